What follows belongs to an exercise in optimizing a design on an open flow for small area; a production flow would make more cautious choices. At most, simulation tests tie the RTL to the original design; equivalence was not proved. Runs are listed by start time; runs that overlapped did not see each other's results, and the first one shown may already differ from the original design. Some runs may be left out. An edit can pass the tests and still lose a function that they never use. The RTL of runs 2 and 3 was laid out without a check of its function. The flow treats the clock pin as an ideal source, which a real chip does not have. No activity file was given, so power comes from the tool's default toggle rates.

**flow/config.mk**
```make
export PLATFORM = sky130hd
export DESIGN_NAME = gpio
export DESIGN_NICKNAME = gpio
export VERILOG_FILES = /design/flow/design.v
export SDC_FILE = /design/flow/constraint.sdc
export NUM_CORES = 4
export LEC_CHECK = 0
export CAP_MARGIN = 20
export CORE_MARGIN = 2
export CORE_UTILIZATION = 40
export SLEW_MARGIN = 20
```
**flow/constraint.sdc**
```tcl
create_clock -name core_clock -period 10.0 [get_ports {clk_i}]
set_input_delay 2.0000 -clock core_clock [delete_from_list [all_inputs] [get_ports {clk_i}]]
set_output_delay 2.0000 -clock core_clock [all_outputs]
set_load 0.01 [all_outputs]
```
**flow/design.v**
```verilog
package gpio_reg_pkg;
  parameter int GPIOCount = 32;
  parameter int BlockAw = 11;
  parameter logic [BlockAw-1:0] GPIO_INFO_OFFSET = 11'h 0;
  parameter logic [BlockAw-1:0] GPIO_CFG_OFFSET = 11'h 4;
  parameter logic [BlockAw-1:0] GPIO_GPIO_MODE_0_OFFSET = 11'h 8;
  parameter logic [BlockAw-1:0] GPIO_GPIO_MODE_1_OFFSET = 11'h c;
  parameter logic [BlockAw-1:0] GPIO_GPIO_EN_OFFSET = 11'h 80;
  parameter logic [BlockAw-1:0] GPIO_GPIO_IN_OFFSET = 11'h 100;
  parameter logic [BlockAw-1:0] GPIO_GPIO_OUT_OFFSET = 11'h 180;
  parameter logic [BlockAw-1:0] GPIO_GPIO_SET_OFFSET = 11'h 200;
  parameter logic [BlockAw-1:0] GPIO_GPIO_CLEAR_OFFSET = 11'h 280;
  parameter logic [BlockAw-1:0] GPIO_GPIO_TOGGLE_OFFSET = 11'h 300;
  parameter logic [BlockAw-1:0] GPIO_INTRPT_RISE_EN_OFFSET = 11'h 380;
  parameter logic [BlockAw-1:0] GPIO_INTRPT_FALL_EN_OFFSET = 11'h 400;
  parameter logic [BlockAw-1:0] GPIO_INTRPT_LVL_HIGH_EN_OFFSET = 11'h 480;
  parameter logic [BlockAw-1:0] GPIO_INTRPT_LVL_LOW_EN_OFFSET = 11'h 500;
  parameter logic [BlockAw-1:0] GPIO_INTRPT_STATUS_OFFSET = 11'h 580;
  parameter logic [BlockAw-1:0] GPIO_INTRPT_RISE_STATUS_OFFSET = 11'h 600;
  parameter logic [BlockAw-1:0] GPIO_INTRPT_FALL_STATUS_OFFSET = 11'h 680;
  parameter logic [BlockAw-1:0] GPIO_INTRPT_LVL_HIGH_STATUS_OFFSET = 11'h 700;
  parameter logic [BlockAw-1:0] GPIO_INTRPT_LVL_LOW_STATUS_OFFSET = 11'h 780;
  parameter logic [19:0] GPIO_INFO_RESVAL = 20'h 800;
  parameter logic [9:0] GPIO_INFO_VERSION_RESVAL = 10'h 2;
  parameter logic [31:0] GPIO_GPIO_IN_RESVAL = 32'h 0;
  parameter logic [31:0] GPIO_GPIO_SET_RESVAL = 32'h 0;
  parameter logic [31:0] GPIO_GPIO_CLEAR_RESVAL = 32'h 0;
  parameter logic [31:0] GPIO_GPIO_TOGGLE_RESVAL = 32'h 0;
  parameter logic [31:0] GPIO_INTRPT_STATUS_RESVAL = 32'h 0;
  typedef enum int {
    GPIO_INFO,
    GPIO_CFG,
    GPIO_GPIO_MODE_0,
    GPIO_GPIO_MODE_1,
    GPIO_GPIO_EN,
    GPIO_GPIO_IN,
    GPIO_GPIO_OUT,
    GPIO_GPIO_SET,
    GPIO_GPIO_CLEAR,
    GPIO_GPIO_TOGGLE,
    GPIO_INTRPT_RISE_EN,
    GPIO_INTRPT_FALL_EN,
    GPIO_INTRPT_LVL_HIGH_EN,
    GPIO_INTRPT_LVL_LOW_EN,
    GPIO_INTRPT_STATUS,
    GPIO_INTRPT_RISE_STATUS,
    GPIO_INTRPT_FALL_STATUS,
    GPIO_INTRPT_LVL_HIGH_STATUS,
    GPIO_INTRPT_LVL_LOW_STATUS
  } gpio_id_e;
  parameter logic [75:0] GPIO_PERMIT = {
    4'b 1111,
    4'b 1111,
    4'b 1111,
    4'b 1111,
    4'b 1111,
    4'b 1111,
    4'b 1111,
    4'b 1111,
    4'b 1111,
    4'b 1111,
    4'b 1111,
    4'b 1111,
    4'b 1111,
    4'b 1111,
    4'b 1111,
    4'b 1111,
    4'b 1111,
    4'b 0001,
    4'b 0111
  };
endpackage
module gpio (
  input  logic        clk_i,
  input  logic        rst_ni,
  input  logic [31:0] gpio_in,
  output logic [31:0] gpio_out,
  output logic [31:0] gpio_tx_en_o,
  output logic [31:0] gpio_in_sync_o,
  output logic        global_interrupt_o,
  output logic [31:0] pin_level_interrupts_o,
  input  logic        reg_valid_i,
  input  logic        reg_write_i,
  input  logic [10:0] reg_addr_i,
  input  logic [31:0] reg_wdata_i,
  input  logic [3:0]  reg_wstrb_i,
  output logic [31:0] reg_rdata_o,
  output logic        reg_error_o,
  output logic        reg_ready_o
);
  logic [10:0] a;
  assign a = reg_addr_i;
  logic lo_grp;
  assign lo_grp = (a[10:4] == 7'd0) && (a[1:0] == 2'd0);
  logic hi_grp;
  assign hi_grp = (a[6:0] == 7'd0) && (a[10:7] != 4'd0);
  logic h_info, h_cfg, h_mode0, h_mode1;
  assign h_info  = lo_grp && (a[3:2] == 2'd0);
  assign h_cfg   = lo_grp && (a[3:2] == 2'd1);
  assign h_mode0 = lo_grp && (a[3:2] == 2'd2);
  assign h_mode1 = lo_grp && (a[3:2] == 2'd3);
  logic [15:0] h;   
  always_comb begin
    for (int k = 0; k < 16; k++) h[k] = hi_grp && (a[10:7] == k[3:0]);
  end
  logic hit;
  assign hit = lo_grp | hi_grp;
  logic strb_all, strb_bad;
  assign strb_all = &reg_wstrb_i;
  assign strb_bad = h_info ? ~&reg_wstrb_i[2:0] :
                    h_cfg  ? ~reg_wstrb_i[0] : ~strb_all;
  assign reg_error_o = ~hit | (reg_write_i & strb_bad);
  assign reg_ready_o = 1'b1;
  logic wr, wr_full;
  assign wr      = reg_valid_i & reg_write_i;
  assign wr_full = wr & strb_all;
  logic rst;
  assign rst = ~rst_ni;
  logic we_cfg, we_mode0, we_mode1, we_en, we_re, we_fe, we_he, we_le;
  assign we_cfg   = (wr & reg_wstrb_i[0] & h_cfg) | rst;
  assign we_mode0 = (wr_full & h_mode0) | rst;
  assign we_mode1 = (wr_full & h_mode1) | rst;
  assign we_en    = (wr_full & h[1]) | rst;
  assign we_re    = (wr_full & h[7]) | rst;
  assign we_fe    = (wr_full & h[8]) | rst;
  assign we_he    = (wr_full & h[9]) | rst;
  assign we_le    = (wr_full & h[10]) | rst;
  logic [31:0] wd;   
  assign wd = reg_wdata_i & {32{rst_ni}};
  logic [1:0]  cfg_q;
  logic [31:0] mode0_q, mode1_q, en_q, re_q, fe_q, he_q, le_q;
  always_ff @(posedge clk_i) begin
    if (we_cfg)   cfg_q   <= wd[1:0];
    if (we_mode0) mode0_q <= wd;
    if (we_mode1) mode1_q <= wd;
    if (we_en)    en_q    <= wd;
    if (we_re)    re_q    <= wd;
    if (we_fe)    fe_q    <= wd;
    if (we_he)    he_q    <= wd;
    if (we_le)    le_q    <= wd;
  end
  logic [63:0] mode;
  assign mode = {mode1_q, mode0_q};
  logic [31:0] out_q, out_d;
  logic w_out, w_set, w_clr, w_tog;
  assign w_out = wr_full & h[3];
  assign w_set = wr_full & h[4];
  assign w_clr = wr_full & h[5];
  assign w_tog = wr_full & h[6];
  always_comb begin
    for (int i = 0; i < 32; i++) begin
      if (rst)
        out_d[i] = 1'b0;
      else if (w_out)
        out_d[i] = reg_wdata_i[i];
      else if (reg_wdata_i[i] & w_set)
        out_d[i] = 1'b1;
      else if (reg_wdata_i[i] & w_clr)
        out_d[i] = 1'b0;
      else if (reg_wdata_i[i] & w_tog)
        out_d[i] = ~out_q[i];
      else
        out_d[i] = out_q[i];
    end
  end
  always_ff @(posedge clk_i) out_q <= out_d;
  assign gpio_out = out_q;
  logic [31:0] s1_q, s2_q, in_q;
  always_ff @(posedge clk_i, negedge rst_ni) begin
    if (!rst_ni) s1_q <= '0;
    else         s1_q <= gpio_in;
  end
  always_ff @(posedge clk_i) s2_q <= s1_q;
  logic [31:0] in_en;
  always_comb begin
    for (int i = 0; i < 32; i++)
      in_en[i] = rst | (en_q[i] & (mode[2*i +: 2] == 2'b00));
  end
  always_ff @(posedge clk_i) begin
    for (int i = 0; i < 32; i++)
      if (in_en[i]) in_q[i] <= s2_q[i];
  end
  assign gpio_in_sync_o = in_q;
  always_comb begin
    for (int i = 0; i < 32; i++)
      gpio_tx_en_o[i] = mode[2*i] ^ (mode[2*i+1] & out_q[i]);
  end
  logic [31:0] ev_r, ev_f, ev_h, ev_l, edges, pending;
  assign ev_r  =  s2_q & ~in_q & re_q;
  assign ev_f  = ~s2_q &  in_q & fe_q;
  assign ev_h  =  in_q & he_q;
  assign ev_l  = ~in_q & le_q;
  assign edges = ev_r | ev_f | ev_h | ev_l;
  logic [31:0] rs_q, fs_q, hs_q, ls_q;
  assign pending = rs_q | fs_q | hs_q | ls_q;
  logic w_st, c_rs, c_fs, c_hs, c_ls;
  assign w_st = wr_full & h[11];
  assign c_rs = (wr_full & h[12]) | w_st | rst;
  assign c_fs = (wr_full & h[13]) | w_st | rst;
  assign c_hs = (wr_full & h[14]) | w_st | rst;
  assign c_ls = (wr_full & h[15]) | w_st | rst;
  logic [31:0] wc;   
  assign wc = reg_wdata_i | {32{rst}};
  always_ff @(posedge clk_i) begin
    rs_q <= (rs_q | ev_r) & ~(wc & {32{c_rs}});
    fs_q <= (fs_q | ev_f) & ~(wc & {32{c_fs}});
    hs_q <= (hs_q | ev_h) & ~(wc & {32{c_hs}});
    ls_q <= (ls_q | ev_l) & ~(wc & {32{c_ls}});
  end
  assign pin_level_interrupts_o = cfg_q[1] ? pending : edges;
  assign global_interrupt_o     = cfg_q[0] ? |pending : |edges;
  logic [31:0] info_v, cfg_v, lo_v;
  assign info_v = 32'h0000_0820;
  assign cfg_v  = {30'd0, cfg_q};
  always_comb begin
    reg_rdata_o = {32{~hit}}
                | ({32{h_info}}  & info_v)
                | ({32{h_cfg}}   & cfg_v)
                | ({32{h_mode0}} & mode0_q)
                | ({32{h_mode1}} & mode1_q)
                | ({32{h[1]}}    & en_q)
                | ({32{h[2]}}    & in_q)
                | ({32{h[3]}}    & out_q)
                | ({32{h[7]}}    & re_q)
                | ({32{h[8]}}    & fe_q)
                | ({32{h[9]}}    & he_q)
                | ({32{h[10]}}   & le_q)
                | ({32{h[11]}}   & pending)
                | ({32{h[12]}}   & rs_q)
                | ({32{h[13]}}   & fs_q)
                | ({32{h[14]}}   & hs_q)
                | ({32{h[15]}}   & ls_q);
  end
endmodule
```
**flow/run.sh**
```bash
#!/bin/bash
# synth_recipe.tcl (not shown) runs the flow's synth.tcl, then flattens the netlist and writes it again
# the make line also repeats each setting of config.mk as NAME=value (left out here)
make -C /OpenROAD-flow-scripts/flow DESIGN_CONFIG=/design/flow/config.mk WORK_HOME=/design/flow/orfs CLKGATE_MAP_FILE= SYNTH_SCRIPT=/design/flow/synth_recipe.tcl finish
```
==> results.yml, run 1 <==
placement:
  gp_congestion: 0.990
  dp_hpwl_microns: 63600
  pre_cts_ws_ns: 1.93
  place.port_buffers: 244
  post_dp_cell_area_sq_mm: 0.0249
yosys:
  synth-simple-area-share: 0.134
  synth-main-ff-cell: "edfxtp_1"
  synth_fa_ha_area_frac: 0
  muxShareOfSynthArea: 0.0301
  syn_inst: 2078
  synth.distinct_cells: 71
  yosys_warnings: 1
  synth_top_area_share: 0.359
  synth_compound_area_frac: 0.216
  synth_xor_area_frac: 0.0130
  synth_seq_cells: 482
  synth_area_leaders: "edfxtp_1 36%, dfxtp_1 18%, a21oi_1 7.3%, nand2_1 3.8%, dfrtp_1 3.7%"
  synth_area_sq_mm: 0.0216
  synth.avg_cell_area_sq_um: 10.4
  synth_top_family_by_area: "compound AO/OA/AOI/OAI gates"
  seq_area_frac_synth: 0.574
  synth-async-reset-ratio: 0.0664
  synth_top_area_cell: "edfxtp_1"
  synth_nets: 2161
  synth_edf_count: 258
clock_network:
  tritoncts: "built"
  cts_made_buffers: 52
  cts-resized-gates: 0
  clockRootBuffer: "clkbuf_16"
  insertion_delay_ns: 0.61
  cts_hold_buffers: 0
  cts_setup_buffers: 0
  cts_max_level: 2
  clk_pin_slew_worst_paths_ns: 0.06
  cts_sinks: 482
  clock_path_buffers: 3
global_route:
  met1_usage: 0.435
  grt_pass1_vias: 18591
  grt_overflow: 0
  grt-busiest-layer: "met2"
  use_met2: 0.485
  antenna_found_initial: 1
  grt_start_max_net_pins: 63
  grtUsageTotal: 0.325
  grt_pass1_wl_microns: 131000
  grtUsageMet3: 0.0823
timing:
  tightest_slew_ns: 1.23
  setup_tns_ns: 0
  hold_viol_final: 0
  finalSetupViolations: 0
  min_period_ns: 8.33
  clock_skew_ns: 0.0152
  slew_viol_final: 0
  worst_slack_ns: 1.67
  period_share: 0.833
  timing.fmax_ghz: 0.120
  slew_headroom: 0.174
  rsz0062_at_grt: "no"
floorplan:
  die_h_microns: 236
  io_pins: 246
  placementRows: 85
  start_util: 0.403
  die_width_microns: 236
  dieArea_sq_mm: 0.0559
  core_sq_mm: 0.0536
pwr:
  p_per_area_mw_per_mm2: 187
  power_leakage_nw: 9.60
  power_mw: 4.98
  irDropWorstVdd_v: 0.000137
cells_and_area:
  final_util: 0.496
  antenna_cells: 0
  drive_gt1_frac: 0.0752
  syn_to_final_growth_pct: 23.1
  fin_nets: 2394
  final_area_sq_mm: 0.0266
  final_cell_mix: "315 x a21oi_1, 258 x edfxtp_1, 238 x clkdlybuf4s50_1"
  final_common_cell: "a21oi_1"
route:
  dr.pass1.iters: 8
  routedWlPerCell_microns: 30.7
  wl_microns: 93500
  ant_nets: 0
  drc: 0
  vias_per_cell: 6.50
  vias: 19833
  drtIter0Drc: 3209
worst_setup_path:
  r2r_end: "in_q[20]"
  reg2reg_slack_ns: 8.44
  cp-start-kind: "input pin"
  cp.arrival_ns: 6.33
  r2r_start: "mode1_q[8]"
  r2r_cells: 3
  crit_required_ns: 8.00
  cp_max_fo: 17
  path_class: "input pin to output pin"
  cp-end-kind: "output pin"
worst_hold_path:
  min_from: "s1_q[4]"
  min_to: "s2_q[4]"
  hold_depth: 0
  hp-class: "flop to flop"
status:
  status: "complete, no violations"
job:
  cap_violations: 0
## synthesized netlist by cell type (5+ instances only)
cell type	n
nor3_1	28
a2111oi_0	5
buf_2	42
nand2_1	218
mux2i_1	57
or4_1	6
nand3_1	23
a211oi_1	46
o31ai_1	33
buf_6	5
o22ai_1	27
o21ai_0	94
dfrtp_1	32
and2_1	35
nor2_1	116
a22oi_1	49
a222oi_1	6
dfxtp_1	192
nand4_1	22
nand2b_1	48
a32oi_1	7
buf_1	8
inv_1	40
a21oi_1	315
nor4_1	36
a211o_1	10
o211ai_1	9
a22o_1	20
mux2_2	5
clkbuf_1	59
a31oi_1	33
nor2b_1	35
a221oi_1	25
a221o_1	8
xnor2_1	32
a21o_1	35
edfxtp_1	258
## where the power goes
part           internal (mW)  total (mW)  switching, mW
combinational          0.243       0.621          0.378
sequential              2.26        2.42          0.162
clock                   1.12        1.94          0.824
## routing by layer
layer  share of wire  up-vias  wire, microns
li1                -     8309              -
met3            0.12      342          11600
met1            0.38     9574          35900
met4           0.062        2           5770
met5         0.00014        -             13
met2            0.43     1606          40200
## flip-flops by register name (all words and copies together), names as in the netlist
name / cells
fe_q: 32
hs_q: 32
mode0_q: 32
s2_q: 32
out_q: 32
rs_q: 32
s1_q: 32
le_q: 32
re_q: 32
en_q: 32
in_q: 32
fs_q: 32
cfg_q: 2
ls_q: 32
mode1_q: 32
he_q: 32
## cells by family after synthesis
group	count (synthesis)
AND/OR/NAND/NOR	592
flip-flops	482
AO/OA/AOI/OAI	747
multiplexers	63
other	1
XOR/XNOR	32
buffers and inverters	161
## worst max-delay path, stage by stage
cell             delay, ns
clkdlybuf4s50_1       0.94
inv_2                 0.59
nand4_1               0.57
nor3_4                0.64
buf_4                 0.49
a22o_1                0.21
nor3_1                0.05
o211ai_1              0.20
clkdlybuf4s50_1       0.61
## stage by stage
step	hold slack [ns]	instances
detailed placement	0.327	2951
floorplan	0.324	2078
CTS	0.339	3047
global placement	0.325	2948
global route	0.346	3049
finish	0.336	3049
## area by class of cell
type / instances / area (sq um)
multi-input combinational: 1435 / 8650
inverter: 43 / 161
clock inverter: 24 / 216
tap: 696 / 871
sequential: 482 / 12400
fill: 4887 / 27000
clock buffer: 72 / 1460
timing repair buffer: 297 / 2850
## worst max-delay path by stage
stage	from	endpoint	slack [ns]	cells past startpoint
3_5_place_dp	reg_addr_i[3]	reg_rdata_o[14]	1.93	9
5_1_grt	reg_addr_i[3]	reg_rdata_o[14]	1.72	9
4_1_cts	reg_addr_i[10]	reg_rdata_o[1]	1.92	9
2_1_floorplan	reg_addr_i[1]	mode1_q[0]	4.04	6
3_3_place_gp	reg_addr_i[10]	reg_rdata_o[0]	1.92	9
6_report	reg_addr_i[3]	reg_rdata_o[14]	1.67	9
==> run 2: changes to the inputs <==
--- a/flow/design.v
+++ b/flow/design.v
@@ -226,9 +226,8 @@
                 | ({32{h[9]}}    & he_q)
                 | ({32{h[10]}}   & le_q)
-                | ({32{h[11]}}   & pending)
-                | ({32{h[12]}}   & rs_q)
-                | ({32{h[13]}}   & fs_q)
-                | ({32{h[14]}}   & hs_q)
-                | ({32{h[15]}}   & ls_q);
+                | ({32{h[11] | h[12]}} & rs_q)
+                | ({32{h[11] | h[13]}} & fs_q)
+                | ({32{h[11] | h[14]}} & hs_q)
+                | ({32{h[11] | h[15]}} & ls_q);
   end
 endmodule
==> flow/flow/run.sh (new file) <==
#!/bin/bash
# Own layout flow: the standard flow (standard.sh) with three changes:
#  - ABC maps the logic with an area-oriented script (flow/area.abc) instead
#    of ORFS's delay-oriented one; everything else in synthesis is unchanged,
#    so the registers are the standard synthesis's;
#  - ports are buffered with buf_1 instead of the default buffer cell;
#  - clock tree: clkbuf_8 clusters, no dummy loads.
# Each tool's output goes to its own log in this folder (and ORFS's logs under
# orfs/logs/).
set -euo pipefail
W=$(pwd)
F=$W/flow

orig_synth=$(grep -o 'SYNTH_SCRIPT=[^ ]*' standard.sh | head -1 | cut -d= -f2-)
cat > "$W/area_synth.tcl" <<TCL
proc abc {args} {
  set i [lsearch -exact \$args -script]
  if {\$i >= 0} { lset args [expr {\$i + 1}] $F/area.abc }
  yosys abc {*}\$args
}
source $orig_synth
TCL
sed "s#SYNTH_SCRIPT=[^ ]*#SYNTH_SCRIPT=$W/area_synth.tcl#" standard.sh > "$W/area_standard.sh"

export BUFFER_PORTS_ARGS="-buffer_cell sky130_fd_sc_hd__buf_1"
export CTS_ARGS="-sink_clustering_enable -repair_clock_nets -dont_use_dummy_load -buf_list {sky130_fd_sc_hd__clkbuf_8} -sink_clustering_size 16 -sink_clustering_max_diameter 60"

bash "$W/area_standard.sh" > "$W/make_flow.log" 2>&1
==> flow/flow/area.abc (new file) <==
strash
dc2
&get -n
&dch -f
&nf -R 1000
&put
==> flow/standard.sh (new file) <==
#!/bin/bash
# synth_recipe.tcl (not shown) runs the flow's synth.tcl, then flattens the netlist and writes it again
# the make line also repeats each setting of config.mk as NAME=value (left out here)
make -C /OpenROAD-flow-scripts/flow DESIGN_CONFIG=/design/flow/config.mk WORK_HOME=/design/flow/orfs CLKGATE_MAP_FILE= SYNTH_SCRIPT=/design/flow/synth_recipe.tcl "${@:-finish}"
--- a/flow/config.mk
+++ b/flow/config.mk
@@ -8,4 +8,5 @@
 export CAP_MARGIN = 20
 export CORE_MARGIN = 2
-export CORE_UTILIZATION = 40
+export CORE_UTILIZATION = 50
+export GPL_TIMING_DRIVEN = 0
 export SLEW_MARGIN = 20
removed: flow/run.sh
==> results.yml, run 2 <==
status:
  status: "complete, no violations"
global_route:
  grt_start_max_net_pins: 39
  antenna_found_initial: 3
  grt_pass1_vias: 16148
  grtUsageTotal: 0.358
  grt_overflow: 0
  grt_pass1_wl_microns: 106000
worst_setup_path:
  r2r_start: "mode1_q[11]"
  crit_required_ns: 8.00
  cp-end-kind: "output pin"
  cp-start-kind: "input pin"
  r2r_end: "in_q[21]"
  cp_max_fo: 15
  reg2reg_slack_ns: 8.77
  r2r_cells: 1
  cp.arrival_ns: 5.91
  path_class: "input pin to output pin"
timing:
  period_share: 0.791
  slew_viol_final: 0
  tightest_slew_ns: 1.09
  slew_headroom: 0.252
  finalSetupViolations: 0
  min_period_ns: 7.91
  rsz0062_at_grt: "no"
  hold_viol_final: 0
  setup_tns_ns: 0
  timing.fmax_ghz: 0.126
  fin_hold_ws_ns: 0.329
  clock_skew_ns: 0.0514
worst_hold_path:
  hold_depth: 0
  hp-class: "flop to flop"
  min_to: "s2_q[27]"
  min_from: "s1_q[27]"
placement:
  gp_congestion: 0.929
  dp_hpwl_microns: 49200
  place.port_buffers: 244
  dpl.cell_count: 2548
floorplan:
  start_util: 0.504
  io_pins: 246
  dieArea_sq_mm: 0.0405
  die_h_microns: 201
  core_sq_mm: 0.0386
  die_width_microns: 201
  placementRows: 72
cells_and_area:
  final_common_cell: "edfxtp_1"
  final.fill_count: 3295
  multi_input_area_sq_mm: 0.00723
  drive_gt1_frac: 0.0647
  seq_area_sq_mm: 0.0124
  syn_to_final_growth_pct: 18.4
  final_cell_mix: "258 x edfxtp_1, 243 x buf_1, 217 x nand2_1"
  final_util: 0.597
  fin_cells: 2592
  fin_nets: 2155
clock_network:
  cts_max_level: 2
  clock_path_buffers: 3
  cts_hold_buffers: 0
  clockRootBuffer: "clkbuf_8"
  tritoncts: "built"
  cts_setup_buffers: 0
  cts_sinks: 482
  cts-resized-gates: 0
  clk_pin_slew_worst_paths_ns: 0.10
  insertion_delay_ns: 0.65
  cts_made_buffers: 40
pwr:
  power_mw: 3.79
  power_leakage_nw: 7.87
  p_per_area_mw_per_mm2: 164
  irDropWorstVdd_v: 0.000105
route:
  vias: 16876
  vias_per_cell: 6.51
  drc: 0
  wl_microns: 73900
  dr.pass1.iters: 9
  routedWlPerCell_microns: 28.5
  drtIter0Drc: 2599
  ant_nets: 0
yosys:
  synth.avg_cell_area_sq_um: 11.3
  synth_top_area_cell: "edfxtp_1"
  synth.distinct_cells: 38
  synthMostInstantiatedCell: "edfxtp_1"
  synth-main-ff-cell: "edfxtp_1"
  netlist_top_cells_count: "258 x edfxtp_1, 225 x nand2_1, 217 x nor2_1"
  syn_inst: 1725
  synth_top_family_by_area: "compound AO/OA/AOI/OAI gates"
  synth_area_sq_mm: 0.0194
  synth_area_leaders: "edfxtp_1 40%, dfxtp_1 20%, a21oi_1 4.9%, nand2_1 4.3%, nor2_1 4.2%"
  synth_xor_area_frac: 0.0144
  synth_fa_ha_area_frac: 0
  synth-async-reset-ratio: 0.0664
  synth_top_area_share: 0.398
  muxShareOfSynthArea: 0.0103
  synth_nets: 1808
  synth-simple-area-share: 0.159
  seq_area_frac_synth: 0.637
  synth_compound_area_frac: 0.174
  synth_seq_cells: 482
  yosys_warnings: 1
  synth_edf_count: 258
job:
  cap_violations: 0
==> run 2: metrics by stage <==
| step | worst slack, ns | cell area, sq um |
|---|---|---|
| finish | 2.09 | 23000 |
| CTS | 2.16 | 23000 |
| global placement | -11.03 | 21000 |
| global route | 1.93 | 23000 |
| floorplan | 2.12 | 19400 |
| detailed placement | 2.18 | 22500 |
==> run 2: kinds of logic after synthesis <==
group / count (synthesis)
muxes: 20
and+or+nand+nor: 677
buffers and inverters: 23
xor gates and xnor gates: 32
DFF: 482
other: 1
AOI/OAI and AO/OA: 490
==> run 2: layout make-up <==
type                       instances  share of cell area
antenna                            4            0.000435
buffer                             1            0.000326
clock buffer                      40              0.0239
inverter                          22             0.00359
multi-input combinational       1220               0.314
sequential                       482               0.538
tap                              518              0.0282
timing repair buffer             305              0.0914
==> run 2: metal layers <==
metal	vias to the layer above	track usage	wire, microns
met5	-	0	0
met4	0	0.162	3300
met3	233	0.0714	8270
met2	1138	0.565	34000
met1	8161	0.480	28300
li1	7344	-	-
==> run 2: worst max-delay path: stages <==
cell	delay [ns]
buf_1	0.07
nor3_1	0.27
nand2_1	0.12
nor4_2	0.77
nand3_1	0.41
nor2_4	0.43
buf_16	0.23
nand2b_1	0.24
o21ai_4	0.33
buf_16	0.23
buf_16	0.19
nand2_1	0.07
nand2_1	0.05
a221oi_1	0.05
nand4_1	0.24
buf_1	0.18
==> run 2: worst max path at each step <==
| stage | to | cells past startpoint | startpoint |
|---|---|---|---|
| detailed placement | reg_rdata_o[11] | 16 | reg_addr_i[6] |
| finish | reg_rdata_o[11] | 16 | reg_addr_i[6] |
| global route | reg_rdata_o[11] | 15 | reg_addr_i[10] |
| CTS | reg_rdata_o[11] | 16 | reg_addr_i[6] |
| global placement | en_q[21] | 2 | rst_ni |
| floorplan | en_q[0] | 7 | reg_addr_i[6] |
==> run 2: power by group <==
| part | switching, mW | leakage, nW | internal, mW |
|---|---|---|---|
| logic | 0.269 | 3.13 | 0.138 |
| registers | 0.135 | 4.46 | 2.25 |
| clock network | 0.630 | 0.288 | 0.359 |
| total | 1.03 | 7.87 | 2.75 |
==> run 3: changes to the inputs <==
--- a/flow/design.v
+++ b/flow/design.v
@@ -110,5 +110,5 @@
   assign strb_bad = h_info ? ~&reg_wstrb_i[2:0] :
                     h_cfg  ? ~reg_wstrb_i[0] : ~strb_all;
-  assign reg_error_o = ~hit | (reg_write_i & strb_bad);
+  assign reg_error_o = reg_valid_i & (~hit | (reg_write_i & strb_bad));
   assign reg_ready_o = 1'b1;
   logic wr, wr_full;
@@ -148,16 +148,13 @@
   assign w_clr = wr_full & h[5];
   assign w_tog = wr_full & h[6];
+  logic w_load, w_mod;
+  assign w_load = w_out | rst;
+  assign w_mod  = w_set | w_clr | w_tog;
   always_comb begin
     for (int i = 0; i < 32; i++) begin
-      if (rst)
-        out_d[i] = 1'b0;
-      else if (w_out)
-        out_d[i] = reg_wdata_i[i];
-      else if (reg_wdata_i[i] & w_set)
-        out_d[i] = 1'b1;
-      else if (reg_wdata_i[i] & w_clr)
-        out_d[i] = 1'b0;
-      else if (reg_wdata_i[i] & w_tog)
-        out_d[i] = ~out_q[i];
+      if (w_load)
+        out_d[i] = wd[i];
+      else if (reg_wdata_i[i] & w_mod)
+        out_d[i] = w_set | (w_tog & ~out_q[i]);
       else
         out_d[i] = out_q[i];
==> flow/flow/area.abc (replaced) <==
strash
dc2
&get -n
&dch -f
&nf -R 1000
&put
buffer -c
topo
stime -c
upsize -c
dnsize -c
==> results.yml, run 3 <==
status:
  status: "complete, no violations"
pwr:
  seqPwrFrac: 0.624
  p_sw_frac: 0.290
  combPwrFrac: 0.115
  irDropWorstVdd_v: 0.000124
  power_switching_mw: 1.13
  p_clk_frac: 0.261
  p_per_area_mw_per_mm2: 173
  intPower_mw: 2.77
  power_leakage_nw: 7.98
timing:
  fin_hold_ws_ns: 0.335
  worst_slack_ns: 1.38
  period_share: 0.862
  min_period_ns: 8.62
  clock_skew_ns: 0.0905
  slew_headroom: 0.136
  tightest_slew_ns: 1.30
  rsz0062_at_grt: "no"
  hold_viol_final: 0
  finalSetupViolations: 0
  slew_viol_final: 0
  timing.fmax_ghz: 0.116
worst_setup_path:
  crit_required_ns: 8.00
  cp_max_fo: 10
  cp-start-kind: "input pin"
  crit_chain: "buf_1 > or2_4 > nor3_4 > nor2b_1 > nand2_1 > nor2_1 > buf_4 > clkbuf_1 > clkbuf_1 > a221oi_1 > nand4_1 > buf_1"
  r2r_cells: 3
  r2r_end: "in_q[13]"
  crit_path_top_delay_cell: "clkbuf_1"
  cpPeakStageDelay_ns: 0.99
  path_class: "input pin to output pin"
  cp.arrival_ns: 6.62
  reg2reg_slack_ns: 8.54
  cp_top_family: "buffers and inverters"
  cp-end-kind: "output pin"
  crit_buf_inv: 5
  r2r_start: "mode0_q[26]"
cells_and_area:
  multi_input_area_sq_mm: 0.00708
  final_cell_mix: "290 x edfxtp_1, 253 x nor2_1, 245 x buf_1"
  final_util: 0.567
  fin_cells: 2639
  seq_area_sq_mm: 0.0127
  final_area_sq_mm: 0.0226
  drive_gt1_frac: 0.0492
  syn_to_final_growth_pct: 11.6
  fin_nets: 2198
  final_common_cell: "edfxtp_1"
  final.fill_count: 3613
route:
  ant_nets: 0
  routedWlPerCell_microns: 34.3
  vias: 18176
  vias_per_cell: 6.89
  drtIter0Drc: 3646
  wl_microns: 90500
  dr.pass1.iters: 10
  drc: 0
yosys:
  synthMostInstantiatedCell: "edfxtp_1"
  syn_inst: 1824
  synth_edf_count: 290
  synth-async-reset-ratio: 0.0664
  synth-main-ff-cell: "edfxtp_1"
  yosys_warnings: 1
  synth_area_leaders: "edfxtp_1 43%, dfxtp_1 16%, nor2_1 4.7%, a21oi_1 4.6%, nand2_1 4.2%"
  seq_area_frac_synth: 0.629
  synth.avg_cell_area_sq_um: 11.1
  synth_area_sq_mm: 0.0202
  netlist_top_cells_count: "290 x edfxtp_1, 253 x nor2_1, 228 x nand2_1"
  synth_top_area_cell: "edfxtp_1"
  synth_seq_cells: 482
  synth_nets: 1907
  synth.distinct_cells: 50
  synth_top_area_share: 0.431
placement:
  gp_congestion: 0.984
  post_dp_cell_area_sq_mm: 0.0220
  dpl.cell_count: 2598
  dp_hpwl_microns: 61400
  place.port_buffers: 242
  pre_cts_ws_ns: 1.69
floorplan:
  placementRows: 73
  core_sq_mm: 0.0398
  die_width_microns: 205
  io_pins: 246
  dieArea_sq_mm: 0.0420
  start_util: 0.507
  die_h_microns: 205
clock_network:
  cts_sinks: 482
  tritoncts: "built"
  cts_made_buffers: 39
  clk_pin_slew_worst_paths_ns: 0.10
  insertion_delay_ns: 0.68
  clockRootBuffer: "clkbuf_8"
  clock_path_buffers: 3
  cts_hold_buffers: 0
  cts_max_level: 2
  cts_setup_buffers: 0
  cts-resized-gates: 0
global_route:
  grtUsageTotal: 0.424
  grt_pass1_vias: 16638
  grt_overflow: 0
  antenna_found_initial: 3
  grt_pass1_wl_microns: 123000
  grt_start_max_net_pins: 33
worst_hold_path:
  hold_depth: 0
  min_to: "s2_q[16]"
  min_from: "s1_q[16]"
  hp-class: "flop to flop"
job:
  cap_violations: 0
run 3: worst max-delay path by stage:
stage	startpoint	endpoint	slack, ns	cells after the start
final	reg_addr_i[8]	reg_rdata_o[5]	1.38	12
after global routing	reg_addr_i[7]	reg_rdata_o[5]	1.52	12
after CTS	reg_addr_i[8]	reg_rdata_o[5]	1.68	12
after detailed placement	reg_addr_i[8]	reg_rdata_o[5]	1.69	12
after global placement	reg_addr_i[7]	en_q[6]	-0.69	9
after floorplan	reg_addr_i[10]	en_q[0]	3.74	8
run 3: layout make-up:
cell class,instances,area share
timing repair buffer,250,0.0480
multi-input combinational,1229,0.314
inverter,18,0.00299
clock buffer,39,0.0238
antenna,1,0.000111
buffer,95,0.0188
sequential,482,0.563
tap,525,0.0291
run 3: power by group through the flow:
stage	combinational (mW)	sequential (mW)	clock, mW
2_1_floorplan	0.241	2.41	0
3_3_place_gp	0.422	2.47	0
3_5_place_dp	0.436	2.47	0
4_1_cts	0.437	2.42	1.01
5_1_grt	0.475	2.45	1.07
6_report	0.448	2.44	1.02
run 3: worst reg2reg max path, cell delays in order, from the launching register on:
cell and delay, ns:
edfxtp_1 0.52, nor2_1 0.46, nand2_1 0.12, nand2_1 0.12
run 3: metal layers:
| metal | part of all wire | vias up | global-route usage |
|---|---|---|---|
| li1 | - | 7411 | - |
| met1 | 0.36 | 8768 | 0.573 |
| met2 | 0.42 | 1671 | 0.614 |
| met3 | 0.16 | 322 | 0.117 |
| met4 | 0.068 | 4 | 0.245 |
| met5 | 0.00038 | - | 0 |
run 3: through the flow:
stage | power, mW | setup TNS, ns
2_1_floorplan | 2.66 | 0
3_3_place_gp | 2.89 | -22.08
3_5_place_dp | 2.90 | 0
4_1_cts | 3.87 | 0
5_1_grt | 3.99 | 0
6_report | 3.90 | 0
run 3: cell families (layout without fill, tap and decap cells):
| family | count (synthesis) | count (layout) | share of synthesized area |
|---|---|---|---|
| other cells | 1 | 2 | 0.000186 |
| xor+xnor | 32 | 32 | 0.0139 |
| simple gates | 712 | 712 | 0.161 |
| flops | 482 | 482 | 0.629 |
| compound gates | 458 | 458 | 0.159 |
| buf+inv | 113 | 402 | 0.0238 |
| mux | 26 | 26 | 0.0129 |
==> run 4: changes to the inputs <==
--- a/flow/design.v
+++ b/flow/design.v
@@ -148,13 +148,16 @@
   assign w_clr = wr_full & h[5];
   assign w_tog = wr_full & h[6];
-  logic w_load, w_mod;
-  assign w_load = w_out | rst;
-  assign w_mod  = w_set | w_clr | w_tog;
   always_comb begin
     for (int i = 0; i < 32; i++) begin
-      if (w_load)
-        out_d[i] = wd[i];
-      else if (reg_wdata_i[i] & w_mod)
-        out_d[i] = w_set | (w_tog & ~out_q[i]);
+      if (rst)
+        out_d[i] = 1'b0;
+      else if (w_out)
+        out_d[i] = reg_wdata_i[i];
+      else if (reg_wdata_i[i] & w_set)
+        out_d[i] = 1'b1;
+      else if (reg_wdata_i[i] & w_clr)
+        out_d[i] = 1'b0;
+      else if (reg_wdata_i[i] & w_tog)
+        out_d[i] = ~out_q[i];
       else
         out_d[i] = out_q[i];
==> results.yml, run 4 <==
global_route:
  grt_start_max_net_pins: 33
  grt_overflow: 0
  antenna_found_initial: 1
  grt_pass1_vias: 16365
  met1_usage: 0.547
  grtUsageTotal: 0.410
  grtUsageMet3: 0.0968
  grt_pass1_wl_microns: 119000
  use_met2: 0.624
  grt-busiest-layer: "met2"
yosys:
  synth_edf_count: 258
  synthMostInstantiatedCell: "edfxtp_1"
  synth.avg_cell_area_sq_um: 11.2
  synth_area_leaders: "edfxtp_1 39%, dfxtp_1 19%, a21oi_1 5.3%, a222oi_1 4.2%, dfrtp_1 4.0%"
  seq_area_frac_synth: 0.622
  syn_inst: 1784
  netlist_top_cells_count: "258 x edfxtp_1, 211 x a21oi_1, 194 x nor2_1"
  synth_area_sq_mm: 0.0199
  synth_top_area_share: 0.389
  yosys_warnings: 1
  synth.distinct_cells: 52
  synth-async-reset-ratio: 0.0664
  synth-main-ff-cell: "edfxtp_1"
  synth_seq_cells: 482
  synth_nets: 1867
  synth_top_area_cell: "edfxtp_1"
clock_network:
  cts_max_level: 2
  cts-resized-gates: 0
  clockRootBuffer: "clkbuf_8"
  insertion_delay_ns: 0.65
  cts_made_buffers: 40
  clk_pin_slew_worst_paths_ns: 0.10
  cts_sinks: 482
  cts_hold_buffers: 0
  tritoncts: "built"
  cts_setup_buffers: 0
  clock_path_buffers: 3
pwr:
  power_leakage_nw: 7.93
  p_per_area_mw_per_mm2: 172
  irDropWorstVdd_v: 0.000102
  power_mw: 3.83
worst_setup_path:
  r2r_cells: 1
  crit_required_ns: 8.00
  cp_max_fo: 10
  cp-start-kind: "input pin"
  path_class: "input pin to output pin"
  r2r_end: "in_q[21]"
  endpoint: "reg_rdata_o[24]"
  crit_path_start: "reg_addr_i[6]"
  r2r_start: "mode1_q[11]"
  reg2reg_slack_ns: 8.61
  cp-end-kind: "output pin"
  cp.arrival_ns: 5.71
placement:
  dp_hpwl_microns: 59400
  gp_congestion: 0.988
  post_dp_cell_area_sq_mm: 0.0218
  pre_cts_ws_ns: 2.45
  dpl.cell_count: 2559
  place.port_buffers: 242
route:
  routedWlPerCell_microns: 33.1
  vias: 17624
  dr.pass1.iters: 9
  drtIter0Drc: 2875
  vias_per_cell: 6.78
  drc: 0
  ant_nets: 0
  wl_microns: 86100
job:
  cap_violations: 0
cells_and_area:
  syn_to_final_growth_pct: 11.9
  final_area_sq_mm: 0.0223
  fin_cells: 2600
  antenna_cells: 0
  drive_gt1_frac: 0.0583
  final_cell_mix: "258 x edfxtp_1, 248 x buf_1, 211 x a21oi_1"
  final_common_cell: "edfxtp_1"
  fin_nets: 2160
  final_util: 0.564
  final.fill_count: 3506
floorplan:
  die_width_microns: 204
  io_pins: 246
  placementRows: 73
  die_h_microns: 204
  dieArea_sq_mm: 0.0415
  core_sq_mm: 0.0395
  start_util: 0.504
timing:
  hold_viol_final: 0
  worst_slack_ns: 2.29
  min_period_ns: 7.71
  slew_headroom: 0.156
  period_share: 0.771
  setup_tns_ns: 0
  rsz0062_at_grt: "no"
  timing.fmax_ghz: 0.130
  fin_hold_ws_ns: 0.326
  slew_viol_final: 0
  tightest_slew_ns: 1.27
  clock_skew_ns: 0.0388
  finalSetupViolations: 0
status:
  status: "complete, no violations"
worst_hold_path:
  min_from: "s1_q[18]"
  hold_depth: 0
  hp-class: "flop to flop"
-- run 4: cell types whose count changed in the layout (fill, tap and decap cells not counted), moves of 12 or more --
| cell | before | now |
|---|---|---|
| o211ai_1 | 0 | 21 |
| nor2_1 | 253 | 194 |
| a21oi_1 | 185 | 211 |
| edfxtp_1 | 290 | 258 |
| o21ai_0 | 30 | 53 |
| buf_4 | 3 | 15 |
| dfxtp_1 | 160 | 192 |
| nand2_1 | 222 | 182 |
| a21o_1 | 33 | 21 |
-- run 4: cell families after synthesis --
logic type | synth area share
other cells | 0.000188
compound gates | 0.182
mux | 0.0110
simple gates | 0.146
buf+inv | 0.0256
flops | 0.622
xor+xnor | 0.0141
-- run 4: worst min path at each step --
| stage | end | slack [ns] |
|---|---|---|
| 2_1_floorplan | s2_q[0] | 0.32 |
| 3_3_place_gp | s2_q[1] | 0.32 |
| 3_5_place_dp | s2_q[3] | 0.33 |
| 4_1_cts | s2_q[18] | 0.32 |
| 6_report | s2_q[18] | 0.33 |
| 5_1_grt | s2_q[18] | 0.33 |
-- run 4: routing by layer --
| layer | routed length, microns | up-vias |
|---|---|---|
| met5 | 17 | - |
| met4 | 5040 | 2 |
| met3 | 10600 | 262 |
| met2 | 37600 | 1325 |
| met1 | 32900 | 8676 |
| li1 | - | 7359 |
-- run 4: power by group --
| group | internal [mW] | switching [mW] | leakage, nW | total, mW |
|---|---|---|---|---|
| Sequential | 2.25 | 0.146 | 4.46 | 2.40 |
| Clock | 0.359 | 0.652 | 0.288 | 1.01 |
| Combinational | 0.131 | 0.285 | 3.18 | 0.416 |
-- run 4: worst max-delay path, cell delays in order --
cell      delay [ns]
buf_1           0.08
nor3_2          0.18
nand2_1         0.10
nor4_4          0.49
nand2_1         0.14
nor2_1          0.61
buf_2           0.54
buf_1           0.89
a222oi_1        0.33
nand3_1         0.17
buf_1           0.16
-- run 4: area by class of cell --
| type | count | area (sq um) | share of cell area |
|---|---|---|---|
| Tap cell | 525 | 657 | 0.0294 |
| Multi-Input combinational cell | 1189 | 7090 | 0.318 |
| Timing Repair Buffer | 251 | 1110 | 0.0496 |
| Sequential cell | 482 | 12400 | 0.555 |
| Buffer | 91 | 434 | 0.0195 |
| Inverter | 22 | 82.6 | 0.00370 |
| Clock buffer | 40 | 551 | 0.0247 |
==> run 5: changes to the inputs <==
--- a/flow/flow/run.sh
+++ b/flow/flow/run.sh
@@ -24,5 +24,5 @@
 
 export BUFFER_PORTS_ARGS="-buffer_cell sky130_fd_sc_hd__buf_1"
-export CTS_ARGS="-sink_clustering_enable -repair_clock_nets -dont_use_dummy_load -buf_list {sky130_fd_sc_hd__clkbuf_8} -sink_clustering_size 16 -sink_clustering_max_diameter 60"
+export CTS_ARGS="-sink_clustering_enable -repair_clock_nets -dont_use_dummy_load -buf_list {sky130_fd_sc_hd__clkbuf_8} -sink_clustering_size 12 -sink_clustering_max_diameter 80"
 
 bash "$W/area_standard.sh" > "$W/make_flow.log" 2>&1
==> results.yml, run 5 <==
floorplan:
  dieArea_sq_mm: 0.0415
  die_width_microns: 204
  start_util: 0.504
  io_pins: 246
  core_sq_mm: 0.0395
  die_h_microns: 204
  placementRows: 73
route:
  routed-wl-met2_microns: 38300
  wl_met3_microns: 10700
  wl_microns: 86300
  drt-met1-wl_microns: 32500
  drc: 0
  drtIter0Drc: 2921
  highest_layer: "met5"
  vias: 17676
  ant_nets: 0
  routedWlPerCell_microns: 33.1
  dr.pass1.iters: 9
  vias_per_cell: 6.78
placement:
  gp_congestion: 0.988
  post_dp_cell_area_sq_mm: 0.0218
  place.port_buffers: 242
  dpl.cell_count: 2559
  dp_hpwl_microns: 59400
global_route:
  antenna_found_initial: 1
  grt_start_max_net_pins: 33
  grtUsageTotal: 0.410
  grt_overflow: 0
  grt_pass1_vias: 16503
  grt_pass1_wl_microns: 119000
timing:
  slew_viol_final: 0
  slew_headroom: 0.129
  hold_viol_final: 0
  period_share: 0.774
  min_period_ns: 7.74
  clock_skew_ns: 0.0513
  timing.fmax_ghz: 0.129
  tightest_slew_ns: 1.31
  finalSetupViolations: 0
  rsz0062_at_grt: "no"
  setup_tns_ns: 0
cells_and_area:
  syn_to_final_growth_pct: 12.4
  fin_cells: 2607
  drive_gt1_frac: 0.0610
  final_util: 0.566
  final_cell_mix: "258 x edfxtp_1, 248 x buf_1, 211 x a21oi_1"
  fin_nets: 2166
  final_common_cell: "edfxtp_1"
  final_area_sq_mm: 0.0224
pwr:
  p_per_area_mw_per_mm2: 174
  power_leakage_nw: 7.97
  irDropWorstVdd_v: 0.000124
  power_mw: 3.89
clock_network:
  clockRootBuffer: "clkbuf_8"
  cts-resized-gates: 0
  tritoncts: "built"
  clk_pin_slew_worst_paths_ns: 0.09
  insertion_delay_ns: 0.67
  cts_setup_buffers: 0
  cts_max_level: 2
  cts_hold_buffers: 0
  cts_sinks: 482
  clock_path_buffers: 3
  cts_made_buffers: 46
yosys:
  synth.distinct_cells: 52
  synth_seq_cells: 482
  syn_inst: 1784
  netlist_top_cells_count: "258 x edfxtp_1, 211 x a21oi_1, 194 x nor2_1"
  synth-main-ff-cell: "edfxtp_1"
  synthMostInstantiatedCell: "edfxtp_1"
  synth_area_sq_mm: 0.0199
  synth_area_leaders: "edfxtp_1 39%, dfxtp_1 19%, a21oi_1 5.3%, a222oi_1 4.2%, dfrtp_1 4.0%"
  synth_nets: 1867
  synth.avg_cell_area_sq_um: 11.2
  seq_area_frac_synth: 0.622
  yosys_warnings: 1
  synth_edf_count: 258
  synth_top_area_share: 0.389
  synth_top_area_cell: "edfxtp_1"
  synth-async-reset-ratio: 0.0664
worst_setup_path:
  crit_path_top_delay_cell: "buf_1"
  cp-start-kind: "input pin"
  cp_max_fo: 10
  path_class: "input pin to output pin"
  cpPeakStageDelay_ns: 0.91
  crit_chain: "buf_1 > nor3_2 > nand2_1 > nor4_4 > nand2_1 > nor2_1 > buf_2 > buf_1 > a222oi_1 > nand3_1 > buf_1"
  cp.arrival_ns: 5.74
  cp_common_cell: "buf_1"
  crit_required_ns: 8.00
  cp-end-kind: "output pin"
worst_hold_path:
  hp-class: "flop to flop"
status:
  status: "complete, no violations"
job:
  cap_violations: 0
run 5: cell counts after synthesis:
Identical to the previous run, type by type.
run 5: critical path, delay by kind of cell:
family / cells / cell delay [ns]
buffers and inverters: 4 / 1.72
AND/OR/NAND/NOR: 6 / 1.70
AO/OA/AOI/OAI: 1 / 0.29
run 5: final cells by class:
| cell class | instances | area [sq um] |
|---|---|---|
| fillers | 3502 | 17100 |
| flip-flops and latches | 482 | 12400 |
| multi-input cells | 1189 | 7090 |
| repair buffers | 251 | 1110 |
| well taps | 525 | 657 |
| clock buffers | 46 | 633 |
| plain buffers | 91 | 434 |
| inverters | 22 | 82.6 |
| diodes | 1 | 2.50 |
run 5: worst paths after layout:
path	startpoint	endpoint	slack [ns]	depth (start not counted)
max in group asynchronous	rst_ni	s1_q[14]	8.02	2
hold reg to reg	s1_q[27]	s2_q[27]	0.33	0
hold / removal	s1_q[27]	s2_q[27]	0.33	0
setup / recovery	reg_addr_i[6]	reg_rdata_o[30]	2.26	11
setup reg to reg	mode1_q[11]	in_q[21]	8.58	1
min in group asynchronous	rst_ni	s1_q[18]	1.38	1
run 5: layer usage:
layer / global-route usage / vias to the layer above
met5: 0 / -
met4: 0.211 / 2
met3: 0.0952 / 253
met2: 0.625 / 1374
met1: 0.549 / 8677
li1: - / 7370
run 5: kinds of logic (layout without fill, tap and decap cells):
family	Yosys count	in the layout	synth area share
buffers and inverters	113	410	0.0256
XOR/XNOR	32	32	0.0141
multiplexers	22	22	0.0110
AND/OR/NAND/NOR	609	609	0.146
other	1	2	0.000188
AO/OA/AOI/OAI	525	525	0.182
flip-flops	482	482	0.622
run 5: through the flow:
step	worst slack [ns]	hold slack (ns)
6_report	2.26	0.327
5_1_grt	2.19	0.337
4_1_cts	2.45	0.340
3_5_place_dp	2.45	0.327
3_3_place_gp	-0.686	0.324
2_1_floorplan	3.92	0.324
run 5: report_power, final:
part	total [mW]	leakage [nW]	internal [mW]	switching, mW
Combinational	0.416	3.18	0.131	0.284
Clock	1.08	0.331	0.410	0.666
Sequential	2.40	4.46	2.25	0.146
==> run 6: changes to the inputs <==
--- a/flow/config.mk
+++ b/flow/config.mk
@@ -8,5 +8,5 @@
 export CAP_MARGIN = 20
 export CORE_MARGIN = 2
-export CORE_UTILIZATION = 50
+export CORE_UTILIZATION = 62
 export GPL_TIMING_DRIVEN = 0
 export SLEW_MARGIN = 20
==> results.yml, run 6 <==
yosys:
  synth_edf_count: 258
  synth.avg_cell_area_sq_um: 11.2
  synthMostInstantiatedCell: "edfxtp_1"
  synth_top_area_cell: "edfxtp_1"
  synth_seq_cells: 482
  netlist_top_cells_count: "258 x edfxtp_1, 211 x a21oi_1, 194 x nor2_1"
  synth_top_area_share: 0.389
  synth-async-reset-ratio: 0.0664
  synth_nets: 1867
  synth_area_sq_mm: 0.0199
  syn_inst: 1784
  synth-main-ff-cell: "edfxtp_1"
  seq_area_frac_synth: 0.622
  synth_area_leaders: "edfxtp_1 39%, dfxtp_1 19%, a21oi_1 5.3%, a222oi_1 4.2%, dfrtp_1 4.0%"
  yosys_warnings: 1
  synth.distinct_cells: 52
floorplan:
  start_util: 0.630
  die_h_microns: 183
  placementRows: 65
  core_sq_mm: 0.0316
  io_pins: 246
  die_width_microns: 183
  dieArea_sq_mm: 0.0336
worst_setup_path:
  crit_required_ns: 8.00
  cp-end-kind: "output pin"
  cp-start-kind: "input pin"
  path_class: "input pin to output pin"
  cp.arrival_ns: 5.77
  cp_max_fo: 10
timing:
  slew_headroom: 0.150
  clock_skew_ns: 0.0607
  timing.fmax_ghz: 0.129
  tightest_slew_ns: 1.28
  hold_viol_final: 0
  finalSetupViolations: 0
  worst_slack_ns: 2.23
  fin_hold_ws_ns: 0.344
  rsz0062_at_grt: "no"
  setup_tns_ns: 0
  min_period_ns: 7.77
  slew_viol_final: 0
  period_share: 0.777
pwr:
  power_mw: 3.86
  irDropWorstVdd_v: 0.000139
  power_leakage_nw: 7.93
  p_per_area_mw_per_mm2: 174
route:
  dr.pass1.iters: 9
  routedWlPerCell_microns: 32.2
  ant_nets: 0
  drc: 0
  drtIter0Drc: 3649
  wl_microns: 79900
  vias: 18074
  vias_per_cell: 7.28
global_route:
  grt_pass1_wl_microns: 111000
  grt_overflow: 0
  grt_pass1_vias: 16827
  grt_start_max_net_pins: 33
  antenna_found_initial: 3
  grtUsageTotal: 0.470
placement:
  pre_cts_ws_ns: 2.50
  place.port_buffers: 242
  gp_congestion: 1.02
  dpl.cell_count: 2434
  dp_hpwl_microns: 54100
cells_and_area:
  final_common_cell: "edfxtp_1"
  fin_cells: 2483
  fin_nets: 2163
  final.fill_count: 2416
  syn_to_final_growth_pct: 11.2
  final_cell_mix: "258 x edfxtp_1, 248 x buf_1, 211 x a21oi_1"
  drive_gt1_frac: 0.0592
clock_network:
  cts_setup_buffers: 0
  insertion_delay_ns: 0.65
  cts_hold_buffers: 0
  cts_sinks: 482
  clk_pin_slew_worst_paths_ns: 0.07
  cts_max_level: 2
  clock_path_buffers: 3
  clockRootBuffer: "clkbuf_8"
  cts_made_buffers: 46
  tritoncts: "built"
  cts-resized-gates: 0
status:
  status: "complete, no violations"
job:
  cap_violations: 0
worst_hold_path:
  hp-class: "flop to flop"
[run 6: cell types whose count changed in the layout (fill, tap and decap cells not counted), sizes merged]
cell | before | now
diode | 1 | 3
clkbuf | 90 | 91
clkdlybuf4s18 | 0 | 1
buf | 298 | 293
[run 6: layout make-up]
class                   instances  area [sq um]  area share
multi-input cells            1189          7090       0.320
clock buffers                  46           633      0.0286
inverters                      22          82.6     0.00372
well taps                     402           503      0.0227
plain buffers                  91           434      0.0196
diodes                          3          7.51    0.000339
repair buffers                248          1030      0.0464
flip-flops and latches        482         12400       0.559
[run 6: through the flow]
| step | cell area [sq um] | util |
|---|---|---|
| after floorplan | 19900 | - |
| after global placement | 21300 | 0.675 |
| after detailed placement | 21500 | 0.680 |
| after CTS | 22200 | 0.700 |
| after global routing | 22200 | 0.701 |
| final | 22200 | 0.701 |
[run 6: cells by family after synthesis]
group	after synthesis	synth area share
simple gates	609	0.146
compound gates	525	0.182
flops	482	0.622
buf+inv	113	0.0256
xor+xnor	32	0.0141
mux	22	0.0110
other cells	1	0.000188
[run 6: worst max-delay path, cell delays in order]
cell and delay, ns:
buf_1 0.08, nor3_2 0.27, nand2_1 0.13, nor4_4 0.47, nand2_1 0.13, nor2_1 0.67, buf_2 0.52, buf_1 0.85
a222oi_1 0.30, nand3_1 0.16, buf_1 0.16
[run 6: final timing paths]
path,from,endpoint,slack [ns],cells past startpoint
max in group asynchronous,rst_ni,s1_q[4],7.99,2
worst max-delay path,reg_addr_i[6],reg_rdata_o[26],2.23,11
worst min register to register,s1_q[17],s2_q[17],0.34,0
worst max register to register,mode1_q[11],in_q[21],8.64,1
min in group asynchronous,rst_ni,s1_q[24],1.40,1
worst min-delay path,s1_q[17],s2_q[17],0.34,0
[run 6: report_power, final]
part           total, mW  internal [mW]  switching [mW]
sequential          2.40           2.25           0.147
combinational      0.407          0.128           0.279
clock               1.05          0.410           0.640
total               3.86           2.79            1.07
[run 6: metal layers]
metal,vias to the layer above,track usage,wire (microns)
li1,7372,-,-
met1,8512,0.598,26500
met2,1791,0.694,33700
met3,399,0.144,13200
met4,0,0.315,6590
met5,-,0,0
==> run 7: changes to the inputs <==
==> flow/flow/area.abc (replaced) <==
strash
dc2
&get -n
&dch -f
&nf -R 1000
&put
buffer -c -S 300 -N 16
topo
stime -c
upsize -c
dnsize -c
==> results.yml, run 7 <==
timing:
  period_share: 0.770
  hold_viol_final: 0
  timing.fmax_ghz: 0.130
  rsz0062_at_grt: "no"
  slew_headroom: 0.173
  min_period_ns: 7.70
  tightest_slew_ns: 1.21
  fin_hold_ws_ns: 0.343
  clock_skew_ns: 0.0371
  finalSetupViolations: 0
  slew_viol_final: 0
placement:
  post_dp_cell_area_sq_mm: 0.0214
  dpl.cell_count: 2400
  gp_congestion: 0.983
  dp_hpwl_microns: 47800
  place.port_buffers: 242
floorplan:
  die_width_microns: 183
  core_sq_mm: 0.0316
  die_h_microns: 183
  dieArea_sq_mm: 0.0334
  start_util: 0.628
  io_pins: 246
  placementRows: 65
yosys:
  netlist_top_cells_count: "258 x edfxtp_1, 211 x a21oi_1, 193 x nor2_1"
  synth-async-reset-ratio: 0.0664
  seq_area_frac_synth: 0.625
  yosys_warnings: 1
  synth.avg_cell_area_sq_um: 11.3
  synth_area_leaders: "edfxtp_1 39%, dfxtp_1 19%, a21oi_1 5.3%, a222oi_1 4.2%, dfrtp_1 4.0%"
  synth_top_area_share: 0.391
  synth_top_area_cell: "edfxtp_1"
  synth-main-ff-cell: "edfxtp_1"
  synth_edf_count: 258
  synthMostInstantiatedCell: "edfxtp_1"
  synth_area_sq_mm: 0.0198
  synth_seq_cells: 482
  synth.distinct_cells: 56
  syn_inst: 1750
  synth_nets: 1833
status:
  status: "complete, no violations"
global_route:
  grt_pass1_wl_microns: 109000
  antenna_found_initial: 2
  grt_pass1_vias: 16563
  grtUsageTotal: 0.456
  use_met2: 0.659
  grt_start_max_net_pins: 33
  grt_overflow: 0
  grtUsageMet3: 0.144
  met1_usage: 0.609
  grt-busiest-layer: "met2"
worst_setup_path:
  cp.arrival_ns: 5.70
  cp_max_fo: 16
  crit_required_ns: 8.00
  cp-end-kind: "output pin"
  cp-start-kind: "input pin"
  path_class: "input pin to output pin"
cells_and_area:
  syn_to_final_growth_pct: 11.4
  final_cell_mix: "258 x edfxtp_1, 244 x buf_1, 211 x a21oi_1"
  drive_gt1_frac: 0.0626
  fin_nets: 2130
  final_area_sq_mm: 0.0221
  fin_cells: 2449
  final_common_cell: "edfxtp_1"
route:
  wl_microns: 77600
  routedWlPerCell_microns: 31.7
  drtIter0Drc: 3370
  vias: 17959
  dr.pass1.iters: 10
  vias_per_cell: 7.33
  drc: 0
  ant_nets: 0
clock_network:
  insertion_delay_ns: 0.62
  cts_setup_buffers: 0
  cts-resized-gates: 0
  clockRootBuffer: "clkbuf_8"
  cts_sinks: 482
  clock_path_buffers: 3
  cts_max_level: 2
  cts_hold_buffers: 0
  cts_made_buffers: 46
  clk_pin_slew_worst_paths_ns: 0.07
  tritoncts: "built"
pwr:
  irDropWorstVdd_v: 0.000139
  p_per_area_mw_per_mm2: 175
  power_mw: 3.86
  power_leakage_nw: 7.92
job:
  cap_violations: 0
worst_hold_path:
  hp-class: "flop to flop"
run 7: cell count changes after synthesis, sizes merged:
cell    change
buf         +2
clkbuf     -36
run 7: power by group:
part / switching [mW] / total (mW) / internal, mW / leakage [nW]
Sequential: 0.139 / 2.39 / 2.25 / 4.46
Combinational: 0.280 / 0.408 / 0.128 / 3.13
Clock: 0.649 / 1.06 / 0.410 / 0.331
Total: 1.07 / 3.86 / 2.79 / 7.92
run 7: per-layer routing:
layer  routed length, microns  vias to the layer above
met5                        0                        -
met4                     5320                        0
met3                    13300                      400
met2                    32200                     1804
met1                    26700                     8460
li1                         -                     7295
run 7: critical path, stage by stage:
cell and delay (ns):
buf_1 0.08, nor3_2 0.19, nand2_1 0.11, nor4_4 0.53, nand2_1 0.15, nor2_1 0.55
buf_2 0.75, buf_2 0.68, a222oi_1 0.24, nand3_1 0.23, buf_1 0.18
run 7: cell type report:
cell class,count,area (sq um)
diodes,2,5.00
plain buffers,57,328
clock buffers,46,633
fillers,2491,9470
inverters,22,82.6
multi-input cells,1189,7090
flip-flops and latches,482,12400
well taps,402,503
repair buffers,249,1050
run 7: kinds of logic (layout without fill, tap and decap cells):
group,count (synthesis),in the layout,synth area share
AOI/OAI and AO/OA,525,525,0.182
buffers and inverters,79,374,0.0198
muxes,22,22,0.0111
and+or+nand+nor,609,609,0.148
DFF,482,482,0.625
other,1,3,0.000189
xor gates and xnor gates,32,32,0.0141
run 7: metrics by stage:
step | TNS [ns] | worst slack, ns | utilization
6_report | 0 | 2.30 | 0.700
5_1_grt | 0 | 2.38 | 0.700
4_1_cts | 0 | 2.65 | 0.700
3_5_place_dp | 0 | 2.67 | 0.680
3_3_place_gp | -44.52 | -1.40 | 0.673
2_1_floorplan | 0 | 3.86 | -
run 7: final timing paths:
path / start / to / slack [ns] / cells after the start
worst min register to register: s1_q[12] / s2_q[12] / 0.34 / 0
worst max register to register: mode1_q[3] / in_q[17] / 8.83 / 1
worst max-delay path: reg_addr_i[6] / reg_rdata_o[20] / 2.30 / 11
max in group asynchronous: rst_ni / s1_q[0] / 8.09 / 2
worst min-delay path: s1_q[12] / s2_q[12] / 0.34 / 0
min in group asynchronous: rst_ni / s1_q[27] / 1.36 / 1
==> run 8: changes to the inputs <==
--- a/flow/design.v
+++ b/flow/design.v
@@ -150,16 +150,6 @@
   always_comb begin
     for (int i = 0; i < 32; i++) begin
-      if (rst)
-        out_d[i] = 1'b0;
-      else if (w_out)
-        out_d[i] = reg_wdata_i[i];
-      else if (reg_wdata_i[i] & w_set)
-        out_d[i] = 1'b1;
-      else if (reg_wdata_i[i] & w_clr)
-        out_d[i] = 1'b0;
-      else if (reg_wdata_i[i] & w_tog)
-        out_d[i] = ~out_q[i];
-      else
-        out_d[i] = out_q[i];
+      out_d[i] = (out_q[i] & ~(reg_wdata_i[i] & (w_clr | w_tog)) & ~(w_out | rst))
+               | (wd[i] & (w_out | w_set | (w_tog & ~out_q[i])));
     end
   end
--- a/flow/flow/run.sh
+++ b/flow/flow/run.sh
@@ -1,4 +1,4 @@
 #!/bin/bash
-# Own layout flow: the standard flow (standard.sh) with three changes:
+# Own layout flow: the standard flow (standard.sh) with these changes:
 #  - ABC maps the logic with an area-oriented script (flow/area.abc) instead
 #    of ORFS's delay-oriented one; everything else in synthesis is unchanged,
==> results.yml, run 8 <==
yosys:
  netlist_top_cells_count: "258 x edfxtp_1, 204 x nand2_1, 192 x dfxtp_1, 192 x nor2_1, 167 x a21oi_1"
  synthMostInstantiatedCell: "edfxtp_1"
  synth_area_sq_mm: 0.0197
  synth_xor_area_frac: 0.0142
  seq_area_frac_synth: 0.630
  synth_top_family_by_area: "compound AO/OA/AOI/OAI gates"
  synth.distinct_cells: 49
  synth_area_leaders: "edfxtp_1 39%, dfxtp_1 20%, a21oi_1 4.2%, dfrtp_1 4.1%, nand2_1 3.9%"
  synth_fa_ha_area_frac: 0
  synth-main-ff-cell: "edfxtp_1"
  syn_inst: 1716
  yosys_warnings: 1
  synth_nets: 1799
  synth.avg_cell_area_sq_um: 11.5
  synth_compound_area_frac: 0.176
  synth_seq_cells: 482
  synth-simple-area-share: 0.146
  muxShareOfSynthArea: 0.0142
  synth-async-reset-ratio: 0.0664
  synth_edf_count: 258
  synth_top_area_share: 0.394
  synth_top_area_cell: "edfxtp_1"
floorplan:
  die_width_microns: 182
  die_h_microns: 182
  io_pins: 246
  core_sq_mm: 0.0314
  start_util: 0.627
  placementRows: 65
  dieArea_sq_mm: 0.0332
worst_setup_path:
  cp-start-kind: "input pin"
  cpPeakStageDelay_ns: 0.50
  cp_max_fo: 16
  path_class: "input pin to output pin"
  crit_chain: "buf_1 > nor4_2 > and3_1 > buf_2 > nand2_1 > nor2_1 > buf_4 > buf_4 > a221oi_1 > and3_1 > nand2_1 > buf_1"
  cp.arrival_ns: 5.27
  cp-end-kind: "output pin"
  crit_path_top_delay_cell: "nor2_1"
  crit_required_ns: 8.00
worst_hold_path:
  hp-class: "flop to flop"
cells_and_area:
  final_cell_mix: "258 x edfxtp_1, 245 x buf_1, 197 x nand2_1"
  multi_input_area_sq_mm: 0.00695
  seq_area_sq_mm: 0.0124
  syn_to_final_growth_pct: 11.4
  fin_nets: 2097
  drive_gt1_frac: 0.0586
  final.fill_count: 2379
  final_common_cell: "edfxtp_1"
clock_network:
  clockRootBuffer: "clkbuf_8"
  clk_pin_slew_worst_paths_ns: 0.08
  cts_hold_buffers: 0
  cts_sinks: 482
  cts-resized-gates: 0
  cts_max_level: 2
  insertion_delay_ns: 0.60
  tritoncts: "built"
  cts_setup_buffers: 0
  clock_path_buffers: 3
  cts_made_buffers: 46
timing:
  finalSetupViolations: 0
  rsz0062_at_grt: "no"
  hold_viol_final: 0
  timing.fmax_ghz: 0.138
  min_period_ns: 7.27
  setup_tns_ns: 0
  slew_viol_final: 0
  period_share: 0.727
  slew_headroom: 0.168
  clock_skew_ns: 0.0477
  tightest_slew_ns: 1.22
pwr:
  p_per_area_mw_per_mm2: 175
  power_mw: 3.83
  irDropWorstVdd_v: 0.000136
  power_leakage_nw: 7.67
status:
  status: "complete, no violations"
placement:
  dp_hpwl_microns: 46600
  gp_congestion: 1.02
  place.port_buffers: 244
route:
  ant_nets: 0
  wl_microns: 75000
  vias: 17456
  drtIter0Drc: 3265
  dr.pass1.iters: 7
  drc: 0
  vias_per_cell: 7.23
  routedWlPerCell_microns: 31.1
global_route:
  antenna_found_initial: 0
  grt_pass1_vias: 16176
  grt_overflow: 0
  grtUsageTotal: 0.441
  grt_start_max_net_pins: 33
  grt_pass1_wl_microns: 105000
job:
  cap_violations: 0
run 8: cell count changes in the layout (fill, tap and decap cells not counted), moves of 8 or more:
cell | previous run | this run
a221oi_1 | 32 | 78
a32o_1 | 0 | 31
o211ai_1 | 21 | 0
o21ai_0 | 53 | 34
a21oi_1 | 211 | 167
a22o_1 | 13 | 47
a21o_1 | 21 | 1
nand4_1 | 25 | 16
nand2_1 | 181 | 197
a222oi_1 | 84 | 32
a22oi_1 | 26 | 34
run 8: layer usage:
metal  routed length, microns  GRT usage  vias up
met5                        0          0        -
met4                     5420      0.279        0
met3                    11800      0.100      390
met2                    32000      0.656     1641
met1                    25800      0.591     8274
li1                         -          -     7151
run 8: final timing paths:
path / from / end / slack [ns] / cells after the start
setup / recovery: reg_addr_i[9] / reg_rdata_o[13] / 2.73 / 12
hold / removal: s1_q[28] / s2_q[28] / 0.34 / 0
setup reg to reg: mode1_q[20] / in_q[26] / 8.79 / 1
hold reg to reg: s1_q[28] / s2_q[28] / 0.34 / 0
max in group asynchronous: rst_ni / s1_q[1] / 7.99 / 2
min in group asynchronous: rst_ni / s1_q[22] / 1.41 / 1
run 8: layout make-up:
cell class | instances | share of cell area
flip-flops and latches | 482 | 0.566
inverters | 22 | 0.00377
diodes | 1 | 0.000114
plain buffers | 55 | 0.0140
multi-input cells | 1157 | 0.317
repair buffers | 250 | 0.0472
well taps | 402 | 0.0230
clock buffers | 46 | 0.0289
run 8: cells by family after synthesis:
| kind of cell | Yosys count |
|---|---|
| AOI/OAI and AO/OA | 483 |
| xor gates and xnor gates | 32 |
| buffers and inverters | 77 |
| DFF | 482 |
| muxes | 28 |
| other | 1 |
| and+or+nand+nor | 613 |
run 8: stage by stage:
step | area, sq um | std cells | setup WS [ns] | utilization | hold slack, ns
CTS | 21900 | 2414 | 2.87 | 0.698 | 0.340
global route | 21900 | 2414 | 2.74 | 0.698 | 0.350
detailed placement | 21300 | 2368 | 2.88 | 0.678 | 0.327
floorplan | 19700 | 1716 | 4.29 | - | 0.324
global placement | 21100 | 2362 | 0.592 | 0.672 | 0.325
finish | 21900 | 2415 | 2.73 | 0.698 | 0.342
run 8: worst max-delay path: cells and delay by family:
kind / cells / cell delay (ns)
simple gates: 6 / 1.65
buf+inv: 5 / 1.47
compound gates: 1 / 0.14
run 8: where the power goes:
part           internal (mW)  total, mW  switching [mW]  leakage [nW]
Sequential              2.25       2.39           0.137          4.46
Combinational          0.127      0.396           0.268          2.88
Clock                  0.410       1.05           0.636         0.331
Total                   2.79       3.83            1.04          7.67
==> run 9: changes to the inputs <==
--- a/flow/flow/run.sh
+++ b/flow/flow/run.sh
@@ -24,5 +24,5 @@
 
 export BUFFER_PORTS_ARGS="-buffer_cell sky130_fd_sc_hd__buf_1"
-export CTS_ARGS="-sink_clustering_enable -repair_clock_nets -dont_use_dummy_load -buf_list {sky130_fd_sc_hd__clkbuf_8} -sink_clustering_size 12 -sink_clustering_max_diameter 80"
+export CTS_ARGS="-sink_clustering_enable -repair_clock_nets -dont_use_dummy_load -buf_list {sky130_fd_sc_hd__clkbuf_8} -sink_clustering_size 14 -sink_clustering_max_diameter 60"
 
 bash "$W/area_standard.sh" > "$W/make_flow.log" 2>&1
==> results.yml, run 9 <==
status:
  status: "complete, no violations"
worst_setup_path:
  crit_required_ns: 8.00
  crit_path_top_delay_cell: "nor2_1"
  r2r_cells: 1
  cp-end-kind: "output pin"
  reg2reg_slack_ns: 8.76
  cp_max_fo: 16
  cpPeakStageDelay_ns: 0.55
  r2r_end: "in_q[26]"
  crit_chain: "buf_1 > nor4_2 > and3_1 > buf_2 > nand2_1 > nor2_1 > buf_4 > buf_4 > a221oi_1 > and3_1 > nand2_1 > buf_1"
  cp.arrival_ns: 5.31
  cp-start-kind: "input pin"
  r2r_start: "mode1_q[21]"
  path_class: "input pin to output pin"
cells_and_area:
  fin_cells: 2411
  syn_to_final_growth_pct: 11.0
  fin_nets: 2092
  drive_gt1_frac: 0.0563
  final_common_cell: "edfxtp_1"
  final_cell_mix: "258 x edfxtp_1, 245 x buf_1, 197 x nand2_1"
  final.fill_count: 2394
worst_hold_path:
  min_to: "s2_q[10]"
  min_from: "s1_q[10]"
  hold_depth: 0
  hp-class: "flop to flop"
route:
  vias: 17544
  highest_layer: "met4"
  drt-met1-wl_microns: 26100
  vias_per_cell: 7.28
  wl_microns: 74900
  dr.pass1.iters: 8
  drc: 0
  drtIter0Drc: 3394
  wl_met3_microns: 11500
  routed-wl-met2_microns: 31900
  ant_nets: 0
  routedWlPerCell_microns: 31.1
clock_network:
  clk_pin_slew_worst_paths_ns: 0.08
  cts_sinks: 482
  tritoncts: "built"
  cts_made_buffers: 41
  insertion_delay_ns: 0.60
  cts_hold_buffers: 0
  clockRootBuffer: "clkbuf_8"
  clock_path_buffers: 3
  cts_setup_buffers: 0
  cts_max_level: 2
  cts-resized-gates: 0
yosys:
  synth_top_area_share: 0.394
  synth_top_family_by_area: "compound AO/OA/AOI/OAI gates"
  netlist_top_cells_count: "258 x edfxtp_1, 204 x nand2_1, 192 x dfxtp_1, 192 x nor2_1, 167 x a21oi_1"
  synth_area_sq_mm: 0.0197
  synth_compound_area_frac: 0.176
  syn_inst: 1716
  synth_xor_area_frac: 0.0142
  synthMostInstantiatedCell: "edfxtp_1"
  synth_fa_ha_area_frac: 0
  synth_seq_cells: 482
  synth.avg_cell_area_sq_um: 11.5
  synth.distinct_cells: 49
  muxShareOfSynthArea: 0.0142
  synth_top_area_cell: "edfxtp_1"
  synth_nets: 1799
  synth-async-reset-ratio: 0.0664
  yosys_warnings: 1
  synth-main-ff-cell: "edfxtp_1"
  synth-simple-area-share: 0.146
  synth_edf_count: 258
  seq_area_frac_synth: 0.630
  synth_area_leaders: "edfxtp_1 39%, dfxtp_1 20%, a21oi_1 4.2%, dfrtp_1 4.1%, nand2_1 3.9%"
timing:
  slew_headroom: 0.168
  setup_tns_ns: 0
  min_period_ns: 7.31
  fin_hold_ws_ns: 0.338
  rsz0062_at_grt: "no"
  tightest_slew_ns: 1.22
  hold_viol_final: 0
  finalSetupViolations: 0
  period_share: 0.731
  timing.fmax_ghz: 0.137
  slew_viol_final: 0
  clock_skew_ns: 0.0460
pwr:
  p_per_area_mw_per_mm2: 173
  irDropWorstVdd_v: 0.000131
  power_leakage_nw: 7.64
floorplan:
  dieArea_sq_mm: 0.0332
  start_util: 0.627
  core_sq_mm: 0.0314
  placementRows: 65
  io_pins: 246
  die_h_microns: 182
  die_width_microns: 182
placement:
  dpl.cell_count: 2368
  dp_hpwl_microns: 46600
  place.port_buffers: 244
  gp_congestion: 1.02
global_route:
  antenna_found_initial: 1
  grt_pass1_vias: 16091
  grtUsageTotal: 0.441
  grt_overflow: 0
  grt_start_max_net_pins: 33
  grt_pass1_wl_microns: 105000
job:
  cap_violations: 0
-- run 9: cell counts after synthesis --
No cell type changed its count.
-- run 9: kinds of logic after synthesis --
logic type | Yosys count
AOI/OAI and AO/OA | 483
other | 1
and+or+nand+nor | 613
DFF | 482
xor gates and xnor gates | 32
buffers and inverters | 77
muxes | 28
-- run 9: cell type report --
cell class,count,area (sq um),share of cell area
Timing Repair Buffer,250,1030,0.0474
Tap cell,402,503,0.0230
Clock buffer,41,564,0.0258
Antenna cell,2,5.00,0.000229
Multi-Input combinational cell,1157,6950,0.318
Sequential cell,482,12400,0.567
Buffer,55,307,0.0140
Inverter,22,82.6,0.00378
-- run 9: how the worst max path moves through the flow --
| stage | startpoint | end |
|---|---|---|
| 4_1_cts | reg_addr_i[9] | reg_rdata_o[13] |
| 3_5_place_dp | reg_addr_i[9] | reg_rdata_o[13] |
| 5_1_grt | reg_addr_i[9] | reg_rdata_o[13] |
| 6_report | reg_addr_i[9] | reg_rdata_o[13] |
| 2_1_floorplan | reg_addr_i[6] | reg_rdata_o[12] |
| 3_3_place_gp | rst_ni | re_q[20] |
-- run 9: stage by stage --
| stage | worst slack [ns] | power, mW | util | instance area (sq um) |
|---|---|---|---|---|
| after global placement | 0.592 | 2.79 | 0.672 | 21100 |
| final | 2.69 | 3.78 | 0.696 | 21800 |
| after detailed placement | 2.88 | 2.81 | 0.678 | 21300 |
| after global routing | 2.72 | 3.87 | 0.696 | 21800 |
| after CTS | 2.87 | 3.74 | 0.696 | 21800 |
| after floorplan | 4.29 | 2.61 | - | 19700 |
-- run 9: worst max-delay path, delay by kind of cell --
kind,cells,cell delay [ns]
AOI/OAI and AO/OA,1,0.14
and+or+nand+nor,6,1.68
buffers and inverters,5,1.47
-- run 9: power breakdown --
| part | switching [mW] | internal, mW |
|---|---|---|
| Sequential | 0.138 | 2.25 |
| Combinational | 0.269 | 0.127 |
| Clock | 0.625 | 0.368 |
| Total | 1.03 | 2.75 |
-- run 9: metal layers --
layer	global-route usage	vias up
met5	0	-
met4	0.287	0
met3	0.101	369
met2	0.650	1721
met1	0.591	8316
li1	-	7138
==> run 10: changes to the inputs <==
==> flow/flow/area.abc (replaced) <==
strash
dc2
&get -n
&dch -f
&nf -R 1000
&put
buffer -c -S 300 -N 16
topo
stime -c
dnsize -c
==> results.yml, run 10 <==
cells_and_area:
  final_common_cell: "edfxtp_1"
  multi_input_area_sq_mm: 0.00692
  syn_to_final_growth_pct: 11.1
  drive_gt1_frac: 0.0524
  final_cell_mix: "258 x edfxtp_1, 244 x buf_1, 197 x nand2_1"
  fin_nets: 2090
  seq_area_sq_mm: 0.0124
  fin_cells: 2408
  final.fill_count: 2448
yosys:
  synth_edf_count: 258
  synth.avg_cell_area_sq_um: 11.4
  netlist_top_cells_count: "258 x edfxtp_1, 204 x nand2_1, 193 x nor2_1"
  synth_area_leaders: "edfxtp_1 40%, dfxtp_1 20%, a21oi_1 4.3%, dfrtp_1 4.1%, nand2_1 3.9%"
  syn_inst: 1716
  yosys_warnings: 1
  synth_top_area_share: 0.396
  synth.distinct_cells: 43
  synth_top_area_cell: "edfxtp_1"
  synth_seq_cells: 482
  synth-main-ff-cell: "edfxtp_1"
  synthMostInstantiatedCell: "edfxtp_1"
  synth_nets: 1799
  synth-async-reset-ratio: 0.0664
  seq_area_frac_synth: 0.633
  synth_area_sq_mm: 0.0196
global_route:
  antenna_found_initial: 2
  grt_pass1_wl_microns: 104000
  grt_overflow: 0
  grt_start_max_net_pins: 33
  grt_pass1_vias: 15980
  grtUsageTotal: 0.438
route:
  routedWlPerCell_microns: 30.6
  drtIter0Drc: 2741
  drt-met1-wl_microns: 25800
  drc: 0
  vias_per_cell: 7.09
  dr.pass1.iters: 9
  highest_layer: "met4"
  wl_microns: 73800
  wl_met3_microns: 11000
  ant_nets: 0
  vias: 17075
  routed-wl-met2_microns: 32500
pwr:
  irDropWorstVdd_v: 0.000131
  p_per_area_mw_per_mm2: 173
  power_leakage_nw: 7.60
clock_network:
  clockRootBuffer: "clkbuf_8"
  cts_setup_buffers: 0
  clock_path_buffers: 3
  cts_sinks: 482
  insertion_delay_ns: 0.60
  cts_made_buffers: 41
  cts_max_level: 2
  clk_pin_slew_worst_paths_ns: 0.10
  tritoncts: "built"
  cts_hold_buffers: 0
  cts-resized-gates: 0
timing:
  clock_skew_ns: 0.0307
  setup_tns_ns: 0
  slew_headroom: 0.124
  tightest_slew_ns: 1.28
  hold_viol_final: 0
  period_share: 0.781
  timing.fmax_ghz: 0.128
  rsz0062_at_grt: "no"
  min_period_ns: 7.81
  finalSetupViolations: 0
  slew_viol_final: 0
worst_setup_path:
  crit_buf_inv: 5
  cp-start-kind: "input pin"
  crit_required_ns: 8.00
  cpPeakStageDelay_ns: 0.68
  crit_path_top_delay_cell: "buf_2"
  cp.arrival_ns: 5.81
  cp-end-kind: "output pin"
  r2r_start: "mode1_q[22]"
  r2r_end: "in_q[27]"
  r2r_cells: 1
  reg2reg_slack_ns: 8.76
  cp_top_family: "buffers and inverters"
  crit_chain: "buf_1 > nor4_1 > and3_1 > clkbuf_1 > nand2_1 > nor2_1 > buf_2 > buf_2 > a221oi_1 > and3_1 > nand2_1 > buf_1"
  cp_max_fo: 16
  path_class: "input pin to output pin"
floorplan:
  die_h_microns: 182
  start_util: 0.625
  die_width_microns: 182
  io_pins: 246
  core_sq_mm: 0.0313
  dieArea_sq_mm: 0.0330
  placementRows: 65
worst_hold_path:
  min_from: "s1_q[25]"
  hp-class: "flop to flop"
  min_to: "s2_q[25]"
  hold_depth: 0
job:
  cap_violations: 0
status:
  status: "complete, no violations"
placement:
  gp_congestion: 0.968
  dpl.cell_count: 2366
  dp_hpwl_microns: 46100
  place.port_buffers: 244
[run 10: final cells by class]
class                      count  area share
sequential                   482       0.570
multi-input combinational   1157       0.318
timing repair buffer         248      0.0462
clock buffer                  41      0.0260
tap                          402      0.0231
buffer                        55      0.0124
inverter                      22     0.00380
antenna                        1    0.000115
[run 10: per-stage QoR]
stage / power (mW) / utilization / hold slack [ns] / cell area [sq um] / worst slack [ns]
final: 3.77 / 0.694 / 0.323 / 21700 / 2.19
after global routing: 3.86 / 0.694 / 0.345 / 21700 / 2.15
after CTS: 3.74 / 0.694 / 0.332 / 21700 / 2.37
after detailed placement: 2.80 / 0.676 / 0.327 / 21200 / 2.37
after global placement: 2.79 / 0.670 / 0.324 / 21000 / 0.836
after floorplan: 2.61 / - / 0.324 / 19600 / 3.90
[run 10: worst max path at each step]
stage	startpoint	end	slack, ns	depth (start not counted)
3_3_place_gp	rst_ni	re_q[20]	0.84	5
6_report	reg_addr_i[9]	reg_rdata_o[13]	2.19	12
2_1_floorplan	reg_addr_i[6]	reg_rdata_o[1]	3.90	10
3_5_place_dp	reg_addr_i[9]	reg_rdata_o[13]	2.37	12
4_1_cts	reg_addr_i[9]	reg_rdata_o[13]	2.37	12
5_1_grt	reg_addr_i[8]	reg_rdata_o[13]	2.15	12
[run 10: metal layers]
layer	track usage	up-vias
li1	-	7137
met1	0.574	8081
met2	0.669	1538
met3	0.124	319
met4	0.228	0
met5	0	-
[run 10: report_power, final]
part,leakage (nW),switching (mW),internal (mW)
sequential,4.46,0.135,2.25
clock,0.295,0.622,0.368
combinational,2.84,0.266,0.125
total,7.60,1.02,2.75
[run 10: cell families after synthesis]
group                  share of synthesized area
buffers and inverters                     0.0158
multiplexers                              0.0143
flip-flops                                 0.633
AO/OA/AOI/OAI                              0.177
XOR/XNOR                                  0.0143
other                                   0.000192
AND/OR/NAND/NOR                            0.145
==> run 11: changes to the inputs <==
--- a/flow/flow/run.sh
+++ b/flow/flow/run.sh
@@ -5,5 +5,6 @@
 #    so the registers are the standard synthesis's;
 #  - ports are buffered with buf_1 instead of the default buffer cell;
-#  - clock tree: clkbuf_8 clusters, no dummy loads.
+#  - clock tree: clkbuf_8 clusters, no dummy loads;
+#  - repair does not use the largest buffers (flow/nobig.tcl).
 # Each tool's output goes to its own log in this folder (and ORFS's logs under
 # orfs/logs/).
@@ -23,4 +24,7 @@
 sed "s#SYNTH_SCRIPT=[^ ]*#SYNTH_SCRIPT=$W/area_synth.tcl#" standard.sh > "$W/area_standard.sh"
 
+export PRE_RESIZE_TCL="$F/nobig.tcl"
+export PRE_CTS_TCL="$F/nobig.tcl"
+export PRE_GLOBAL_ROUTE_TCL="$F/nobig.tcl"
 export BUFFER_PORTS_ARGS="-buffer_cell sky130_fd_sc_hd__buf_1"
 export CTS_ARGS="-sink_clustering_enable -repair_clock_nets -dont_use_dummy_load -buf_list {sky130_fd_sc_hd__clkbuf_8} -sink_clustering_size 14 -sink_clustering_max_diameter 60"
==> flow/flow/nobig.tcl (new file) <==
# Keep the largest buffers out of repair, so that it buffers high-fanout nets
# with smaller ones.
set_dont_use {sky130_fd_sc_hd__buf_8 sky130_fd_sc_hd__buf_12 sky130_fd_sc_hd__buf_16}
==> results.yml, run 11 <==
clock_network:
  tritoncts: "built"
  cts_sinks: 482
  cts_hold_buffers: 0
  cts-resized-gates: 0
  insertion_delay_ns: 0.61
  cts_setup_buffers: 0
  clk_pin_slew_worst_paths_ns: 0.09
  cts_made_buffers: 41
yosys:
  synth-async-reset-ratio: 0.0664
  synth_nets: 1799
  synth.avg_cell_area_sq_um: 11.4
  synth_top_area_share: 0.396
  synth-main-ff-cell: "edfxtp_1"
  seq_area_frac_synth: 0.633
  synth_seq_cells: 482
  synthMostInstantiatedCell: "edfxtp_1"
  syn_inst: 1716
  synth_area_sq_mm: 0.0196
  synth_area_leaders: "edfxtp_1 40%, dfxtp_1 20%, a21oi_1 4.3%, dfrtp_1 4.1%, nand2_1 3.9%"
  yosys_warnings: 1
  synth_edf_count: 258
  netlist_top_cells_count: "258 x edfxtp_1, 204 x nand2_1, 193 x nor2_1"
  synth_top_area_cell: "edfxtp_1"
  synth.distinct_cells: 43
route:
  vias_per_cell: 7.12
  vias: 17148
  drtIter0Drc: 3097
  ant_nets: 0
  drc: 0
  dr.pass1.iters: 8
  wl_microns: 74000
  routedWlPerCell_microns: 30.8
floorplan:
  die_h_microns: 182
  dieArea_sq_mm: 0.0330
  start_util: 0.625
  core_sq_mm: 0.0313
  placementRows: 65
  io_pins: 246
  die_width_microns: 182
status:
  status: "complete, no violations"
timing:
  hold_viol_final: 0
  fin_hold_ws_ns: 0.320
  rsz0062_at_grt: "no"
  timing.fmax_ghz: 0.127
  clock_skew_ns: 0.0295
  finalSetupViolations: 0
  min_period_ns: 7.87
  slew_viol_final: 0
  period_share: 0.787
  slew_headroom: 0.152
  setup_tns_ns: 0
  tightest_slew_ns: 1.24
worst_setup_path:
  path_class: "input pin to output pin"
  cp-end-kind: "output pin"
  cp_max_fo: 16
  crit_required_ns: 8.00
  cp.arrival_ns: 5.87
  cp-start-kind: "input pin"
placement:
  dpl.cell_count: 2366
  gp_congestion: 0.968
  dp_hpwl_microns: 46200
  post_dp_cell_area_sq_mm: 0.0211
  place.port_buffers: 244
cells_and_area:
  final.fill_count: 2427
  antenna_cells: 0
  fin_nets: 2090
  drive_gt1_frac: 0.0524
  final_cell_mix: "258 x edfxtp_1, 244 x buf_1, 197 x nand2_1"
  syn_to_final_growth_pct: 10.8
  fin_cells: 2407
  final_common_cell: "edfxtp_1"
  final_area_sq_mm: 0.0217
global_route:
  grt_pass1_wl_microns: 104000
  grt_start_max_net_pins: 33
  grtUsageTotal: 0.442
  grt_overflow: 0
  antenna_found_initial: 1
  grt_pass1_vias: 16073
pwr:
  irDropWorstVdd_v: 0.000134
  p_per_area_mw_per_mm2: 174
  power_leakage_nw: 7.58
worst_hold_path:
  hp-class: "flop to flop"
job:
  cap_violations: 0
[run 11: changes by cell type in the layout (fill, tap and decap cells not counted)]
cell and delta:
buf_6 +4, buf_12 -3, buf_16 -1, diode_2 -1
[run 11: routing by layer]
layer	wire [microns]	share of wire	track usage
met4	4610	0.062	0.249
met2	32400	0.44	0.672
met5	0	0	0
met3	10900	0.15	0.110
met1	26000	0.35	0.585
[run 11: where the power goes]
| group | total, mW | switching [mW] | internal (mW) |
|---|---|---|---|
| clock network | 0.990 | 0.622 | 0.368 |
| logic | 0.389 | 0.265 | 0.123 |
| registers | 2.39 | 0.135 | 2.25 |
[run 11: logic make-up (layout without fill, tap and decap cells)]
kind of cell / Yosys count / after routing / share of synthesized area
buf+inv: 77 / 366 / 0.0158
xor+xnor: 32 / 32 / 0.0143
flops: 482 / 482 / 0.633
other cells: 1 / 1 / 0.000192
compound gates: 483 / 483 / 0.177
mux: 28 / 28 / 0.0143
simple gates: 613 / 613 / 0.145
[run 11: critical path, stage by stage]
cell and delay (ns):
buf_1 0.18, nor4_1 0.45, and3_1 0.21, clkbuf_1 0.25
nand2_1 0.09, nor2_1 0.62, buf_2 0.65, buf_2 0.69
a221oi_1 0.16, and3_1 0.23, nand2_1 0.14, buf_1 0.17
[run 11: cell type report]
type                       instances  area, sq um  share of cell area
timing repair buffer             248          962              0.0444
sequential                       482        12400               0.571
buffer                            55          270              0.0125
multi-input combinational       1157         6920               0.319
clock buffer                      41          564              0.0260
inverter                          22         82.6             0.00381
tap                              402          503              0.0232
[run 11: metrics by stage]
step	power [mW]	util	setup WS, ns
floorplan	2.61	-	3.90
global placement	2.79	0.670	0.836
detailed placement	2.80	0.675	2.37
CTS	3.74	0.693	2.36
global route	3.86	0.693	2.13
finish	3.77	0.693	2.13
[run 11: path summary, 6_finish.rpt]
check	start	to	slack [ns]	cells past startpoint
worst max-delay path	reg_addr_i[9]	reg_rdata_o[13]	2.13	12
worst min-delay path	s1_q[25]	s2_q[25]	0.32	0
max in group asynchronous	rst_ni	s1_q[16]	7.94	2
worst min register to register	s1_q[25]	s2_q[25]	0.32	0
worst max register to register	mode1_q[22]	in_q[27]	8.73	1
min in group asynchronous	rst_ni	s1_q[26]	1.37	1

[separate check: timing with driven ports]
How much do the figures lean on ideal ports? The routed layouts below were timed once more, with nothing changed but the port constraints.
Step 1 sets driving cells, clkbuf_16 on the clock port and buf_2 on the other inputs (assumed; they add their load-dependent delay and slew).
Step 2, shift: input delay + t, output delay - t, t = (earliest + latest rising clock arrival at the registers) / 2. This alone moves slack from input paths to output paths.
Three values: ideal, step 1, step 2; two values: the first two.
| run | shift t [ns] | slack for setup (ns) | worst hold slack (ns) | clock arrival spread, ns | worst data-port slew with drivers (ns) |
|---|---|---|---|---|---|
| run 1 | 0.667 | 1.674 / 1.643 / 1.643 | 0.336 / 0.336 / 0.336 | 0.020 / 0.021 | 0.06 |
| run 2 | 0.672 | 2.086 / 2.067 / 2.067 | 0.329 / 0.329 / 0.329 | 0.052 / 0.052 | 0.08 |
| run 3 | 0.690 | 1.376 / 1.324 / 1.324 | 0.335 / 0.335 / 0.335 | 0.104 / 0.103 | 0.07 |
| run 4 | 0.692 | 2.288 / 2.252 / 2.252 | 0.326 / 0.326 / 0.326 | 0.047 / 0.047 | 0.09 |
| run 5 | 0.684 | 2.261 / 2.218 / 2.218 | 0.327 / 0.327 / 0.327 | 0.098 / 0.098 | 0.10 |
| run 6 | 0.666 | 2.230 / 2.210 / 2.210 | 0.344 / 0.344 / 0.344 | 0.066 / 0.067 | 0.07 |
| run 7 | 0.657 | 2.296 / 2.276 / 2.276 | 0.343 / 0.343 / 0.343 | 0.045 / 0.045 | 0.10 |
| run 8 | 0.633 | 2.728 / 2.707 / 2.707 | 0.342 / 0.342 / 0.342 | 0.049 / 0.049 | 0.04 |
| run 9 | 0.629 | 2.690 / 2.669 / 2.669 | 0.338 / 0.338 / 0.338 | 0.047 / 0.047 | 0.04 |
| run 10 | 0.631 | 2.191 / 2.169 / 2.169 | 0.323 / 0.323 / 0.323 | 0.033 / 0.033 | 0.09 |
| run 11 | 0.649 | 2.128 / 2.107 / 2.107 | 0.320 / 0.320 / 0.320 | 0.031 / 0.031 | 0.10 |
After both steps every run listed still meets setup and hold. For run 3, which loses most, drivers alone change the setup slack by -0.052 ns; drivers and shift together by -0.052 ns.
